What follows belongs to an exercise in optimizing a design on an open flow for small area; a production flow would make more cautious choices.
Only simulation tests tie the RTL to the original design; equivalence was not proved.
Runs are listed by start time; runs that overlapped did not see each other's results, and the first one shown may already differ from the original design.
The series may have gaps, and a smaller design here may also do less where the tests do not look.
Power and IR drop assume default switching activity.

==> flow/design.v <==
module MySPI (
	input  logic		  theClock, theReset,
	input  logic        MySPI_clk, MySPI_cs, MySPI_sdi,
	output logic  		  MySPI_sdo,
	output logic [7:0]  Config,
	input  logic [7:0]  Status,
	input  logic [15:0] speedR,
	input  logic [15:0] speedL, 
	input  logic [15:0] speedOdoR, 
	input  logic [15:0] speedOdoL, 
	input  logic [15:0] speedB,
	input  logic [15:0] speedFH,
	input  logic [15:0] speedFV,
	input  logic [15:0] sonar12, sonar34, sonar56,
	input  logic [15:0] lt24,
	input  logic [15:0] adc,
	output logic [15:0] PICtoFPGA);
parameter A_Config     			= 15'h00;
parameter A_Status     			= 15'h01;
parameter A_speedR				= 15'h22;
parameter A_speedL				= 15'h32;
parameter A_speedOdoR			= 15'h26;
parameter A_speedOdoL			= 15'h36;
parameter A_speedB				= 15'h50;
parameter A_speedFH				= 15'h52;
parameter A_speedFV				= 15'h54;
parameter A_sonar12				= 15'h41;
parameter A_sonar34				= 15'h42;
parameter A_sonar56				= 15'h43;
parameter A_lt24					= 15'h12;
parameter A_adc					= 15'h19;
parameter A_PICtoFPGA			= 15'h10;
typedef enum logic [3:0] {
	S_Wait, 
	S_Addr, S_Addr_00, S_Addr_01, S_Addr_11,
	S_Data, S_Data_00, S_Data_01, S_Data_11,
	S_End} statetype;
statetype	SPI_state, SPI_nextstate;
logic			SPI_CLK0, SPI_CLK;
logic			SPI_CS0, SPI_CS;
logic [3:0] SPI_counter;
logic			SPI_counter_reset, SPI_counter_inc;	 
logic [15:0] SPI_address, SPI_data;
logic			SPI_address_shift;
logic			SPI_data_shift, SPI_data_load, SPI_data_update;
assign MySPI_sdo = SPI_data[15];
always @ (posedge theClock)
begin
	SPI_CLK0 <= MySPI_clk;	SPI_CLK  <= SPI_CLK0;
	SPI_CS0  <= MySPI_cs;	SPI_CS   <= SPI_CS0;
end
always_ff @ (posedge theClock)
	SPI_state <= SPI_nextstate;
always_comb
begin
	SPI_nextstate = SPI_state;
	case (SPI_state)
		S_Wait	 : if (SPI_CS) SPI_nextstate = S_Wait;
							else SPI_nextstate = S_Addr;
		S_Addr	 : SPI_nextstate = S_Addr_00;
		S_Addr_00 : if (SPI_CLK) SPI_nextstate = S_Addr_01;
		S_Addr_01 : SPI_nextstate = S_Addr_11;
		S_Addr_11 : if (SPI_CLK) SPI_nextstate = S_Addr_11;
							else if (SPI_counter == 4'b0000) SPI_nextstate = S_Data;
								else SPI_nextstate = S_Addr_00;
		S_Data	 : SPI_nextstate = S_Data_00;
		S_Data_00 : if (SPI_CLK) SPI_nextstate = S_Data_01;
		S_Data_01 : SPI_nextstate = S_Data_11;
		S_Data_11 : if (SPI_CLK) SPI_nextstate = S_Data_11;
							else if (SPI_counter == 4'b0000) SPI_nextstate = S_End;
								else SPI_nextstate = S_Data_00;
		S_End     : SPI_nextstate = S_Wait;
	endcase
	if (SPI_CS) SPI_nextstate = S_Wait;
end
assign SPI_counter_reset = ((SPI_state == S_Addr)    | (SPI_state == S_Data));
assign SPI_counter_inc   = ((SPI_state == S_Addr_01) | (SPI_state == S_Data_01));
assign SPI_address_shift = (SPI_state == S_Addr_01);
assign SPI_data_shift	 = (SPI_state == S_Data_01);
assign SPI_data_load		 = (SPI_state == S_Data);
assign SPI_data_update   = ((SPI_state == S_End) & SPI_address[15]);
always_ff @ (posedge theClock)
begin
	if (SPI_counter_reset) SPI_counter <= 4'b0000;
		else if (SPI_counter_inc) SPI_counter <= SPI_counter + 1;
	if (SPI_address_shift) SPI_address <= { SPI_address[14:0], MySPI_sdi };
	if (SPI_data_shift) SPI_data <= { SPI_data[14:0], MySPI_sdi };
		else if (SPI_data_load)
		begin
			case (SPI_address[14:0])
				A_Config    		: SPI_data <= {8'b0, Config};
				A_Status    		: SPI_data <= {8'b0, Status};
				A_speedR				: SPI_data <= speedR;
				A_speedL				: SPI_data <= speedL;
				A_speedOdoR			: SPI_data <= speedOdoR;
				A_speedOdoL			: SPI_data <= speedOdoL;
				A_sonar12			: SPI_data <= sonar12;
				A_sonar34			: SPI_data <= sonar34;
				A_sonar56			: SPI_data <= sonar56;
				A_speedB				: SPI_data <= speedB;
				A_speedFH			: SPI_data <= speedFH;
				A_speedFV			: SPI_data <= speedFV;
				A_lt24				: SPI_data <= lt24;
				A_adc					: SPI_data <= adc;
				A_PICtoFPGA			: SPI_data <= PICtoFPGA;
			endcase
			if(SPI_address[14:0] == A_speedB)
				PICtoFPGA[15] <= 1'b1;
			else
				PICtoFPGA[15] <= 1'b0;
		end
	if (theReset) Config <= 8'h00;
		else if ((SPI_data_update) & (SPI_address[14:0] == A_Config)) Config <= SPI_data[7:0];
	if (theReset) PICtoFPGA <= 16'h00;
		else if ((SPI_data_update) & (SPI_address[14:0] == A_PICtoFPGA)) PICtoFPGA[14:0] <= SPI_data[14:0];
end
endmodule
module sonars(
input  logic clk, reset, S1, S2, S3,  
output logic T1, T2, T3,				  
output logic [19:0] R1, R2, R3); 	  
logic [19:0] triggerDelay, count1, count2, count3;
logic [8:0]  triggerCount;
logic [2:0]  triggers;
logic [1:0]  active;
assign {T3, T2, T1} = triggers;
always_ff @(posedge clk, posedge reset)
begin
	if(reset)
	begin
		triggerDelay <= 20'b0;
		triggerCount <= 9'b0;
		triggers	    <= 3'b0;
		active		 <= 2'b0;
		R1				 <= 20'b0;
		R2				 <= 20'b0;
		R3				 <= 20'b0;
	end
	else
	begin
		if(triggerDelay == 20'd882400)  
		begin										 
			case(active)
				2'b10: begin 				 
							R3 <= count3; 
							triggers <= 3'b001;
							active <= 2'b00;   
						 end
				2'b00: begin 				 
							R1 <= count1; 
							triggers <= 3'b010;
							active <= 2'b01;   
						 end
				2'b01: begin				 
							R2 <= count2; 
							triggers <= 3'b100;
							active <= 2'b10;
						 end
			endcase
			triggerDelay <= 20'b0;		 
			triggerCount <= 9'b0;
		end
		else
		begin
			triggerCount <= triggerCount + 9'b1;
			triggerDelay <= triggerDelay + 20'b1;
			if(triggerCount == 9'd700)		 
				triggers <= 3'b0;
		end
	end
end
always_ff @(posedge clk, posedge reset)
begin 
	if(reset)
	begin
		count1 <= 20'b0;
		count2 <= 20'b0;
		count3 <= 20'b0;
	end
	else
	begin
		case(active)
			2'b00: if(T1) 		count1 <= 20'b0;					 
						else if(count1 <= 20'd10000) count1 <= count1 + 20'b1;	 
							else if (S1) count1 <= count1 + 20'b1;
								else count1 <= count1;				 
			2'b01: if(T2) 		count2 <= 20'b0;
						else if(count2 <= 20'd10000) count2 <= count2 + 20'b1;
							else if(S2) count2 <= count2 + 20'b1;
								else count2 <= count2;
			2'b10: if(T3) 		count3 <= 20'b0;
						else if(count3 <= 20'd10000) count3 <= count3 + 20'b1;
							else if(S3) count3 <= count3 + 20'b1;
								else count3 <= count3; 
		endcase
	end
end
endmodule 
module robinsun_core(
	input  logic        clk,           
	input  logic        rst,           
	input  logic        spi_sck,
	input  logic        spi_cs_n,
	input  logic        spi_sdi,
	output logic        spi_sdo,
	input  logic [5:0]  sonar_echo,    
	output logic [5:0]  sonar_trig,    
	input  logic [1:0]  key,
	input  logic [3:0]  sw,
	input  logic        start_n,       
	input  logic [5:0]  mot_pins,      
	input  logic [15:0] speed_r,
	input  logic [15:0] speed_l,
	input  logic [15:0] speed_odo_r,
	input  logic [15:0] speed_odo_l,
	input  logic [15:0] speed_b,
	input  logic [15:0] speed_fh,
	input  logic [15:0] speed_fv,
	input  logic [15:0] cpu_signal,    
	input  logic [15:0] adc,
	output logic [7:0]  config_reg,    
	output logic [15:0] pic_to_fpga,   
	output logic        parasol);
logic START;
logic [7:0] Status;
assign START = ~start_n;
always @ (posedge clk)
	Status <= {sw, 2'b00, key};
logic [19:0] R1, R2, R3, R4, R5, R6;
logic [7:0] dist1, dist2, dist3, dist4, dist5, dist6;
logic [15:0] sonar12, sonar34, sonar56;
sonars front( .clk(clk), .reset(rst), .S1(sonar_echo[0]), .S2(sonar_echo[1]), .S3(sonar_echo[2]),
              .T1(sonar_trig[0]), .T2(sonar_trig[1]), .T3(sonar_trig[2]), .R1(R1), .R2(R2), .R3(R3));
sonars back ( .clk(clk), .reset(rst), .S1(sonar_echo[3]), .S2(sonar_echo[4]), .S3(sonar_echo[5]),
              .T1(sonar_trig[3]), .T2(sonar_trig[4]), .T3(sonar_trig[5]), .R1(R4), .R2(R5), .R3(R6));
assign dist1 = R1/2941;		assign dist2 = R2/2941;		assign dist3 = R3/2941;
assign dist4 = R4/2941;		assign dist5 = R5/2941;		assign dist6 = R6/2941;
assign sonar12 = {dist1, dist2}; 	assign sonar34 = {dist3, dist4}; 	assign sonar56 = {dist5, dist6};
MySPI MySPI_instance(
	.theClock(clk),           .theReset(rst),
	.MySPI_clk(spi_sck),      .MySPI_cs(spi_cs_n), .MySPI_sdi(spi_sdi), .MySPI_sdo(spi_sdo),
	.Config(config_reg),      .Status(Status),
	.speedR(speed_r),
	.speedL(speed_l),
	.speedOdoR(speed_odo_r),
	.speedOdoL(speed_odo_l),
	.speedB(speed_b),
	.speedFH(speed_fh),
	.speedFV(speed_fv),
	.sonar12(sonar12),        .sonar34(sonar34),   .sonar56(sonar56),
	.lt24({START, mot_pins, cpu_signal[8:0]}),
	.adc(adc),
	.PICtoFPGA(pic_to_fpga));
logic [23:0] parasoltimer;
always_ff @(posedge clk, posedge rst)
begin
	if(rst)
		parasoltimer <= 24'b0;
	else
	if((pic_to_fpga[0] || cpu_signal == 16'd41) && parasoltimer < 24'd2500000)
		parasoltimer <= parasoltimer + 1'b1;
end
always_ff @(posedge clk)
if(parasoltimer > 24'd1 && (pic_to_fpga[0] || cpu_signal == 16'd41) && parasoltimer < 24'd2500000)
	parasol <= 1'b1;
else
	parasol <= 1'b0;
endmodule
==> flow/run.sh <==
#!/bin/bash
# synth_recipe.tcl (not shown) runs the flow's synth.tcl, then flattens the netlist and writes it again
# the make line also repeats each setting of config.mk as NAME=value (left out here)
make -C /OpenROAD-flow-scripts/flow DESIGN_CONFIG=/design/flow/config.mk WORK_HOME=/design/flow/orfs CLKGATE_MAP_FILE= SYNTH_SCRIPT=/design/flow/synth_recipe.tcl finish
==> flow/config.mk <==
export PLATFORM = sky130hd
export DESIGN_NAME = robinsun_core
export DESIGN_NICKNAME = robinsun_core
export VERILOG_FILES = /design/flow/design.v
export SDC_FILE = /design/flow/constraint.sdc
export NUM_CORES = 4
export LEC_CHECK = 0
export CAP_MARGIN = 20
export CORE_MARGIN = 2
export CORE_UTILIZATION = 40
export PLACE_DENSITY = 0.6
export SLEW_MARGIN = 20
==> flow/constraint.sdc <==
create_clock -name core_clock -period 20.0 [get_ports {clk}]
set_input_delay 4.0000 -clock core_clock [delete_from_list [all_inputs] [get_ports {clk}]]
set_output_delay 4.0000 -clock core_clock [all_outputs]
set_load 0.01 [all_outputs]
==> metrics.yaml, run 1 <==
detailed_routing:
  drt-pass1-iter-count: 5
  routed_wirelength_um: 84400
  wire_per_inst_um: 19.4
  viasPerCell: 5.77
  drtIter0Drc: 2303
  ant_nets: 0
  drc_errors: 0
  vias: 25100
worst_hold_path:
  hold_class: "flop to flop"
critical_path:
  worstSetupPathType: "flop to flop"
  cp_max_fo: 39
  path_buf_inv: 3
  path_delay_family: "compound AO/OA/AOI/OAI gates"
  cp-start-kind: "flop"
  slowest_delay_ns: 0.90
  arrival_ns: 13.38
  r2r_setup_slack_ns: 6.95
  cp-end-kind: "flop"
  required_ns: 20.32
  slowest_stage: "nor4_4"
sta:
  fin_crit_ns: 13.05
  final.setup_skew_ns: 0.0381
  rsz0062_at_grt: "false"
  setup_viol: 0
  fmax_mhz: 76.6
  finalCritPeriodShare_pct: 65.3
  tns_ns: 0
  slew_headroom_pct: 27.2
  finalHoldViolCount: 0
  worst_pin_slew_ns: 1.08
  maxSlewViolCount: 0
logic_synthesis:
  yosysWarnings: 4
  syn-num-nets: 3409
  async_reset_ff_share_pct: 81.6
  synth_top_area_cell: "dfrtp_1"
  syn_inst: 3216
  ys_seq_elements: 407
  synth-main-ff-cell: "dfrtp_1"
  synthDominantCellAreaShare_pct: 29.7
  syn_area_um2: 28000
  post_synth_num_cell_types: 141
  synth_area_leaders: "dfrtp_1 (30%), nand2_1 (5.2%), nor2_1 (4.7%)"
  synth_edf_count: 32
  avgSynthCellArea_um2: 8.71
  seq_area_frac_synth_pct: 36.2
place:
  hpwl_um: 63700
  portBuffers: 199
  placed_area_um2: 30900
  gp_congestion: 0.934
  placedCellCount: 4254
cells_and_area:
  final_nets: 3558
  layout.area.seq_um2: 10100
  stdcell_count: 4343
  final_util_pct: 46.7
  largest_reg_flops: 24
  layout-drive-gt1-share_pct: 11.0
  multiInputGateArea_um2: 17000
  largest_register: "parasoltimer"
  syn2layout_area_growth_pct: 16.1
  diodes: 0
  final_cell_mix: "nand2_1 (389), nor2_1 (354), dfrtp_1 (332)"
  nFillCells: 6794
  final_area_um2: 32500
  layout_commonest_cell: "nand2_1"
global_routing:
  grt_pass1_wl_um: 134000
  grt_pass1_vias: 23500
  grtUsageMet3_pct: 2.55
  grt_max_degree: 186
  grt_antenna_before_repair: 0
  grt.total_usage_pct: 23.1
  grt_use_met1_pct: 33.7
  grt_overflow: 0
  grt_use_met2_pct: 37.0
  top_usage_layer: "met2"
floorplan:
  rows: 97
  start_util_pct: 40.2
  io_pins: 200
  die_area_um2: 72100
  dieHeight_um: 269
  die_width_um: 269
  core_um2: 69700
clocking:
  cts_setup_buffers: 0
  worstSkewPairLatency_ns: 0.60
  htreeDepth: 2
  clk_path_buf_depth: 3
  clkTransAtPathRegs_ns: 0.06
  cts_buffers: 47
  cts-root-buf: "clkbuf_16"
  cts_tree: "done"
  cts_hold_buf: 0
  cts_resized: 0
  clkSinkCount: 407
power:
  leakagePower_nw: 13.3
  p_per_area_nw_per_um2: 57.2
  vdd.ir_drop.worst_mv: 0.0675
job:
  maxCapViolCount: 0
run_status:
  status: "no timing/DRC/antenna violations"
cells in the mapped netlist, types with 13 or more instances:
library cell  count
o21ai_0         177
buf_2            17
nand3_1         149
a222oi_1         13
a21oi_1         140
buf_4            19
o21a_1           20
a22oi_1          17
ha_1             25
a21o_1           14
edfxtp_1         32
a221oi_1         31
a221o_1          13
o21ai_1          28
or2_2            18
a2111oi_0        14
o22ai_1          21
xnor2_1         126
and2_1           37
or3_1            40
nor3_1           77
nand2_1         389
nor4_1           36
o211ai_1         28
nand2b_1         32
a41oi_1          23
dfrtp_1         332
nor2_1          354
nand4_1          47
o31ai_1          22
mux2_2           92
a211oi_1         28
clkbuf_1         84
or4_1            13
and3_1           54
nor2b_1          20
mux2i_1          89
dfxtp_1          43
a31oi_1          36
xor2_1           99
inv_1            77
path summary, 6_finish.rpt:
check	startpoint	to	cells past startpoint
setup / recovery	MySPI_instance.SPI_address[4]	MySPI_instance.SPI_data[8]	36
hold / removal	MySPI_instance.SPI_CS0	MySPI_instance.SPI_CS	0
setup reg to reg	MySPI_instance.SPI_address[4]	MySPI_instance.SPI_data[8]	36
hold reg to reg	MySPI_instance.SPI_CS0	MySPI_instance.SPI_CS	0
max in group asynchronous	rst	back.count2[9]	6
min in group asynchronous	rst	front.R2[18]	3
final cells by class:
type	instances	share of cell area (%)
timing repair buffer	236	7.10
tap	940	3.62
sequential	407	31.2
clock buffer	62	4.10
clock inverter	25	0.816
inverter	77	0.912
multi-input combinational	2596	52.3
cell families (layout without fill, tap and decap cells):
| group | after synthesis | after routing | share of synthesized area (%) |
|---|---|---|---|
| AO/OA/AOI/OAI | 800 | 800 | 20.9 |
| AND/OR/NAND/NOR | 1349 | 1349 | 23.8 |
| adder cells (fa/ha/maj) | 28 | 28 | 1.23 |
| XOR/XNOR | 231 | 231 | 7.43 |
| flip-flops | 407 | 407 | 36.2 |
| multiplexers | 188 | 188 | 7.23 |
| buffers and inverters | 213 | 400 | 3.30 |
power breakdown:
part	internal (mW)	total [mW]	switching [mW]	leakage, nW
clock	0.524	0.889	0.365	0.775
sequential	0.845	0.861	0.0164	5.16
combinational	0.0518	0.110	0.0581	7.37
total	1.42	1.86	0.439	13.3
through the flow:
step / hold WS (ns) / total power [mW] / setup slack, ns
6_report: 0.387 / 1.86 / 6.95
3_5_place_dp: 0.372 / 0.986 / 7.26
4_1_cts: 0.387 / 1.88 / 7.21
5_1_grt: 0.384 / 1.93 / 6.11
3_3_place_gp: 0.368 / 0.985 / 7.52
2_1_floorplan: 0.310 / 0.929 / 6.46
routing by layer:
metal	share of wire, %	routed length, um	vias to the layer above
met3	4.6	3870	111
met4	1.9	1590	0
met1	48	40400	12200
li1	-	-	12100
met2	46	38600	645
met5	0	0	-
==> run 2: changes to the inputs <==
==> flow/design.v (replaced) <==
module MySPI (
	input  logic		  theClock, theReset,
	input  logic        MySPI_clk, MySPI_cs, MySPI_sdi,
	output logic  		  MySPI_sdo,
	output logic [7:0]  Config,
	input  logic [7:0]  Status,
	input  logic [15:0] speedR,
	input  logic [15:0] speedL,
	input  logic [15:0] speedOdoR,
	input  logic [15:0] speedOdoL,
	input  logic [15:0] speedB,
	input  logic [15:0] speedFH,
	input  logic [15:0] speedFV,
	input  logic [7:0]  dist1, dist2, dist3, dist4, dist5, dist6,
	input  logic        valid1, valid2, valid3,
	input  logic [15:0] lt24,
	input  logic [15:0] adc,
	output logic [15:0] PICtoFPGA);
logic [3:0]  SPI_clk_sync;         
logic [1:0]  SPI_cs_sync;
logic [4:0]  SPI_counter;          
logic        SPI_write;            
logic        SPI_high;             
logic [6:0]  SPI_address;          
logic [15:0] SPI_data;
wire SPI_CS   = SPI_cs_sync[1];
wire SPI_rise = ~SPI_CS &  SPI_clk_sync[2] & ~SPI_clk_sync[3];
wire SPI_fall = ~SPI_CS & ~SPI_clk_sync[2] &  SPI_clk_sync[3];
wire SPI_data_load   = SPI_fall & (SPI_counter == 5'd16);
wire SPI_data_update = SPI_fall & (SPI_counter == 5'd0) & SPI_write;
function automatic logic addr_is(input logic [6:0] a);
	addr_is = ~SPI_high & (SPI_address == a);
endfunction
assign MySPI_sdo = SPI_data[15];
always_ff @ (posedge theClock)
begin
	SPI_clk_sync <= {SPI_clk_sync[2:0], MySPI_clk};
	SPI_cs_sync  <= {SPI_cs_sync[0], MySPI_cs};
end
always_ff @ (posedge theClock)
begin
	if (SPI_CS) SPI_counter <= 5'd0;
		else if (SPI_rise) SPI_counter <= SPI_counter + 5'd1;
	if (SPI_rise & ~SPI_counter[4])
	begin
		SPI_address <= {SPI_address[5:0], MySPI_sdi};
		if (~SPI_counter[3]) begin
			SPI_write <= SPI_address[6];
			SPI_high  <= 1'b0;
		end else
			SPI_high  <= SPI_high | SPI_address[6];
	end
	if (SPI_rise & SPI_counter[4]) SPI_data <= { SPI_data[14:0], MySPI_sdi };
		else if (SPI_data_load)
		begin
			if (addr_is(7'h00)) SPI_data <= {8'b0, Config};
			if (addr_is(7'h01)) SPI_data <= {8'b0, Status};
			if (addr_is(7'h22)) SPI_data <= speedR;
			if (addr_is(7'h32)) SPI_data <= speedL;
			if (addr_is(7'h26)) SPI_data <= speedOdoR;
			if (addr_is(7'h36)) SPI_data <= speedOdoL;
			if (addr_is(7'h41)) SPI_data <= {valid1 ? dist1 : 8'b0, valid2 ? dist2 : 8'b0};
			if (addr_is(7'h42)) SPI_data <= {valid3 ? dist3 : 8'b0, valid1 ? dist4 : 8'b0};
			if (addr_is(7'h43)) SPI_data <= {valid2 ? dist5 : 8'b0, valid3 ? dist6 : 8'b0};
			if (addr_is(7'h50)) SPI_data <= speedB;
			if (addr_is(7'h52)) SPI_data <= speedFH;
			if (addr_is(7'h54)) SPI_data <= speedFV;
			if (addr_is(7'h12)) SPI_data <= lt24;
			if (addr_is(7'h19)) SPI_data <= adc;
			if (addr_is(7'h10)) SPI_data <= PICtoFPGA;
		end
	if (theReset) PICtoFPGA[15] <= 1'b0;
		else if (SPI_data_load) PICtoFPGA[15] <= addr_is(7'h50);
	if (theReset) Config <= 8'h00;
		else if (SPI_data_update & addr_is(7'h00)) Config <= SPI_data[7:0];
	if (theReset) PICtoFPGA[14:0] <= 15'h00;
		else if (SPI_data_update & addr_is(7'h10)) PICtoFPGA[14:0] <= SPI_data[14:0];
end
endmodule
module sonars(
input  logic        clk, reset,
input  logic [5:0]  S,             
output logic [5:0]  T,             
output logic [7:0]  D1, D2, D3, D4, D5, D6,    
output logic        V1, V2, V3);   
logic [19:0] delay;                
logic [1:0]  active;               
logic        wrapped;              
logic        trig;                 
logic        first;                
wire windowEnd = &{delay[19], delay[18], delay[16], delay[14], delay[13], delay[12],
                   delay[10], delay[9], delay[7], delay[6], delay[5]};
wire trigEnd   = &{delay[7], delay[5], delay[4], delay[3], delay[2]};
wire loadHi    = (delay[19:8] == 12'h027);
wire load      = loadHi & (first ? (delay[7:0] == 8'h10) : (delay[7:0] == 8'hCD));
assign first = (active == 2'd0) & ~wrapped;
assign V1 = ~first;
assign V2 = wrapped | active[1];
assign V3 = wrapped;
wire [2:0] t = {trig & active[1], trig & active[0], trig & ~active[1] & ~active[0]};
assign T = {t, t};
always_ff @(posedge clk, posedge reset)
	if (reset) begin
		delay   <= 20'b0;
		active  <= 2'b0;
		wrapped <= 1'b0;
		trig    <= 1'b0;
	end else if (windowEnd) begin
		delay   <= 20'b0;
		active  <= active[1] ? 2'd0 : active + 2'd1;
		wrapped <= wrapped | active[1];
		trig    <= 1'b1;
	end else begin
		delay   <= delay + 20'd1;
		if (trigEnd) trig <= 1'b0;
	end
sonar_bank front(.clk(clk), .load(load), .windowEnd(windowEnd), .active(active),
                 .S(S[2:0]), .D1(D1), .D2(D2), .D3(D3));
sonar_bank back (.clk(clk), .load(load), .windowEnd(windowEnd), .active(active),
                 .S(S[5:3]), .D1(D4), .D2(D5), .D3(D6));
endmodule
module sonar_bank(
input  logic       clk, load, windowEnd,
input  logic [1:0] active,
input  logic [2:0] S,
output logic [7:0] D1, D2, D3);
logic [11:0] r;
logic [7:0]  q;
wire echo = active[1] ? S[2] : (active[0] ? S[1] : S[0]);
wire rMax = &{r[11], r[9], r[8], r[6], r[5], r[4], r[3], r[2]};
always_ff @(posedge clk)
begin
	if (load) begin
		q <= 8'd3;                  
		r <= 12'd1178;
	end else if (echo) begin
		if (rMax) begin
			r <= 12'd0;
			q <= q + 8'd1;
		end else
			r <= r + 12'd1;
	end
	if (windowEnd) begin
		if (active == 2'd0) D1 <= q;
		if (active == 2'd1) D2 <= q;
		if (active[1])      D3 <= q;
	end
end
endmodule
module robinsun_core(
	input  logic        clk,           
	input  logic        rst,           
	input  logic        spi_sck,
	input  logic        spi_cs_n,
	input  logic        spi_sdi,
	output logic        spi_sdo,
	input  logic [5:0]  sonar_echo,    
	output logic [5:0]  sonar_trig,    
	input  logic [1:0]  key,
	input  logic [3:0]  sw,
	input  logic        start_n,       
	input  logic [5:0]  mot_pins,      
	input  logic [15:0] speed_r,
	input  logic [15:0] speed_l,
	input  logic [15:0] speed_odo_r,
	input  logic [15:0] speed_odo_l,
	input  logic [15:0] speed_b,
	input  logic [15:0] speed_fh,
	input  logic [15:0] speed_fv,
	input  logic [15:0] cpu_signal,    
	input  logic [15:0] adc,
	output logic [7:0]  config_reg,    
	output logic [15:0] pic_to_fpga,   
	output logic        parasol);
logic START;
logic [5:0] StatusBits;
assign START = ~start_n;
always @ (posedge clk)
	StatusBits <= {sw, key};
logic [7:0] dist1, dist2, dist3, dist4, dist5, dist6;
logic       valid1, valid2, valid3;
sonars sonars_instance(.clk(clk), .reset(rst), .S(sonar_echo), .T(sonar_trig),
                       .D1(dist1), .D2(dist2), .D3(dist3), .D4(dist4), .D5(dist5), .D6(dist6),
                       .V1(valid1), .V2(valid2), .V3(valid3));
MySPI MySPI_instance(
	.theClock(clk),           .theReset(rst),
	.MySPI_clk(spi_sck),      .MySPI_cs(spi_cs_n), .MySPI_sdi(spi_sdi), .MySPI_sdo(spi_sdo),
	.Config(config_reg),      .Status({StatusBits[5:2], 2'b00, StatusBits[1:0]}),
	.speedR(speed_r),
	.speedL(speed_l),
	.speedOdoR(speed_odo_r),
	.speedOdoL(speed_odo_l),
	.speedB(speed_b),
	.speedFH(speed_fh),
	.speedFV(speed_fv),
	.dist1(dist1), .dist2(dist2), .dist3(dist3), .dist4(dist4), .dist5(dist5), .dist6(dist6),
	.valid1(valid1), .valid2(valid2), .valid3(valid3),
	.lt24({START, mot_pins, cpu_signal[8:0]}),
	.adc(adc),
	.PICtoFPGA(pic_to_fpga));
logic [21:0] parasoltimer;         
wire parasolRun  = pic_to_fpga[0] || cpu_signal == 16'd41;
wire parasolDone = &{parasoltimer[21], parasoltimer[18], parasoltimer[17], parasoltimer[13],
                     parasoltimer[10], parasoltimer[8], parasoltimer[7], parasoltimer[5]};
always_ff @(posedge clk, posedge rst)
begin
	if(rst)
		parasoltimer <= 22'b0;
	else
	if(parasolRun && !parasolDone)
		parasoltimer <= parasoltimer + 1'b1;
end
always_ff @(posedge clk)
	parasol <= (parasoltimer[21:1] != 21'd0) && parasolRun && !parasolDone;
endmodule
==> metrics.yaml, run 2 <==
critical_path:
  arrival_ns: 2.00
  cp_max_fo: 13
  cp-end-kind: "output port"
  cp-start-kind: "flop"
  r2r_setup_slack_ns: 16.69
  worstSetupPathType: "flop to output port"
  crit_path_cell_trace: "and2_1 > clkdlybuf4s50_1"
  path_buf_inv: 1
  required_ns: 16.00
  slowest_stage: "dfrtp_1"
  slowest_delay_ns: 0.64
  path_delay_family: "flip-flops"
place:
  gp_congestion: 0.917
  dp_slack_ns: 13.51
  portBuffers: 199
  hpwl_um: 25300
cells_and_area:
  multiInputGateArea_um2: 5040
  layout-drive-gt1-share_pct: 8.02
  layout_commonest_cell: "clkdlybuf4s50_1"
  layout.area.seq_um2: 4980
  syn2layout_area_growth_pct: 29.9
  largest_register: "parasoltimer"
  largest_reg_flops: 22
  reg.largest.list: "parasoltimer (22), sonars_instance.delay (20)"
  nFillCells: 2324
  final_cell_mix: "clkdlybuf4s50_1 (199), nor2_1 (123), dfxtp_1 (82)"
  final_nets: 1394
logic_synthesis:
  post_synth_num_cell_types: 82
  syn-num-nets: 1215
  synth_area_leaders: "edfxtp_1 (21%), dfxtp_1 (16%), dfrtp_1 (11%)"
  avgSynthCellArea_um2: 9.95
  synth_top_area_cell: "edfxtp_1"
  synth-main-ff-cell: "dfxtp_1"
  syn_area_um2: 10300
  seq_area_frac_synth_pct: 48.2
  yosysWarnings: 4
  synthDominantCellAreaShare_pct: 21.2
  synth_edf_count: 73
  syn_inst: 1039
  netlist_top_cells_count: "nor2_1 (123), dfxtp_1 (82), nand2_1 (75)"
  async_reset_ff_share_pct: 22.9
  ys_seq_elements: 201
  yosysMostFrequentCell: "nor2_1"
detailed_routing:
  drtIter0Drc: 931
  drt-pass1-iter-count: 6
  routed_wirelength_um: 34200
  drc_errors: 0
  wire_per_inst_um: 21.8
  ant_nets: 0
  vias: 9030
  viasPerCell: 5.77
sta:
  tns_ns: 0
  maxSlewViolCount: 0
  slew_headroom_pct: 25.3
  fin_crit_ns: 6.00
  finalCritPeriodShare_pct: 30.0
  fin_hold_ws_ns: 0.336
  final.setup_skew_ns: 0.0127
  setup_viol: 0
  setup_slack_ns: 14.00
  fmax_mhz: 167
  rsz0062_at_grt: "false"
  worst_pin_slew_ns: 1.11
  finalHoldViolCount: 0
power:
  combinationalPowerShare_pct: 9.1
  leakagePower_nw: 4.76
  vdd.ir_drop.worst_mv: 0.0684
  clockPowerShare_pct: 44.4
  seq_power_share_pct: 46.5
  netSwitchingPower_mw: 0.228
  p_per_area_nw_per_um2: 74.3
  intPower_mw: 0.769
  switching_share_pct: 22.9
clocking:
  htreeDepth: 1
  cts-root-buf: "clkbuf_16"
  cts_tree: "done"
  clk_path_buf_depth: 3
  worstSkewPairLatency_ns: 0.52
  cts_resized: 0
  cts_buffers: 23
  clkSinkCount: 201
  cts_hold_buf: 0
  cts_setup_buffers: 0
  clkTransAtPathRegs_ns: 0.06
global_routing:
  grt_antenna_before_repair: 0
  grt_pass1_vias: 8462
  grt_pass1_wl_um: 51100
  grt_overflow: 0
  grt_max_degree: 50
  grt.total_usage_pct: 24.8
run_status:
  status: "no timing/DRC/antenna violations"
floorplan:
  rows: 58
  core_um2: 25300
  die_area_um2: 27100
  die_width_um: 165
  start_util_pct: 40.9
  io_pins: 200
  dieHeight_um: 165
job:
  maxCapViolCount: 0
worst_hold_path:
  hold_class: "flop to flop"
[run 2: changes by cell type after synthesis, sizes merged, moves of 41 or more]
cell,previous run,this run
mux2,93,2
xor2,102,36
a21oi,149,58
xnor2,129,34
clkbuf,85,32
o21ai,216,44
edfxtp,32,73
mux2i,95,29
dfrtp,332,46
nor3,87,25
nand3,150,45
nand2,390,75
nor2,359,126
inv,77,13
[run 2: final cells by class]
class                   count  area share [%]
inverters                  13           0.373
repair buffers            216            15.8
multi-input cells         763            37.6
well taps                 330            3.08
clock inverters            12            1.15
flip-flops and latches    201            37.1
clock buffers              30            4.87
diodes                      1          0.0186
[run 2: power by group through the flow]
stage | logic, mW | clock network (mW) | registers [mW]
after CTS | 0.0916 | 0.450 | 0.463
final | 0.0909 | 0.443 | 0.463
after global placement | 0.0893 | 0 | 0.471
after floorplan | 0.0476 | 0 | 0.466
after detailed placement | 0.0909 | 0 | 0.471
after global routing | 0.101 | 0.469 | 0.466
[run 2: worst reg2reg max path, cell delays in order (launching register included)]
cell and delay [ns]:
edfxtp_1 0.73, or3_1 0.66, nor3_1 0.82, nand3_1 0.16, a31oi_1 0.43, o32a_1 0.26, o22a_1 0.13
[run 2: kinds of logic after synthesis]
group,share of synthesized area (%)
multiplexers,4.99
adder cells (fa/ha/maj),0.969
AND/OR/NAND/NOR,21.4
buffers and inverters,3.29
flip-flops,48.2
XOR/XNOR,5.93
AO/OA/AOI/OAI,15.2
[run 2: layer usage]
| layer | vias to the layer above | share of wire [%] | GRT usage (%) |
|---|---|---|---|
| met4 | 0 | 3.2 | 8.10 |
| met5 | - | 0 | 0 |
| li1 | 4235 | - | - |
| met3 | 65 | 7.8 | 3.42 |
| met1 | 4323 | 44 | 36.0 |
| met2 | 407 | 45 | 38.1 |
[run 2: final timing paths]
kind,start,endpoint,cells after the start
worst min register to register,MySPI_instance.SPI_clk_sync[0],MySPI_instance.SPI_clk_sync[1],0
worst max-delay path,sonars_instance.active[1],sonar_trig[2],2
min in group asynchronous,rst,sonars_instance.wrapped,3
worst max register to register,MySPI_instance.SPI_address[0],MySPI_instance.SPI_data[8],6
max in group asynchronous,rst,parasoltimer[15],3
worst min-delay path,MySPI_instance.SPI_clk_sync[0],MySPI_instance.SPI_clk_sync[1],0
[run 2: metrics by stage]
stage                     utilization [%]  std cells  instance area (um^2)  power (mW)
final                                53.1       1566                 13400       0.997
after global routing                 53.1       1565                 13400        1.04
after CTS                            53.0       1563                 13400        1.00
after detailed placement             49.8       1521                 12600       0.562
after global placement               49.8       1521                 12600       0.561
after floorplan                         -       1039                 10300       0.513
==> run 3: changes to the inputs <==
--- a/flow/design.v
+++ b/flow/design.v
@@ -3,7 +3,7 @@
 	input  logic        MySPI_clk, MySPI_cs, MySPI_sdi,
 	output logic  		  MySPI_sdo,
 	output logic [7:0]  Config,
-	input  logic [7:0]  Status,
+	input  logic [7:0]  Status,        
 	input  logic [15:0] speedR,
 	input  logic [15:0] speedL,
 	input  logic [15:0] speedOdoR,
@@ -23,14 +23,16 @@
 logic        SPI_high;             
 logic [6:0]  SPI_address;          
 logic [15:0] SPI_data;
+function automatic logic addr_is(input logic [6:0] a);
+	addr_is = ~SPI_high & (SPI_address == a);
+endfunction
 wire SPI_CS   = SPI_cs_sync[1];
 wire SPI_rise = ~SPI_CS &  SPI_clk_sync[2] & ~SPI_clk_sync[3];
 wire SPI_fall = ~SPI_CS & ~SPI_clk_sync[2] &  SPI_clk_sync[3];
+wire SPI_prefall = ~SPI_CS & ~SPI_clk_sync[1] & SPI_clk_sync[2];
 wire SPI_data_load   = SPI_fall & (SPI_counter == 5'd16);
+wire SPI_status_load = SPI_prefall & (SPI_counter == 5'd16) & addr_is(7'h01);
 wire SPI_data_update = SPI_fall & (SPI_counter == 5'd0) & SPI_write;
-function automatic logic addr_is(input logic [6:0] a);
-	addr_is = ~SPI_high & (SPI_address == a);
-endfunction
 assign MySPI_sdo = SPI_data[15];
 always_ff @ (posedge theClock)
 begin
@@ -51,10 +53,10 @@
 			SPI_high  <= SPI_high | SPI_address[6];
 	end
 	if (SPI_rise & SPI_counter[4]) SPI_data <= { SPI_data[14:0], MySPI_sdi };
+		else if (SPI_status_load) SPI_data <= {8'b0, Status};
 		else if (SPI_data_load)
 		begin
 			if (addr_is(7'h00)) SPI_data <= {8'b0, Config};
-			if (addr_is(7'h01)) SPI_data <= {8'b0, Status};
 			if (addr_is(7'h22)) SPI_data <= speedR;
 			if (addr_is(7'h32)) SPI_data <= speedL;
 			if (addr_is(7'h26)) SPI_data <= speedOdoR;
@@ -88,11 +90,12 @@
 logic        wrapped;              
 logic        trig;                 
 logic        first;                
-wire windowEnd = &{delay[19], delay[18], delay[16], delay[14], delay[13], delay[12],
-                   delay[10], delay[9], delay[7], delay[6], delay[5]};
-wire trigEnd   = &{delay[7], delay[5], delay[4], delay[3], delay[2]};
-wire loadHi    = (delay[19:8] == 12'h027);
-wire load      = loadHi & (first ? (delay[7:0] == 8'h10) : (delay[7:0] == 8'hCD));
+localparam logic [19:0] WSTART = 20'h9CA43;
+wire windowEnd = (delay & 20'hDFFFF) == (20'h4E521 & 20'hDFFFF);    
+wire trigEnd   = (delay & 20'h7E080) == (20'hA74A3 & 20'h7E080);
+wire load      = first ? ((delay & 20'hFFEFB) == (20'hF2E58 & 20'hFFEFB))
+                       : ((delay & 20'hFF7FF) == (20'hEF7E1 & 20'hFF7FF));
+wire feedback  = delay[19] ^ delay[2] ^ windowEnd;
 assign first = (active == 2'd0) & ~wrapped;
 assign V1 = ~first;
 assign V2 = wrapped | active[1];
@@ -101,18 +104,17 @@
 assign T = {t, t};
 always_ff @(posedge clk, posedge reset)
 	if (reset) begin
-		delay   <= 20'b0;
+		delay   <= WSTART;
 		active  <= 2'b0;
 		wrapped <= 1'b0;
 		trig    <= 1'b0;
-	end else if (windowEnd) begin
-		delay   <= 20'b0;
-		active  <= active[1] ? 2'd0 : active + 2'd1;
-		wrapped <= wrapped | active[1];
-		trig    <= 1'b1;
 	end else begin
-		delay   <= delay + 20'd1;
-		if (trigEnd) trig <= 1'b0;
+		delay   <= {delay[18:0], feedback};
+		if (windowEnd) begin
+			active  <= active[1] ? 2'd0 : active + 2'd1;
+			wrapped <= wrapped | active[1];
+			trig    <= 1'b1;
+		end else if (trigEnd) trig <= 1'b0;
 	end
 sonar_bank front(.clk(clk), .load(load), .windowEnd(windowEnd), .active(active),
                  .S(S[2:0]), .D1(D1), .D2(D2), .D3(D3));
@@ -173,10 +175,7 @@
 	output logic [15:0] pic_to_fpga,   
 	output logic        parasol);
 logic START;
-logic [5:0] StatusBits;
 assign START = ~start_n;
-always @ (posedge clk)
-	StatusBits <= {sw, key};
 logic [7:0] dist1, dist2, dist3, dist4, dist5, dist6;
 logic       valid1, valid2, valid3;
 sonars sonars_instance(.clk(clk), .reset(rst), .S(sonar_echo), .T(sonar_trig),
@@ -185,7 +184,7 @@
 MySPI MySPI_instance(
 	.theClock(clk),           .theReset(rst),
 	.MySPI_clk(spi_sck),      .MySPI_cs(spi_cs_n), .MySPI_sdi(spi_sdi), .MySPI_sdo(spi_sdo),
-	.Config(config_reg),      .Status({StatusBits[5:2], 2'b00, StatusBits[1:0]}),
+	.Config(config_reg),      .Status({sw, 2'b00, key}),
 	.speedR(speed_r),
 	.speedL(speed_l),
 	.speedOdoR(speed_odo_r),
==> flow/flow/run.sh (new file) <==
#!/bin/bash
# Own layout flow: the standard layout (standard.sh, ORFS) with three changes:
#  - synthesis maps the logic with an area-oriented abc script (flow/area.abc) instead of
#    ORFS's speed script; everything else in the synthesis, flip-flops included, is the standard flow's
#  - the port buffers are the smallest buffer, buf_1
#  - clock tree synthesis adds no dummy loads
# Each tool's output stays in orfs/logs; make's own output goes to flow_make.log.
set -euo pipefail
W=$(pwd)
F=$W/flow
{ head -n 1 synth_recipe.tcl; sed "s#@ABC_SCRIPT@#$F/area.abc#" "$F/abc_override.tcl"; tail -n +2 synth_recipe.tcl; } > "$W/own_synth.tcl"
bash standard.sh "SYNTH_SCRIPT=$W/own_synth.tcl" \
  "BUFFER_PORTS_ARGS=-buffer_cell sky130_fd_sc_hd__buf_1" \
  "CTS_ARGS=-sink_clustering_enable -repair_clock_nets -dont_use_dummy_load" \
  finish > "$W/flow_make.log" 2>&1
==> flow/flow/abc_override.tcl (new file) <==
# abc with an area-oriented script of its own in place of ORFS's speed script
# (which buffers and upsizes for timing the 20 ns clock does not need).
# Only the combinational logic changes: flip-flops are mapped before abc.
proc abc {args} {
  set i [lsearch -exact $args -script]
  if { $i >= 0 } { set args [lreplace $args $i [expr {$i + 1}]] }
  set i [lsearch -exact $args -constr]
  if { $i >= 0 } { set args [lreplace $args $i [expr {$i + 1}]] }
  yosys abc -script @ABC_SCRIPT@ {*}$args
}
==> flow/flow/area.abc (new file) <==
strash
&get -n
&fraig -x
&put
scorr
dc2
strash
strash
&get -n
&dch -f
&nf
&put
strash
&get -n
&dch -f
&nf
&put
strash
&get -n
&dch -f
&nf
&put
strash
&get -n
&dch -f
&nf
&put
strash
&get -n
&dch -f
&nf
&put
strash
&get -n
&dch -f
&nf
&put
strash
&get -n
&dch -f
&nf
&put
strash
&get -n
&dch -f
&nf
&put
==> flow/standard.sh (new file) <==
#!/bin/bash
# synth_recipe.tcl (not shown) runs the flow's synth.tcl, then flattens the netlist and writes it again
# the make line also repeats each setting of config.mk as NAME=value (left out here)
make -C /OpenROAD-flow-scripts/flow DESIGN_CONFIG=/design/flow/config.mk WORK_HOME=/design/flow/orfs CLKGATE_MAP_FILE= SYNTH_SCRIPT=/design/flow/synth_recipe.tcl "${@:-finish}"
removed: flow/run.sh
==> metrics.yaml, run 3 <==
power:
  netSwitchingPower_mw: 0.176
  leakagePower_nw: 3.82
  vdd.ir_drop.worst_mv: 0.0605
  p_per_area_nw_per_um2: 76.1
  clockPowerShare_pct: 35.3
  switching_share_pct: 22.5
  combinationalPowerShare_pct: 6.8
  seq_power_share_pct: 57.9
  intPower_mw: 0.606
  p_total_mw: 0.782
clocking:
  cts-root-buf: "clkbuf_16"
  cts_tree: "done"
  cts_resized: 0
  cts_buffers: 17
  htreeDepth: 4
  cts_hold_buf: 0
  clk_path_buf_depth: 2
  cts_setup_buffers: 0
  clkTransAtPathRegs_ns: 0.07
  worstSkewPairLatency_ns: 0.44
  clkSinkCount: 195
global_routing:
  grt_max_degree: 47
  grt_pass1_wl_um: 39800
  grt.total_usage_pct: 23.4
  grt_antenna_before_repair: 0
  grt_overflow: 0
  grt_pass1_vias: 7106
logic_synthesis:
  yosysMostFrequentCell: "a21oi_1"
  ys_seq_elements: 195
  avgSynthCellArea_um2: 10.4
  synthDominantCellAreaShare_pct: 25.2
  synth-main-ff-cell: "dfxtp_1"
  synth_fa_ha_area_share_pct: 1.01
  synth_xor_area_share_pct: 2.12
  synthMuxAreaShare_pct: 2.35
  post_synth_num_cell_types: 50
  synthSimpleGateAreaFrac_pct: 18.4
  synth_edf_count: 73
  synth_top_family_by_area: "compound AO/OA/AOI/OAI gates"
  async_reset_ff_share_pct: 23.6
  netlist_top_cells_count: "a21oi_1 (109), nand2_1 (89), dfxtp_1 (76)"
  yosysWarnings: 4
  synth_area_leaders: "edfxtp_1 (25%), dfxtp_1 (17%), dfrtp_1 (11%)"
  syn_area_um2: 8690
  seq_area_frac_synth_pct: 56.1
  syn-num-nets: 1014
  synth_compound_area_share_pct: 19.4
  syn_inst: 839
  synth_top_area_cell: "edfxtp_1"
floorplan:
  start_util_pct: 41.1
  dieHeight_um: 151
  rows: 53
  core_um2: 21200
  die_area_um2: 22900
  io_pins: 200
  die_width_um: 151
sta:
  fmax_mhz: 148
  finalCritPeriodShare_pct: 33.9
  fin_hold_ws_ns: 0.330
  setup_viol: 0
  worst_pin_slew_ns: 0.957
  tns_ns: 0
  final.setup_skew_ns: 0.0263
  finalHoldViolCount: 0
  rsz0062_at_grt: "false"
  slew_headroom_pct: 36.0
  maxSlewViolCount: 0
  fin_crit_ns: 6.78
run_status:
  status: "no timing/DRC/antenna violations"
place:
  gp_congestion: 0.915
  hpwl_um: 20300
  placed_area_um2: 9840
  portBuffers: 199
critical_path:
  slowest_stage: "a31oi_1"
  crit_path_frequent_cell: "and3_1"
  path_buf_inv: 1
  cp-start-kind: "input port"
  reg2reg_from: "MySPI_instance.SPI_address[0]"
  cp-end-kind: "flop"
  slowest_delay_ns: 0.54
  arrival_ns: 7.12
  path_delay_family: "simple AND/OR/NAND/NOR gates"
  required_ns: 20.35
  crit_path_cell_trace: "buf_1 > nor3_1 > and3_1 > a41oi_1 > a31oi_1 > nand4_1 > or2_0 > nor2_1 > nand3_1 > nor2_1 > and3_1 > and3_1 > xor2_1"
  cp_max_fo: 7
  crit_start: "cpu_signal[11]"
  worstSetupPathType: "input port to flop"
detailed_routing:
  drc_errors: 0
  ant_nets: 0
  drtIter0Drc: 490
  viasPerCell: 5.83
  drt-pass1-iter-count: 8
  routed_wirelength_um: 27200
  vias: 7797
  wire_per_inst_um: 20.3
cells_and_area:
  final_area_um2: 10300
  layout_commonest_cell: "buf_1"
  diodes: 0
  multiInputGateArea_um2: 3770
  syn2layout_area_growth_pct: 18.3
  reg.largest.list: "parasoltimer (22), sonars_instance.delay (20)"
  final_cell_mix: "buf_1 (199), a21oi_1 (109), nand2_1 (89)"
  largest_register: "parasoltimer"
  largest_reg_flops: 22
  layout-drive-gt1-share_pct: 3.67
  layout.area.seq_um2: 4880
  final_nets: 1240
  nFillCells: 1994
worst_hold_path:
  worstHoldStart: "MySPI_instance.SPI_cs_sync[0]"
  hold_class: "flop to flop"
job:
  maxCapViolCount: 0
-- run 3: logic make-up (layout without fill, tap and decap cells) --
family                   after synthesis  after routing
AND/OR/NAND/NOR                      318            318
AO/OA/AOI/OAI                        265            265
flip-flops                           195            195
XOR/XNOR                              21             21
multiplexers                          20             20
buffers and inverters                 13            237
adder cells (fa/ha/maj)                7              7
-- run 3: per-stage QoR --
step                      setup WS (ns)  util [%]  std cells
after CTS                         13.22      48.5       1337
after detailed placement          12.79      46.5       1320
after global placement            12.93      46.5       1320
after global routing              12.94      48.6       1338
after floorplan                   13.62         -        839
final                             13.22      48.6       1338
-- run 3: area by class of cell --
class | instances | share of cell area, %
Inverter | 10 | 0.365
Sequential cell | 195 | 47.4
Clock buffer | 17 | 4.14
Tap cell | 275 | 3.35
Multi-Input combinational cell | 631 | 36.7
Timing Repair Buffer | 210 | 8.07
-- run 3: routing by layer --
metal	track usage [%]	share of wire, %	vias to the layer above	routed length [um]
met3	5.33	8.5	59	2320
met5	0	0	-	0
met4	9.77	3.3	0	895
met2	38.6	47	323	12900
met1	29.8	41	3680	11100
li1	-	-	3735	-
-- run 3: worst register-to-register path: cells and delay by family (launching register included) --
| family | cells | cell delay (ns) |
|---|---|---|
| compound gates | 9 | 1.91 |
| simple gates | 3 | 1.17 |
| flops | 1 | 0.63 |
-- run 3: power groups by stage --
stage | Sequential, mW | Clock (mW) | Combinational, mW
2_1_floorplan | 0.456 | 0 | 0.0323
3_3_place_gp | 0.460 | 0 | 0.0520
3_5_place_dp | 0.460 | 0 | 0.0534
4_1_cts | 0.452 | 0.282 | 0.0536
5_1_grt | 0.456 | 0.296 | 0.0615
6_report | 0.453 | 0.276 | 0.0531
-- run 3: final timing paths --
check | slack [ns] | endpoint | cells after the start
min in group asynchronous | 3.95 | parasoltimer[3] | 4
worst max register to register | 15.98 | MySPI_instance.SPI_data[1] | 12
max in group asynchronous | 15.61 | sonars_instance.delay[17] | 4
worst max-delay path | 13.22 | parasoltimer[19] | 13
worst min-delay path | 0.33 | MySPI_instance.SPI_cs_sync[1] | 0
worst min register to register | 0.33 | MySPI_instance.SPI_cs_sync[1] | 0
==> run 4: changes to the inputs <==
--- a/flow/design.v
+++ b/flow/design.v
@@ -33,6 +33,36 @@
 wire SPI_data_load   = SPI_fall & (SPI_counter == 5'd16);
 wire SPI_status_load = SPI_prefall & (SPI_counter == 5'd16) & addr_is(7'h01);
 wire SPI_data_update = SPI_fall & (SPI_counter == 5'd0) & SPI_write;
+wire [6:0] adr = SPI_address;
+wire selConfig = ~adr[6] & ~adr[5] & ~adr[4] & ~adr[0];  
+wire selStatus = ~adr[6] & ~adr[3] & adr[0];             
+wire selP2F    = ~adr[6] & adr[4] & ~adr[1] & ~adr[0];   
+wire selLt24   = ~adr[6] & ~adr[5] & adr[4] & adr[1];    
+wire selAdc    =  adr[3];                                
+wire selR      =  adr[5] & ~adr[4] & ~adr[2];            
+wire selOdoR   =  adr[5] & ~adr[4] & adr[2];             
+wire selL      =  adr[5] & adr[4] & ~adr[2];             
+wire selOdoL   =  adr[5] & adr[4] & adr[2];              
+wire selS12    =  adr[6] & ~adr[1] & adr[0];             
+wire selS34    =  adr[6] & ~adr[4] & adr[1] & ~adr[0];   
+wire selS56    =  adr[1] & adr[0];                       
+wire selB      =  adr[6] & adr[4] & ~adr[2] & ~adr[1];   
+wire selFH     =  adr[6] & adr[4] & adr[1];              
+wire selFV     =  adr[6] & adr[2];                       
+wire SPI_mapped = addr_is(7'h00) | addr_is(7'h01) | addr_is(7'h10) | addr_is(7'h12) |
+                  addr_is(7'h19) | addr_is(7'h22) | addr_is(7'h26) | addr_is(7'h32) |
+                  addr_is(7'h36) | addr_is(7'h41) | addr_is(7'h42) | addr_is(7'h43) |
+                  addr_is(7'h50) | addr_is(7'h52) | addr_is(7'h54);
+wire [15:0] SPI_load_value =
+	({16{selConfig}} & {8'b0, Config})  | ({16{selStatus}} & {8'b0, Status}) |
+	({16{selP2F}}    & PICtoFPGA)       | ({16{selLt24}}   & lt24)           |
+	({16{selAdc}}    & adc)             | ({16{selR}}      & speedR)         |
+	({16{selOdoR}}   & speedOdoR)       | ({16{selL}}      & speedL)         |
+	({16{selOdoL}}   & speedOdoL)       | ({16{selB}}      & speedB)         |
+	({16{selFH}}     & speedFH)         | ({16{selFV}}     & speedFV)        |
+	{{8{selS12 & valid1}} & dist1, {8{selS12 & valid2}} & dist2} |
+	{{8{selS34 & valid3}} & dist3, {8{selS34 & valid1}} & dist4} |
+	{{8{selS56 & valid2}} & dist5, {8{selS56 & valid3}} & dist6};
 assign MySPI_sdo = SPI_data[15];
 always_ff @ (posedge theClock)
 begin
@@ -53,24 +83,7 @@
 			SPI_high  <= SPI_high | SPI_address[6];
 	end
 	if (SPI_rise & SPI_counter[4]) SPI_data <= { SPI_data[14:0], MySPI_sdi };
-		else if (SPI_status_load) SPI_data <= {8'b0, Status};
-		else if (SPI_data_load)
-		begin
-			if (addr_is(7'h00)) SPI_data <= {8'b0, Config};
-			if (addr_is(7'h22)) SPI_data <= speedR;
-			if (addr_is(7'h32)) SPI_data <= speedL;
-			if (addr_is(7'h26)) SPI_data <= speedOdoR;
-			if (addr_is(7'h36)) SPI_data <= speedOdoL;
-			if (addr_is(7'h41)) SPI_data <= {valid1 ? dist1 : 8'b0, valid2 ? dist2 : 8'b0};
-			if (addr_is(7'h42)) SPI_data <= {valid3 ? dist3 : 8'b0, valid1 ? dist4 : 8'b0};
-			if (addr_is(7'h43)) SPI_data <= {valid2 ? dist5 : 8'b0, valid3 ? dist6 : 8'b0};
-			if (addr_is(7'h50)) SPI_data <= speedB;
-			if (addr_is(7'h52)) SPI_data <= speedFH;
-			if (addr_is(7'h54)) SPI_data <= speedFV;
-			if (addr_is(7'h12)) SPI_data <= lt24;
-			if (addr_is(7'h19)) SPI_data <= adc;
-			if (addr_is(7'h10)) SPI_data <= PICtoFPGA;
-		end
+		else if (SPI_status_load | (SPI_data_load & SPI_mapped & ~addr_is(7'h01))) SPI_data <= SPI_load_value;
 	if (theReset) PICtoFPGA[15] <= 1'b0;
 		else if (SPI_data_load) PICtoFPGA[15] <= addr_is(7'h50);
 	if (theReset) Config <= 8'h00;
@@ -126,21 +139,20 @@
 input  logic [1:0] active,
 input  logic [2:0] S,
 output logic [7:0] D1, D2, D3);
+localparam logic [11:0] RLOAD = 12'hC05;    
 logic [11:0] r;
 logic [7:0]  q;
 wire echo = active[1] ? S[2] : (active[0] ? S[1] : S[0]);
-wire rMax = &{r[11], r[9], r[8], r[6], r[5], r[4], r[3], r[2]};
+wire rMax = (r & 12'hEFB) == (12'hE6C & 12'hEFB);
+wire feedback = r[11] ^ r[0] ^ rMax;
 always_ff @(posedge clk)
 begin
 	if (load) begin
 		q <= 8'd3;                  
-		r <= 12'd1178;
+		r <= RLOAD;
 	end else if (echo) begin
-		if (rMax) begin
-			r <= 12'd0;
-			q <= q + 8'd1;
-		end else
-			r <= r + 12'd1;
+		r <= {r[10:0], feedback};
+		if (rMax) q <= q + 8'd1;
 	end
 	if (windowEnd) begin
 		if (active == 2'd0) D1 <= q;
@@ -197,17 +209,16 @@
 	.lt24({START, mot_pins, cpu_signal[8:0]}),
 	.adc(adc),
 	.PICtoFPGA(pic_to_fpga));
-logic [21:0] parasoltimer;         
+logic [21:0] parasoltimer;
 wire parasolRun  = pic_to_fpga[0] || cpu_signal == 16'd41;
-wire parasolDone = &{parasoltimer[21], parasoltimer[18], parasoltimer[17], parasoltimer[13],
-                     parasoltimer[10], parasoltimer[8], parasoltimer[7], parasoltimer[5]};
+wire parasolDone = (parasoltimer & 22'h3E7FBF) == (22'h378139 & 22'h3E7FBF);
 always_ff @(posedge clk, posedge rst)
 begin
 	if(rst)
 		parasoltimer <= 22'b0;
 	else
 	if(parasolRun && !parasolDone)
-		parasoltimer <= parasoltimer + 1'b1;
+		parasoltimer <= {parasoltimer[20:0], ~(parasoltimer[21] ^ parasoltimer[20])};
 end
 always_ff @(posedge clk)
 	parasol <= (parasoltimer[21:1] != 21'd0) && parasolRun && !parasolDone;
==> metrics.yaml, run 4 <==
run_status:
  status: "no timing/DRC/antenna violations"
global_routing:
  grt_use_met2_pct: 36.5
  grtUsageMet3_pct: 4.38
  grt_max_degree: 47
  grt_use_met1_pct: 30.7
  grt.total_usage_pct: 22.5
  grt_antenna_before_repair: 0
  grt_pass1_wl_um: 37000
  top_usage_layer: "met2"
  grt_pass1_vias: 6494
  grt_overflow: 0
logic_synthesis:
  synthDominantCellAreaShare_pct: 26.8
  syn_inst: 682
  synth-main-ff-cell: "dfxtp_1"
  syn-num-nets: 854
  ys_seq_elements: 195
  syn_area_um2: 8180
  seq_area_frac_synth_pct: 59.6
  netlist_top_cells_count: "dfxtp_1 (76), nor2_1 (76), edfxtp_1 (73)"
  synth_top_area_cell: "edfxtp_1"
  synth_edf_count: 73
  post_synth_num_cell_types: 51
  avgSynthCellArea_um2: 12.0
  async_reset_ff_share_pct: 23.6
  yosysWarnings: 4
  synth_area_leaders: "edfxtp_1 (27%), dfxtp_1 (19%), dfrtp_1 (11%)"
place:
  hpwl_um: 17700
  placedCellCount: 1163
  gp_congestion: 0.811
  dp_slack_ns: 13.77
  portBuffers: 199
cells_and_area:
  largest_register: "parasoltimer"
  syn2layout_area_growth_pct: 20.2
  reg.largest.list: "parasoltimer (22), sonars_instance.delay (20)"
  nFillCells: 1904
  layout-drive-gt1-share_pct: 5.38
  layout_commonest_cell: "buf_1"
  final_cell_mix: "buf_1 (199), dfxtp_1 (76), nor2_1 (75)"
  largest_reg_flops: 22
  final_nets: 1084
  final_util_pct: 48.7
  stdcell_count: 1181
detailed_routing:
  vias: 6841
  viasPerCell: 5.79
  drc_errors: 0
  ant_nets: 0
  routed_wirelength_um: 24700
  drt-pass1-iter-count: 6
  wire_per_inst_um: 20.9
  drtIter0Drc: 640
critical_path:
  r2r-end: "MySPI_instance.Config[1]"
  crit_start: "cpu_signal[10]"
  worstSetupPathType: "input port to flop"
  r2r_cells: 6
  required_ns: 20.30
  cp_max_fo: 25
  reg2reg_from: "MySPI_instance.SPI_address[4]"
  cp-end-kind: "flop"
  cp-start-kind: "input port"
  arrival_ns: 6.06
  crit_path_end: "parasoltimer[2]"
  r2r_setup_slack_ns: 17.34
sta:
  finalHoldViolCount: 0
  setup_slack_ns: 14.24
  slew_headroom_pct: 31.4
  tns_ns: 0
  final.setup_skew_ns: 0.0310
  finalCritPeriodShare_pct: 28.8
  worst_pin_slew_ns: 1.03
  setup_viol: 0
  maxSlewViolCount: 0
  fin_crit_ns: 5.76
  rsz0062_at_grt: "false"
  fmax_mhz: 174
clocking:
  cts_resized: 0
  clkSinkCount: 195
  htreeDepth: 4
  cts_tree: "done"
  cts-root-buf: "clkbuf_16"
  clk_path_buf_depth: 2
  worstSkewPairLatency_ns: 0.43
  clkTransAtPathRegs_ns: 0.06
  cts_hold_buf: 0
  cts_setup_buffers: 0
  cts_buffers: 17
power:
  vdd.ir_drop.worst_mv: 0.0607
  p_per_area_nw_per_um2: 83.1
  p_total_mw: 0.817
  leakagePower_nw: 3.56
floorplan:
  die_width_um: 147
  io_pins: 200
  die_area_um2: 21600
  start_util_pct: 40.5
  core_um2: 20200
  rows: 52
  dieHeight_um: 147
job:
  maxCapViolCount: 0
worst_hold_path:
  hold_class: "flop to flop"
[run 4: changes by cell type after synthesis, moves of 19 or more]
| cell | previous run | this run |
|---|---|---|
| and3_1 | 41 | 15 |
| a21oi_1 | 109 | 21 |
| a222oi_1 | 14 | 38 |
| nand2_1 | 89 | 42 |
| a22oi_1 | 6 | 25 |
| o21ai_0 | 41 | 9 |
| mux2i_1 | 17 | 46 |
[run 4: worst min-delay path by stage]
stage                                   start                        endpoint  slack (ns)  cells after the start
2_1_floorplan  MySPI_instance.SPI_clk_sync[0]  MySPI_instance.SPI_clk_sync[1]        0.31                      0
3_3_place_gp   MySPI_instance.SPI_clk_sync[0]  MySPI_instance.SPI_clk_sync[1]        0.31                      0
3_5_place_dp   MySPI_instance.SPI_clk_sync[0]  MySPI_instance.SPI_clk_sync[1]        0.31                      0
4_1_cts        MySPI_instance.SPI_clk_sync[0]  MySPI_instance.SPI_clk_sync[1]        0.33                      0
5_1_grt        MySPI_instance.SPI_clk_sync[0]  MySPI_instance.SPI_clk_sync[1]        0.34                      0
6_report        MySPI_instance.SPI_cs_sync[0]   MySPI_instance.SPI_cs_sync[1]        0.33                      0
[run 4: logic make-up (layout without fill, tap and decap cells)]
kind of cell | after synthesis | after routing | synth area share [%]
buf+inv | 14 | 242 | 0.780
mux | 64 | 64 | 8.11
simple gates | 241 | 241 | 14.9
flops | 195 | 195 | 59.6
fa+ha+maj | 4 | 4 | 0.612
other cells | 0 | 1 | 0
xor+xnor | 8 | 8 | 0.857
compound gates | 156 | 156 | 15.1
[run 4: critical path, cell delays in order]
cell and delay [ns]:
buf_1 0.07, nor4b_1 0.69, nand4_1 0.16, o21bai_1 0.42, o21ai_4 0.32, mux2_1 0.39
[run 4: cell type report]
class,count,area [um^2],share of cell area [%]
Sequential cell,195,4880,49.6
Multi-Input combinational cell,473,3290,33.4
Timing Repair Buffer,214,860,8.74
Clock buffer,17,425,4.33
Tap cell,270,338,3.44
Inverter,11,41.3,0.420
Antenna cell,1,2.50,0.0255
[run 4: routing by layer]
layer / vias up / part of all wire [%]
met2: 298 / 47
met1: 3320 / 43
met3: 35 / 7.4
met4: 0 / 2.0
met5: - / 0
li1: 3188 / -
[run 4: report_power, final]
group	internal (mW)	switching (mW)
logic	0.0359	0.0348
registers	0.444	0.0265
clock network	0.148	0.127
[run 4: through the flow]
stage | hold WS [ns] | area [um^2]
after floorplan | 0.310 | 8180
after CTS | 0.332 | 9820
after global routing | 0.337 | 9830
final | 0.331 | 9830
after global placement | 0.315 | 9390
after detailed placement | 0.313 | 9390
==> run 5: changes to the inputs <==
==> flow/flow/run.sh (replaced) <==
#!/bin/bash
# Own layout flow: the standard layout (standard.sh, ORFS) with three changes:
#  - synthesis maps the logic with an area-oriented abc script (flow/area.abc) instead of
#    ORFS's speed script; everything else in the synthesis, flip-flops included, is the standard flow's
#  - the port buffers are the smallest buffer, buf_1
#  - clock tree synthesis builds the tree of clkbuf_8 cells only and adds no dummy loads
# Each tool's output stays in orfs/logs; make's own output goes to flow_make.log.
set -euo pipefail
W=$(pwd)
F=$W/flow
{ head -n 1 synth_recipe.tcl; sed "s#@ABC_SCRIPT@#$F/area.abc#" "$F/abc_override.tcl"; tail -n +2 synth_recipe.tcl; } > "$W/own_synth.tcl"
bash standard.sh "SYNTH_SCRIPT=$W/own_synth.tcl" \
  "BUFFER_PORTS_ARGS=-buffer_cell sky130_fd_sc_hd__buf_1" \
  "CTS_ARGS=-sink_clustering_enable -repair_clock_nets -dont_use_dummy_load -buf_list sky130_fd_sc_hd__clkbuf_8" \
  finish > "$W/flow_make.log" 2>&1
--- a/flow/config.mk
+++ b/flow/config.mk
@@ -7,6 +7,6 @@
 export LEC_CHECK = 0
 export CAP_MARGIN = 20
 export CORE_MARGIN = 2
-export CORE_UTILIZATION = 40
-export PLACE_DENSITY = 0.6
+export CORE_UTILIZATION = 60
+export PLACE_DENSITY = 0.7
 export SLEW_MARGIN = 20
==> metrics.yaml, run 5 <==
logic_synthesis:
  post_synth_num_cell_types: 51
  netlist_top_cells_count: "dfxtp_1 (76), nor2_1 (76), edfxtp_1 (73)"
  syn_inst: 682
  syn-num-nets: 854
  avgSynthCellArea_um2: 12.0
  synthDominantCellAreaShare_pct: 26.8
  ys_seq_elements: 195
  synth_area_leaders: "edfxtp_1 (27%), dfxtp_1 (19%), dfrtp_1 (11%)"
  synth_edf_count: 73
  synth-main-ff-cell: "dfxtp_1"
  seq_area_frac_synth_pct: 59.6
  async_reset_ff_share_pct: 23.6
  yosysWarnings: 4
  synth_top_area_cell: "edfxtp_1"
  syn_area_um2: 8180
detailed_routing:
  wire_per_inst_um: 21.9
  viasPerCell: 6.54
  ant_nets: 0
  drc_errors: 0
  vias: 7093
  drtIter0Drc: 758
  routed_wirelength_um: 23800
  drt-pass1-iter-count: 7
worst_hold_path:
  worstHoldStart: "MySPI_instance.SPI_clk_sync[0]"
  hold_class: "flop to flop"
  min_path_cells: 0
place:
  dp_slack_ns: 14.03
  gp_congestion: 0.889
  portBuffers: 199
  hpwl_um: 17200
  placedCellCount: 1067
cells_and_area:
  layout.area.seq_um2: 4880
  final_cell_mix: "buf_1 (199), dfxtp_1 (76), nor2_1 (75)"
  largest_register: "parasoltimer"
  diodes: 0
  stdcell_count: 1084
  reg.largest.list: "parasoltimer (22), sonars_instance.delay (20)"
  multiInputGateArea_um2: 3280
  nFillCells: 1017
  final_nets: 1082
  largest_reg_flops: 22
  layout_commonest_cell: "buf_1"
  syn2layout_area_growth_pct: 16.1
  final_util_pct: 71.4
  layout-drive-gt1-share_pct: 5.18
sta:
  worst_pin_slew_ns: 1.23
  tns_ns: 0
  setup_viol: 0
  rsz0062_at_grt: "false"
  fin_crit_ns: 5.52
  finalCritPeriodShare_pct: 27.6
  fin_hold_ws_ns: 0.329
  final.setup_skew_ns: 0.0276
  slew_headroom_pct: 17.8
  finalHoldViolCount: 0
  setup_slack_ns: 14.48
  maxSlewViolCount: 0
  fmax_mhz: 181
power:
  p_per_area_nw_per_um2: 77.3
  vdd.ir_drop.worst_mv: 0.0715
  leakagePower_nw: 3.46
critical_path:
  r2r_cells: 6
  reg2reg_from: "MySPI_instance.SPI_address[4]"
  slowest_delay_ns: 0.53
  slowest_stage: "a221o_1"
  crit_path_cell_trace: "buf_1 > and3b_1 > a221o_1 > and4_1 > and4_1 > a31oi_1 > a211oi_1"
  path_buf_inv: 1
  crit_path_frequent_cell: "and4_1"
  path_depth: 7
  worstSetupPathType: "input port to flop"
  cp_max_fo: 13
  crit_start: "sonar_echo[4]"
  arrival_ns: 5.90
  crit_path_end: "sonars_instance.back.q[5]"
  r2r_setup_slack_ns: 17.36
  cp-end-kind: "flop"
  r2r-end: "MySPI_instance.Config[7]"
  path_delay_family: "simple AND/OR/NAND/NOR gates"
  cp-start-kind: "input port"
  required_ns: 20.38
clocking:
  clkTransAtPathRegs_ns: 0.09
  clk_path_buf_depth: 2
  cts_setup_buffers: 0
  cts-root-buf: "clkbuf_8"
  clkSinkCount: 195
  htreeDepth: 4
  cts_tree: "done"
  cts_buffers: 17
  cts_resized: 0
  worstSkewPairLatency_ns: 0.46
  cts_hold_buf: 0
global_routing:
  grt_pass1_wl_um: 36100
  grt_pass1_vias: 6769
  grt_max_degree: 47
  grt.total_usage_pct: 32.8
  grt_antenna_before_repair: 0
  grt_overflow: 0
job:
  maxCapViolCount: 0
floorplan:
  core_um2: 13300
  die_width_um: 121
  start_util_pct: 61.5
  dieHeight_um: 121
  die_area_um2: 14600
  io_pins: 200
  rows: 42
run_status:
  status: "no timing/DRC/antenna violations"
[run 5: cell counts after synthesis]
No cell type changed its count.
[run 5: worst min-delay path by stage]
stage	end	slack [ns]
floorplan	MySPI_instance.SPI_clk_sync[1]	0.31
detailed placement	MySPI_instance.SPI_clk_sync[1]	0.31
global route	MySPI_instance.SPI_clk_sync[1]	0.34
finish	MySPI_instance.SPI_clk_sync[1]	0.33
global placement	MySPI_instance.SPI_cs_sync[1]	0.31
CTS	MySPI_instance.SPI_clk_sync[1]	0.33
[run 5: layer usage]
layer  up-vias  share of wire, %  track usage [%]
met5         -                 0                0
met4         0               3.5             14.9
met3        64               8.3             6.84
met2       426                48             54.1
met1      3423                40             41.7
li1       3180                 -                -
[run 5: logic make-up (layout without fill, tap and decap cells)]
family	after synthesis	in the layout	share of synthesized area (%)
AOI/OAI and AO/OA	156	156	15.1
xor gates and xnor gates	8	8	0.857
adders and majority gates	4	4	0.612
buffers and inverters	14	240	0.780
DFF	195	195	59.6
muxes	64	64	8.11
and+or+nand+nor	241	241	14.9
[run 5: metrics by stage]
| step | power, mW | cell area, um^2 |
|---|---|---|
| finish | 0.734 | 9500 |
| global route | 0.764 | 9500 |
| CTS | 0.736 | 9490 |
| detailed placement | 0.551 | 9260 |
| global placement | 0.544 | 9260 |
| floorplan | 0.517 | 8180 |
[run 5: power by group]
part / switching (mW) / total (mW) / internal [mW]
registers: 0.0273 / 0.471 / 0.444
logic: 0.0357 / 0.0715 / 0.0358
clock network: 0.116 / 0.191 / 0.0753
[run 5: cell type report]
type	instances	share of cell area, %
repair buffers	212	8.89
clock buffers	17	2.46
well taps	176	2.32
inverters	11	0.435
multi-input cells	473	34.5
flip-flops and latches	195	51.3
==> run 6: changes to the inputs <==
--- a/flow/design.v
+++ b/flow/design.v
@@ -33,6 +33,7 @@
 wire SPI_data_load   = SPI_fall & (SPI_counter == 5'd16);
 wire SPI_status_load = SPI_prefall & (SPI_counter == 5'd16) & addr_is(7'h01);
 wire SPI_data_update = SPI_fall & (SPI_counter == 5'd0) & SPI_write;
+wire SPI_data_shift  = SPI_rise & SPI_counter[4];
 wire [6:0] adr = SPI_address;
 wire selConfig = ~adr[6] & ~adr[5] & ~adr[4] & ~adr[0];  
 wire selStatus = ~adr[6] & ~adr[3] & adr[0];             
@@ -53,16 +54,32 @@
                   addr_is(7'h19) | addr_is(7'h22) | addr_is(7'h26) | addr_is(7'h32) |
                   addr_is(7'h36) | addr_is(7'h41) | addr_is(7'h42) | addr_is(7'h43) |
                   addr_is(7'h50) | addr_is(7'h52) | addr_is(7'h54);
-wire [15:0] SPI_load_value =
-	({16{selConfig}} & {8'b0, Config})  | ({16{selStatus}} & {8'b0, Status}) |
-	({16{selP2F}}    & PICtoFPGA)       | ({16{selLt24}}   & lt24)           |
-	({16{selAdc}}    & adc)             | ({16{selR}}      & speedR)         |
-	({16{selOdoR}}   & speedOdoR)       | ({16{selL}}      & speedL)         |
-	({16{selOdoL}}   & speedOdoL)       | ({16{selB}}      & speedB)         |
-	({16{selFH}}     & speedFH)         | ({16{selFV}}     & speedFV)        |
-	{{8{selS12 & valid1}} & dist1, {8{selS12 & valid2}} & dist2} |
-	{{8{selS34 & valid3}} & dist3, {8{selS34 & valid1}} & dist4} |
-	{{8{selS56 & valid2}} & dist5, {8{selS56 & valid3}} & dist6};
+wire ldConfig = SPI_clk_sync[3] & selConfig;
+wire ldStatus = SPI_clk_sync[3] & selStatus;
+wire ldP2F    = SPI_clk_sync[3] & selP2F;
+wire ldLt24   = SPI_clk_sync[3] & selLt24;
+wire ldAdc    = SPI_clk_sync[3] & selAdc;
+wire ldR      = SPI_clk_sync[3] & selR;
+wire ldOdoR   = SPI_clk_sync[3] & selOdoR;
+wire ldL      = SPI_clk_sync[3] & selL;
+wire ldOdoL   = SPI_clk_sync[3] & selOdoL;
+wire ldS12    = SPI_clk_sync[3] & selS12;
+wire ldS34    = SPI_clk_sync[3] & selS34;
+wire ldS56    = SPI_clk_sync[3] & selS56;
+wire ldB      = SPI_clk_sync[3] & selB;
+wire ldFH     = SPI_clk_sync[3] & selFH;
+wire ldFV     = SPI_clk_sync[3] & selFV;
+wire [15:0] SPI_data_next =
+	({16{SPI_data_shift}} & {SPI_data[14:0], MySPI_sdi}) |
+	({16{ldConfig}} & {8'b0, Config})  | ({16{ldStatus}} & {8'b0, Status}) |
+	({16{ldP2F}}    & PICtoFPGA)       | ({16{ldLt24}}   & lt24)           |
+	({16{ldAdc}}    & adc)             | ({16{ldR}}      & speedR)         |
+	({16{ldOdoR}}   & speedOdoR)       | ({16{ldL}}      & speedL)         |
+	({16{ldOdoL}}   & speedOdoL)       | ({16{ldB}}      & speedB)         |
+	({16{ldFH}}     & speedFH)         | ({16{ldFV}}     & speedFV)        |
+	{{8{ldS12 & valid1}} & dist1, {8{ldS12 & valid2}} & dist2} |
+	{{8{ldS34 & valid3}} & dist3, {8{ldS34 & valid1}} & dist4} |
+	{{8{ldS56 & valid2}} & dist5, {8{ldS56 & valid3}} & dist6};
 assign MySPI_sdo = SPI_data[15];
 always_ff @ (posedge theClock)
 begin
@@ -82,8 +99,8 @@
 		end else
 			SPI_high  <= SPI_high | SPI_address[6];
 	end
-	if (SPI_rise & SPI_counter[4]) SPI_data <= { SPI_data[14:0], MySPI_sdi };
-		else if (SPI_status_load | (SPI_data_load & SPI_mapped & ~addr_is(7'h01))) SPI_data <= SPI_load_value;
+	if (SPI_data_shift | SPI_status_load | (SPI_data_load & SPI_mapped & ~addr_is(7'h01)))
+		SPI_data <= SPI_data_next;
 	if (theReset) PICtoFPGA[15] <= 1'b0;
 		else if (SPI_data_load) PICtoFPGA[15] <= addr_is(7'h50);
 	if (theReset) Config <= 8'h00;
==> metrics.yaml, run 6 <==
power:
  clockPowerShare_pct: 26.2
  netSwitchingPower_mw: 0.173
  leakagePower_nw: 3.61
  combinationalPowerShare_pct: 9.4
  switching_share_pct: 23.9
  p_per_area_nw_per_um2: 76.5
  seq_power_share_pct: 64.4
  intPower_mw: 0.551
  vdd.ir_drop.worst_mv: 0.0604
detailed_routing:
  drc_errors: 0
  routed_wirelength_um: 23900
  vias: 7158
  drtIter0Drc: 733
  viasPerCell: 6.60
  ant_nets: 0
  wire_per_inst_um: 22.0
  drt-pass1-iter-count: 8
floorplan:
  io_pins: 200
  die_area_um2: 14500
  dieHeight_um: 120
  rows: 42
  start_util_pct: 61.2
  core_um2: 13200
  die_width_um: 120
clocking:
  clk_path_buf_depth: 2
  clkTransAtPathRegs_ns: 0.09
  worstSkewPairLatency_ns: 0.46
  cts-root-buf: "clkbuf_8"
  cts_resized: 0
  cts_hold_buf: 0
  cts_tree: "done"
  cts_buffers: 17
  htreeDepth: 4
  clkSinkCount: 195
  cts_setup_buffers: 0
cells_and_area:
  reg.largest.list: "parasoltimer (22), sonars_instance.delay (20)"
  nFillCells: 1015
  layout-drive-gt1-share_pct: 5.62
  final_nets: 1082
  syn2layout_area_growth_pct: 16.8
  largest_reg_flops: 22
  diodes: 0
  final_cell_mix: "buf_1 (199), dfxtp_1 (76), edfxtp_1 (73)"
  stdcell_count: 1084
  layout_commonest_cell: "buf_1"
  largest_register: "parasoltimer"
sta:
  finalCritPeriodShare_pct: 27.9
  maxSlewViolCount: 0
  rsz0062_at_grt: "false"
  finalHoldViolCount: 0
  fin_hold_ws_ns: 0.331
  worst_pin_slew_ns: 1.23
  setup_viol: 0
  fin_crit_ns: 5.57
  final.setup_skew_ns: 0.0272
  tns_ns: 0
  fmax_mhz: 179
  slew_headroom_pct: 17.0
logic_synthesis:
  synthDominantCellAreaShare_pct: 27.0
  synth_edf_count: 73
  synth_top_area_cell: "edfxtp_1"
  yosysWarnings: 4
  yosysMostFrequentCell: "dfxtp_1"
  async_reset_ff_share_pct: 23.6
  synth_area_leaders: "edfxtp_1 (27%), dfxtp_1 (19%), dfrtp_1 (11%)"
  seq_area_frac_synth_pct: 60.1
  syn-num-nets: 852
  synth-main-ff-cell: "dfxtp_1"
  avgSynthCellArea_um2: 11.9
  ys_seq_elements: 195
  post_synth_num_cell_types: 52
  netlist_top_cells_count: "dfxtp_1 (76), edfxtp_1 (73), nor2_1 (61)"
  syn_inst: 680
  syn_area_um2: 8110
critical_path:
  cp-start-kind: "flop"
  reg2reg_from: "MySPI_instance.SPI_clk_sync[3]"
  crit_path_cell_trace: "nor2_1 > and2_0 > buf_1"
  path_delay_family: "flip-flops"
  arrival_ns: 1.57
  path_buf_inv: 1
  worstSetupPathType: "flop to output port"
  required_ns: 16.00
  cp-end-kind: "output port"
  crit_start: "sonars_instance.active[1]"
  slowest_stage: "dfrtp_1"
  slowest_delay_ns: 0.55
  cp_max_fo: 12
global_routing:
  grt.total_usage_pct: 33.0
  grt_overflow: 0
  grt_use_met2_pct: 53.9
  top_usage_layer: "met2"
  grt_antenna_before_repair: 0
  grt_max_degree: 55
  grt_pass1_wl_um: 36300
  grtUsageMet3_pct: 7.41
  grt_pass1_vias: 6896
  grt_use_met1_pct: 42.0
worst_hold_path:
  hold_class: "flop to flop"
  worstHoldStart: "MySPI_instance.SPI_clk_sync[0]"
place:
  placedCellCount: 1066
  portBuffers: 199
  hpwl_um: 17100
  gp_congestion: 0.958
run_status:
  status: "no timing/DRC/antenna violations"
job:
  maxCapViolCount: 0
==> run 6: layout make-up <==
type	count	area (um^2)	share of cell area [%]
multi-input combinational	474	3240	34.2
timing repair buffer	214	867	9.16
sequential	195	4880	51.5
inverter	8	31.3	0.330
clock buffer	17	234	2.47
tap	176	220	2.33
==> run 6: path summary, 6_finish.rpt <==
kind	end	slack [ns]	cells after the start
setup / recovery	sonar_trig[0]	14.43	3
hold / removal	MySPI_instance.SPI_clk_sync[1]	0.33	0
setup reg to reg	MySPI_instance.SPI_data[6]	17.01	3
hold reg to reg	MySPI_instance.SPI_clk_sync[1]	0.33	0
max in group asynchronous	sonars_instance.delay[18]	15.55	3
min in group asynchronous	sonars_instance.wrapped	3.93	3
==> run 6: stage by stage <==
stage	total power, mW	setup WS [ns]	util (%)	area, um^2
final	0.724	14.43	71.5	9470
after floorplan	0.511	14.05	-	8110
after global placement	0.537	14.16	69.5	9200
after global routing	0.754	14.33	71.5	9470
after CTS	0.727	14.40	71.3	9440
after detailed placement	0.543	14.03	69.5	9210
==> run 6: kinds of logic (layout without fill, tap and decap cells) <==
| family | count (synthesis) | after routing | synth area share (%) |
|---|---|---|---|
| compound gates | 163 | 163 | 15.8 |
| xor+xnor | 4 | 4 | 0.432 |
| fa+ha+maj | 4 | 4 | 0.617 |
| buf+inv | 11 | 239 | 0.648 |
| flops | 195 | 195 | 60.1 |
| mux | 53 | 53 | 6.87 |
| simple gates | 250 | 250 | 15.5 |
==> run 6: worst reg2reg max path: stages, from the launching register on <==
cell     delay (ns)
dfxtp_1        0.44
nor3b_1        0.53
and2_1         0.79
a31o_1         0.83
==> run 6: power groups by stage <==
stage / clock [mW] / combinational [mW] / sequential [mW]
final: 0.189 / 0.0684 / 0.466
after global routing: 0.206 / 0.0771 / 0.470
after CTS: 0.192 / 0.0685 / 0.466
after detailed placement: 0 / 0.0681 / 0.475
after global placement: 0 / 0.0636 / 0.473
after floorplan: 0 / 0.0433 / 0.467
==> run 6: routing by layer <==
| metal | up-vias | share of wire [%] |
|---|---|---|
| met1 | 3370 | 38 |
| met3 | 64 | 10 |
| met2 | 518 | 48 |
| met5 | - | 0 |
| met4 | 0 | 3.5 |
| li1 | 3206 | - |
==> run 7: changes to the inputs <==
--- a/flow/config.mk
+++ b/flow/config.mk
@@ -7,6 +7,6 @@
 export LEC_CHECK = 0
 export CAP_MARGIN = 20
 export CORE_MARGIN = 2
-export CORE_UTILIZATION = 60
-export PLACE_DENSITY = 0.7
+export CORE_UTILIZATION = 72
+export PLACE_DENSITY = 0.82
 export SLEW_MARGIN = 20
==> metrics.yaml, run 7 <==
detailed_routing:
  drt-pass1-iter-count: 6
  viasPerCell: 7.10
  vias: 7447
  drc_errors: 0
  ant_nets: 0
  drtIter0Drc: 1248
  wire_per_inst_um: 24.1
  routed_wirelength_um: 25300
sta:
  rsz0062_at_grt: "false"
  tns_ns: 0
  finalCritPeriodShare_pct: 29.2
  fin_crit_ns: 5.84
  finalHoldViolCount: 0
  maxSlewViolCount: 0
  fmax_mhz: 171
  slew_headroom_pct: 22.3
  worst_pin_slew_ns: 1.16
  final.setup_skew_ns: 0.0361
  setup_viol: 0
critical_path:
  required_ns: 20.35
  cp-end-kind: "flop"
  cp-start-kind: "input port"
  slowest_stage: "clkinv_2"
  arrival_ns: 6.19
  path_delay_family: "buffers and inverters"
  r2r_setup_slack_ns: 16.97
  cp_max_fo: 54
  worstSetupPathType: "input port to flop"
  path_buf_inv: 2
  crit_path_cell_trace: "buf_1 > clkinv_2 > o21ai_0 > nor2_1"
  slowest_delay_ns: 1.03
clocking:
  htreeDepth: 4
  cts_hold_buf: 0
  cts_resized: 0
  clkSinkCount: 195
  cts-root-buf: "clkbuf_8"
  cts_setup_buffers: 0
  cts_buffers: 17
  clk_path_buf_depth: 2
  cts_tree: "done"
  clkTransAtPathRegs_ns: 0.08
  worstSkewPairLatency_ns: 0.48
cells_and_area:
  largest_register: "parasoltimer"
  layout-drive-gt1-share_pct: 5.72
  final_nets: 1083
  layout_commonest_cell: "buf_1"
  reg.largest.list: "parasoltimer (22), sonars_instance.delay (20)"
  final_cell_mix: "buf_1 (199), dfxtp_1 (76), edfxtp_1 (73)"
  syn2layout_area_growth_pct: 16.3
  largest_reg_flops: 22
  diodes: 0
  final_util_pct: 86.3
place:
  portBuffers: 199
  hpwl_um: 17800
  gp_congestion: 0.925
logic_synthesis:
  synth_edf_count: 73
  syn_inst: 680
  syn_area_um2: 8110
  synth-main-ff-cell: "dfxtp_1"
  yosysMostFrequentCell: "dfxtp_1"
  netlist_top_cells_count: "dfxtp_1 (76), edfxtp_1 (73), nor2_1 (61)"
  ys_seq_elements: 195
  synthDominantCellAreaShare_pct: 27.0
  syn-num-nets: 852
  async_reset_ff_share_pct: 23.6
  synth_area_leaders: "edfxtp_1 (27%), dfxtp_1 (19%), dfrtp_1 (11%)"
  yosysWarnings: 4
  seq_area_frac_synth_pct: 60.1
  avgSynthCellArea_um2: 11.9
  synth_top_area_cell: "edfxtp_1"
  post_synth_num_cell_types: 52
power:
  vdd.ir_drop.worst_mv: 0.0808
  p_per_area_nw_per_um2: 77.8
  p_total_mw: 0.734
  leakagePower_nw: 3.61
floorplan:
  core_um2: 10900
  dieHeight_um: 110
  io_pins: 200
  die_width_um: 110
  die_area_um2: 12100
  start_util_pct: 74.2
  rows: 38
global_routing:
  grt.total_usage_pct: 42.8
  grt_antenna_before_repair: 0
  grt_overflow: 0
  grt_pass1_vias: 7204
  grt_max_degree: 55
  grt_pass1_wl_um: 37900
run_status:
  status: "no timing/DRC/antenna violations"
worst_hold_path:
  hold_class: "flop to flop"
job:
  maxCapViolCount: 0
==> run 7: routing by layer <==
| layer | wire (um) | up-vias | track usage, % |
|---|---|---|---|
| met1 | 8170 | 3477 | 47.3 |
| met2 | 12200 | 613 | 69.9 |
| met5 | 51 | - | 4.46 |
| li1 | - | 3198 | - |
| met3 | 3290 | 157 | 16.0 |
| met4 | 1580 | 2 | 26.2 |
==> run 7: worst reg2reg max path: stages (launching register included) <==
cell and delay [ns]:
edfxtp_1 0.61, nor4_1 0.47, a2bb2oi_1 0.12, a2111oi_0 0.36, a21oi_1 0.09, o21ai_0 0.17
a31o_1 0.79
==> run 7: final timing paths <==
| kind | to | cells after the start | startpoint |
|---|---|---|---|
| hold / removal | MySPI_instance.SPI_cs_sync[1] | 0 | MySPI_instance.SPI_cs_sync[0] |
| hold reg to reg | MySPI_instance.SPI_cs_sync[1] | 0 | MySPI_instance.SPI_cs_sync[0] |
| min in group asynchronous | sonars_instance.delay[2] | 2 | rst |
| max in group asynchronous | parasoltimer[6] | 2 | rst |
| setup / recovery | MySPI_instance.PICtoFPGA[1] | 4 | rst |
| setup reg to reg | MySPI_instance.SPI_data[8] | 6 | MySPI_instance.SPI_address[1] |
==> run 7: metrics by stage <==
stage | instances | hold slack (ns) | instance area (um^2) | worst slack, ns
detailed placement | 1032 | 0.315 | 9170 | 14.03
global placement | 1032 | 0.310 | 9170 | 14.18
floorplan | 680 | 0.310 | 8110 | 14.05
global route | 1049 | 0.344 | 9430 | 13.94
CTS | 1049 | 0.335 | 9410 | 14.36
finish | 1049 | 0.337 | 9430 | 14.16
==> run 7: cell families (layout without fill, tap and decap cells) <==
| logic type | count (synthesis) | after routing | synth area share, % |
|---|---|---|---|
| and+or+nand+nor | 250 | 250 | 15.5 |
| DFF | 195 | 195 | 60.1 |
| AOI/OAI and AO/OA | 163 | 163 | 15.8 |
| xor gates and xnor gates | 4 | 4 | 0.432 |
| muxes | 53 | 53 | 6.87 |
| adders and majority gates | 4 | 4 | 0.617 |
| buffers and inverters | 11 | 240 | 0.648 |
==> run 7: final cells by class <==
| class | instances | area [um^2] |
|---|---|---|
| clock buffer | 17 | 234 |
| fill | 568 | 1500 |
| inverter | 8 | 31.3 |
| multi-input combinational | 474 | 3250 |
| sequential | 195 | 4880 |
| tap | 140 | 175 |
| timing repair buffer | 215 | 867 |
==> run 7: report_power, final <==
part | switching (mW) | total (mW) | internal [mW]
Clock | 0.118 | 0.193 | 0.0752
Combinational | 0.0372 | 0.0712 | 0.0339
Sequential | 0.0280 | 0.470 | 0.442
==> run 8: changes to the inputs <==
==> flow/flow/run.sh (replaced) <==
#!/bin/bash
# Own layout flow: the standard layout (standard.sh, ORFS) with these changes:
#  - synthesis maps the logic with an area-oriented abc script (flow/area.abc) instead of
#    ORFS's speed script; everything else in the synthesis, flip-flops included, is the standard flow's
#  - the port buffers are the smallest buffer, buf_1
#  - after the placement's repair, flow/post_resize.tcl downsizes the repaired cells and
#    repairs again with small buffers
#  - clock tree synthesis builds the tree of clkbuf_8 cells only and adds no dummy loads
# Each tool's output stays in orfs/logs; make's own output goes to flow_make.log.
set -euo pipefail
W=$(pwd)
F=$W/flow
{ head -n 1 synth_recipe.tcl; sed "s#@ABC_SCRIPT@#$F/area.abc#" "$F/abc_override.tcl"; tail -n +2 synth_recipe.tcl; } > "$W/own_synth.tcl"
bash standard.sh "SYNTH_SCRIPT=$W/own_synth.tcl" \
  "BUFFER_PORTS_ARGS=-buffer_cell sky130_fd_sc_hd__buf_1" \
  "POST_RESIZE_TCL=$F/post_resize.tcl" \
  "CTS_ARGS=-sink_clustering_enable -repair_clock_nets -dont_use_dummy_load -buf_list sky130_fd_sc_hd__clkbuf_8" \
  finish > "$W/flow_make.log" 2>&1
==> flow/flow/post_resize.tcl (new file) <==
# After ORFS's repair_design at placement: give every sized-up gate and repair
# buffer its smallest size, then repair again with buffers of at most buf_2,
# so only the nets that need more drive get it.
set n 0
foreach inst [get_cells *] {
  set ref [get_property $inst ref_name]
  if {[regexp {^(sky130_fd_sc_hd__\w+)_([248])$} $ref -> base sz]} {
    if {[string match *clkbuf* $base] || [string match *df* $base]} continue
    foreach s {1 2} {
      if {$s >= $sz} break
      if {[llength [get_lib_cells -quiet ${base}_$s]]} { replace_cell $inst ${base}_$s; incr n; break }
    }
  }
}
puts "downsized $n cells"
report_design_area
set_dont_use {sky130_fd_sc_hd__buf_4 sky130_fd_sc_hd__buf_6 sky130_fd_sc_hd__buf_8 sky130_fd_sc_hd__buf_12 sky130_fd_sc_hd__buf_16}
repair_design -slew_margin 20 -cap_margin 20 -match_cell_footprint
report_design_area
--- a/flow/config.mk
+++ b/flow/config.mk
@@ -7,6 +7,6 @@
 export LEC_CHECK = 0
 export CAP_MARGIN = 20
 export CORE_MARGIN = 2
-export CORE_UTILIZATION = 72
-export PLACE_DENSITY = 0.82
+export CORE_UTILIZATION = 60
+export PLACE_DENSITY = 0.7
 export SLEW_MARGIN = 20
==> metrics.yaml, run 8 <==
critical_path:
  arrival_ns: 5.97
  cp-end-kind: "flop"
  slowest_delay_ns: 0.80
  cp-start-kind: "input port"
  r2r_setup_slack_ns: 16.90
  path_delay_family: "buffers and inverters"
  required_ns: 20.34
  crit_path_cell_trace: "buf_1 > buf_1 > inv_2 > bufbuf_16 > o21ai_0 > nor2_1"
  path_buf_inv: 4
  crit_path_frequent_cell: "buf_1"
  worstSetupPathType: "input port to flop"
  cp_max_fo: 34
  slowest_stage: "buf_1"
place:
  hpwl_um: 17300
  gp_congestion: 0.958
  portBuffers: 199
  placedCellCount: 1070
clocking:
  cts-root-buf: "clkbuf_8"
  cts_hold_buf: 0
  clkTransAtPathRegs_ns: 0.09
  clkSinkCount: 195
  htreeDepth: 4
  cts_setup_buffers: 0
  clk_path_buf_depth: 2
  worstSkewPairLatency_ns: 0.45
  cts_tree: "done"
  cts_buffers: 17
  cts_resized: 0
sta:
  slew_headroom_pct: 24.9
  final.setup_skew_ns: 0.0258
  maxSlewViolCount: 0
  finalCritPeriodShare_pct: 28.2
  rsz0062_at_grt: "false"
  setup_viol: 0
  fmax_mhz: 178
  worst_pin_slew_ns: 1.12
  fin_hold_ws_ns: 0.317
  finalHoldViolCount: 0
  fin_crit_ns: 5.63
  tns_ns: 0
detailed_routing:
  routed_wirelength_um: 23900
  drt-pass1-iter-count: 7
  drtIter0Drc: 757
  viasPerCell: 6.63
  drc_errors: 0
  ant_nets: 0
  vias: 7213
  wire_per_inst_um: 22.0
floorplan:
  die_area_um2: 14500
  io_pins: 200
  core_um2: 13200
  die_width_um: 120
  rows: 42
  start_util_pct: 61.2
  dieHeight_um: 120
cells_and_area:
  final_nets: 1086
  largest_reg_flops: 22
  diodes: 0
  final_cell_mix: "buf_1 (213), dfxtp_1 (76), edfxtp_1 (73)"
  largest_register: "parasoltimer"
  layout_commonest_cell: "buf_1"
  syn2layout_area_growth_pct: 16.3
  layout-drive-gt1-share_pct: 4.17
  stdcell_count: 1088
  reg.largest.list: "parasoltimer (22), sonars_instance.delay (20)"
logic_synthesis:
  synth_top_family_by_area: "compound AO/OA/AOI/OAI gates"
  ys_seq_elements: 195
  synth_fa_ha_area_share_pct: 0.617
  synth_area_leaders: "edfxtp_1 (27%), dfxtp_1 (19%), dfrtp_1 (11%)"
  yosysWarnings: 4
  syn_area_um2: 8110
  syn-num-nets: 852
  synth_compound_area_share_pct: 15.8
  synth_edf_count: 73
  synthSimpleGateAreaFrac_pct: 15.5
  yosysMostFrequentCell: "dfxtp_1"
  syn_inst: 680
  post_synth_num_cell_types: 52
  async_reset_ff_share_pct: 23.6
  synth_xor_area_share_pct: 0.432
  synth_top_area_cell: "edfxtp_1"
  synthMuxAreaShare_pct: 6.87
  avgSynthCellArea_um2: 11.9
  synthDominantCellAreaShare_pct: 27.0
  netlist_top_cells_count: "dfxtp_1 (76), edfxtp_1 (73), nor2_1 (61)"
  synth-main-ff-cell: "dfxtp_1"
  seq_area_frac_synth_pct: 60.1
global_routing:
  grt.total_usage_pct: 32.9
  grt_max_degree: 35
  grt_antenna_before_repair: 0
  grt_pass1_wl_um: 36300
  grt_overflow: 0
  grt_pass1_vias: 6907
power:
  p_per_area_nw_per_um2: 76.8
  vdd.ir_drop.worst_mv: 0.0686
  leakagePower_nw: 3.57
worst_hold_path:
  hold_class: "flop to flop"
run_status:
  status: "no timing/DRC/antenna violations"
job:
  maxCapViolCount: 0
-- run 8: changes by cell type in the layout (fill, tap and decap cells not counted), sizes merged --
cell	previous run	this run
buf	215	216
clkinv	8	7
inv	0	1
bufbuf	0	1
clkbuf	17	18
-- run 8: path summary, 6_finish.rpt --
kind | start | to | cells past startpoint
max in group asynchronous | rst | sonars_instance.delay[14] | 4
max reg2reg | MySPI_instance.SPI_address[1] | MySPI_instance.SPI_data[2] | 6
min in group asynchronous | rst | sonars_instance.wrapped | 3
min | MySPI_instance.SPI_cs_sync[0] | MySPI_instance.SPI_cs_sync[1] | 0
max | rst | MySPI_instance.PICtoFPGA[2] | 6
min reg2reg | MySPI_instance.SPI_cs_sync[0] | MySPI_instance.SPI_cs_sync[1] | 0
-- run 8: area by class of cell --
cell class | count | area [um^2]
clock buffers | 17 | 234
fillers | 1011 | 3810
inverters | 8 | 30.0
multi-input cells | 474 | 3220
flip-flops and latches | 195 | 4880
well taps | 176 | 220
repair buffers | 218 | 852
-- run 8: cell families (layout without fill, tap and decap cells) --
family | Yosys count | in the layout
compound gates | 163 | 163
xor+xnor | 4 | 4
fa+ha+maj | 4 | 4
buf+inv | 11 | 243
flops | 195 | 195
mux | 53 | 53
simple gates | 250 | 250
-- run 8: power by group --
group / internal [mW] / switching [mW]
Combinational: 0.0343 / 0.0342
Clock: 0.0754 / 0.114
Sequential: 0.442 / 0.0251
Total: 0.551 / 0.173
-- run 8: layer usage --
layer  up-vias  wire length, um  share of wire (%)  global-route usage [%]
li1       3205                -                  -                       -
met1      3493             9230                 39                    41.7
met2       442            11400                 48                    54.3
met3        73             2230                9.3                    6.42
met4         0             1050                4.4                    16.5
met5         -                0                  0                       0
-- run 8: per-stage QoR --
stage	cell area (um^2)	power, mW	worst slack, ns	utilization [%]
5_1_grt	9430	0.754	14.25	71.2
3_3_place_gp	9200	0.537	14.16	69.5
4_1_cts	9410	0.727	14.44	71.1
6_report	9430	0.725	14.37	71.2
3_5_place_dp	9180	0.543	13.98	69.3
2_1_floorplan	8110	0.511	14.05	-

## afterwards: timing with drivers on the ports
In the flow no input, the clock included, has a driving cell. The finished layouts below were timed again as built, in two steps.
Step 1: set_driving_cell puts a clkbuf_16 on clk and a buf_2 on each other input, an assumption about the parent block.
Step 2 adds t to the input delays and takes it off the output delays; t is the mean of the earliest and latest rising clock arrival at the registers after step 1. Input paths then give back, and output paths get back, about the clock's delay inside the block.
Slacks: ideal / step 1 / step 2; pairs: ideal / step 1.
run | shift t [ns] | slack for setup (ns) | cell pins on the clock port's net
run 1 | 0.644 | 6.948 / 6.948 / 6.948 | 1
run 2 | 0.567 | 14.002 / 13.950 / 13.502 | 1
run 3 | 0.471 | 13.223 / 13.243 / 12.772 | 1
run 4 | 0.463 | 14.241 / 14.263 / 13.801 | 1
run 5 | 0.487 | 14.479 / 14.474 / 14.007 | 1
run 6 | 0.480 | 14.426 / 14.390 / 14.046 | 1
run 7 | 0.502 | 14.158 / 14.154 / 13.651 | 1
run 8 | 0.471 | 14.370 / 14.377 / 13.906 | 1
After both steps every run listed still meets setup and hold. The setup slack of run 7, which loses most, moves by -0.004 ns with the drivers and by -0.507 ns with both steps.
